Source: an optimization exercise on an open RTL-to-GDS flow (aim: small area and a short achievable clock period). Production flows keep margins and buffers that such runs may drop.
Only simulation tests tie the RTL to the original design; equivalence was not proved.
Runs are listed by start time; runs that overlapped did not see each other's results, and the first one shown may already differ from the original design.
The series may have gaps, and a smaller design here may also do less where the tests do not look.

## constraint.sdc

```tcl
create_clock -name core_clock -period 10.0 [get_ports {clock}]
set_input_delay 2.0000 -clock core_clock [delete_from_list [all_inputs] [get_ports {clock}]]
set_output_delay 2.0000 -clock core_clock [all_outputs]
set_load 0.01 [all_outputs]
```

## config.mk

```make
export PLATFORM = sky130hd
export DESIGN_NAME = LegLiteSystem
export DESIGN_NICKNAME = LegLiteSystem
export VERILOG_FILES = /design/flow/design.v
export SDC_FILE = /design/flow/constraint.sdc
export NUM_CORES = 4
export LEC_CHECK = 0
export CAP_MARGIN = 20
export CORE_MARGIN = 5
export CORE_UTILIZATION = 45
export PLACE_DENSITY = 0.6
export SLEW_MARGIN = 20
```

## design.v

```verilog
`timescale 1ns / 1ps
module DMemory_IO(
     output logic [15:0] rdata,   
     output logic [6:0] io_display,  
     input logic clock,   
     input logic [15:0] addr,    
     input logic [15:0] wdata,   
     input logic write,   
     input logic read,    
     input logic io_sw0,  
     input logic io_sw1   
     );
reg [15:0] memcell[0:127];  
always_comb
	begin
	if (read == 0) rdata = 0;
	else  
		begin
		if (addr >= 0 && addr < 256) 
               rdata = memcell[addr[7:1]]; 
		else if (addr == 16'hfff0) 		
               rdata = {14'd0,io_sw1,io_sw0};
		else rdata = 0;  
		end
	end
always_ff @(posedge clock)
	if (write == 1 && addr == 16'hfffa) 
         io_display <= wdata[6:0];
always_ff @(posedge clock)
     if (write == 1 && addr>= 0 && addr < 256) 
          memcell[addr[7:1]] <= wdata;
endmodule
module RegFile(
     output logic [15:0] rdata1,   
     output logic [15:0] rdata2,   
     input logic clock,		
     input logic [15:0] wdata,    
     input logic [2:0] waddr,    
     input logic [2:0] raddr1,   
     input logic [2:0] raddr2,   
     input logic write     
     );			
reg [15:0] regcell[0:7];		 
always_ff @(posedge clock) 
     if (write==1) regcell[waddr]<=wdata;
always_comb
     begin
     if (raddr1 == 7) 	rdata1 = 0;
     else rdata1 = regcell[raddr1];
     end
always_comb
     begin
     if (raddr2 == 7) 	rdata2 = 0;
     else rdata2 = regcell[raddr2];
     end
endmodule
module ALU(
     output logic [15:0] result,  
     output logic zero_result,  
     input logic [15:0] indata0,      
     input logic [15:0] indata1,      
     input logic [2:0] select        
     );		
always_comb
	case(select)
	0: result = indata0 + indata1;
	1: result = indata0 - indata1;
	2: result = indata1;
	3: result = indata0 | indata1;
	4: result = indata0 & indata1;
	default: result = 0;
	endcase
always_comb  
	if (result == 0) 	zero_result = 1;
	else 			  	zero_result = 0;
endmodule
module MUX2(
     output logic [15:0] result,    
     input logic [15:0] indata0,   
     input logic [15:0] indata1,   
     input logic select     
     );	
always_comb
	case(select)
	0: result = indata0;
	1: result = indata1;
	endcase
endmodule
module MUX3(
     output logic [2:0] result,    
     input logic [2:0] indata0,   
     input logic [2:0] indata1,   
     input logic select     
     );	
always_comb
	case(select)
	0: result = indata0;
	1: result = indata1;
	endcase
endmodule
module MUX4(
     output logic [15:0] result,  
     input logic [15:0] indata0,  
     input logic [15:0] indata1,  
     input logic [15:0] indata2,  
     input logic [15:0] indata3,  
     input logic [1:0] select     
     );	
always_comb
	case(select)
	0: result = indata0;
	1: result = indata1;
	2: result = indata2;
	3: result = indata3;
	endcase
endmodule
`timescale 1ns / 1ps
module PCLogic(
     output logic [15:0] pc,   
     input logic clock,  
     input logic [15:0] signext,	 
     input logic uncondbranch,
     input logic branch,	
     input logic alu_zero,	
     input logic reset	
     );
always_ff @(posedge clock)
	begin
	if (reset==1) pc <= 0;
	else if ((uncondbranch == 1) || (branch == 1 && alu_zero == 1)) 
	pc <= pc + (signext << 1);
	else pc <= pc+2;  
	end
endmodule
`timescale 1ns / 1ps
module Control(
     output logic reg2loc,
     output logic uncondbranch,
     output logic branch,
     output logic memread,
     output logic memtoreg,
     output logic [2:0] alu_select,
     output logic memwrite,
     output logic alusrc,
     output logic regwrite,
     input logic [3:0] opcode
     );
always_comb
	case(opcode)
	0:	 
		begin
		reg2loc = 0;
		uncondbranch = 0;
		branch = 0;   
		memread = 0;  
		memtoreg = 0;
		alu_select = 0;  
		memwrite = 0; 
		alusrc = 0; 
		regwrite = 1;
		end
	5:     
	    begin
	    reg2loc = 0;
        uncondbranch = 0;
        branch = 0;   
        memread = 1;  
        memtoreg = 1;
        alu_select = 0; 
        memwrite = 0; 
        alusrc = 1; 
        regwrite = 1;
        end
     6:     
        begin
        reg2loc = 1;
        uncondbranch = 0;
        branch = 0;   
        memread = 0;  
        memtoreg = 1;
        alu_select = 0; 
        memwrite = 1; 
        alusrc = 1; 
        regwrite = 0;
        end
    7:     
        begin
        reg2loc = 1;
        uncondbranch = 0;
        branch = 1;   
        memread = 0;  
        memtoreg = 0;
        alu_select = 2; 
        memwrite = 0; 
        alusrc = 0; 
        regwrite = 0;
        end
    8:     
        begin
        reg2loc = 0;
        uncondbranch = 0;
        branch = 0;   
        memread = 0;  
        memtoreg = 0;
        alu_select = 0; 
        memwrite = 0; 
        alusrc = 1; 
        regwrite = 1;
        end
    9:     
        begin
        reg2loc = 0;
        uncondbranch = 0;
        branch = 0;   
        memread = 0;  
        memtoreg = 0;
        alu_select = 4; 
        memwrite = 0; 
        alusrc = 1; 
        regwrite = 1;
        end          
	default:
		begin
		reg2loc = 0;
		uncondbranch = 0;
		branch = 0;   
		memread = 0;   
		memtoreg = 0;  
		alu_select = 0; 
		memwrite = 0; 
		alusrc = 0;    
		regwrite = 0;
		end
	endcase
endmodule
`timescale 1ns / 1ps
module LEGLiteSingle(
	iaddr,		 
	daddr,		 
	dwrite,		 
	dread,		 
	dwdata,		 
	alu_out,	 
	clock,
	idata,		 
	ddata,		 
	reset
	);
output [15:0] iaddr;
output [15:0] daddr;	
output dwrite;
output dread;
output [15:0] dwdata;
output [15:0] alu_out;
input clock;
input [15:0] idata;  
input [15:0] ddata;	
input reset;
wire reg2loc, uncondbranch, branch, memread, memtoreg, memwrite, alusrc, regwrite;
wire [2:0] aluSelect;
wire alu_zero;
wire [15:0] signExtend; 
assign signExtend = {{10{idata[11]}}, idata[11:6]};	
wire [15:0] aluresult;
wire [15:0] rdata1, rdata2, wdata;
wire [15:0] dmemMuxresult, aluMuxresult;
wire [2:0] regMuxresult;
PCLogic pc(iaddr, clock, signExtend, uncondbranch, branch, alu_zero, reset);
MUX3 regMux(regMuxresult,idata[11:9], idata[2:0], reg2loc);
Control cUnit(reg2loc, uncondbranch, branch,memread, memtoreg, aluSelect[2:0], memwrite, alusrc, regwrite, idata[15:12]);
RegFile reg1(rdata1[15:0], rdata2[15:0], clock, dmemMuxresult, idata[2:0], idata[5:3], regMuxresult, regwrite);
MUX2 aluMux(aluMuxresult, rdata2, signExtend, alusrc);
ALU alu1(aluresult, alu_zero, aluMuxresult, rdata1, aluSelect);
MUX2 dmem(dmemMuxresult, aluresult, ddata, memtoreg);
assign daddr = aluresult;     
assign alu_out = aluresult;  
assign dwrite = memwrite; 
assign dread = memread;
assign dwdata = rdata2;
assign wdata = dmemMuxresult;
endmodule
module LegLiteSystem(
     output logic [15:0] iaddr,       
     output logic [15:0] alu_out,     
     output logic [6:0]  io_display,  
     input  logic        clock,
     input  logic        reset,       
     input  logic [15:0] idata,       
     input  logic        io_sw0,
     input  logic        io_sw1
     );
wire [15:0] daddr, dwdata, ddata;
wire dwrite, dread;
LEGLiteSingle cpu(
     .iaddr(iaddr), .daddr(daddr), .dwrite(dwrite), .dread(dread),
     .dwdata(dwdata), .alu_out(alu_out), .clock(clock), .idata(idata),
     .ddata(ddata), .reset(reset));
DMemory_IO dmem(
     .rdata(ddata), .io_display(io_display), .clock(clock), .addr(daddr),
     .wdata(dwdata), .write(dwrite), .read(dread), .io_sw0(io_sw0),
     .io_sw1(io_sw1));
endmodule
```

## run.sh

```bash
#!/bin/bash
# synth_recipe.tcl (not shown) runs the flow's synth.tcl, then flattens the netlist and writes it again
# the make line also repeats each setting of config.mk as NAME=value (left out here)
make -C /OpenROAD-flow-scripts/flow DESIGN_CONFIG=/design/flow/config.mk WORK_HOME=/design/flow/orfs CLKGATE_MAP_FILE= SYNTH_SCRIPT=/design/flow/synth_recipe.tcl finish
```

==> flow_summary.ini, run 1 <==
[critical_path]
crit_buf_inv = 5
slowest_delay_ns = 0.50
path_cells = clkdlybuf4s50_1 > and3b_1 > mux2i_4 > buf_4 > mux2i_1 > nor2_1 > a21oi_1 > a21oi_4 > mux2_2 > ha_1 > o21a_1 > o21ai_0 > a211oi_2 > o41ai_2 > buf_4 > a21oi_1 > a211o_1 > and2_1 > mux2i_1 > and2_1 > inv_1 > clkdlybuf4s50_1
critical_path.slowest_cell = clkdlybuf4s50_1
path_delay_family = buffers and inverters
end_kind = output port
r2r_cells = 34
arrival_ns = 7.55
path_class = input pin to output port
r2r_start = cpu.reg1.regcell[5][1]$_DFFE_PP_
required_ns = 8.00
cp-start-kind = input pin
worst-path-stages = 22
worst_r2r_endpoint = cpu.pc.pc[15]$_SDFF_PP0_
path_max_fanout = 23
worst-r2r-setup-slack_ns = 2.51

[logic_synthesis]
ys_async_sr_fraction = 0
synth_area_sq_um = 85100
seq_area_frac_synth = 0.7714
yosysTopAreaCellShare = 0.7679
synth_edf_count = 2176
synth_commonest_cells = 2176 x edfxtp_1, 602 x o22ai_1, 496 x nand2_1
synth_seq_cells = 2191
synthCells = 5519
syn_avg_cell_area_sq_um = 15.42
synth.most_common_cell = edfxtp_1
synth.area.top_cells = edfxtp_1 77%, o22ai_1 4.4%, nand2_1 2.2%, nor2_1 2.0%, mux4_2 0.98%
synth_top_flop_cell = edfxtp_1
synth.largest_area_cell = edfxtp_1
synth_cell_types = 87
ys_warn_count = 7

[grt]
grt_pass1_wl_microns = 416100
grt_start_max_net_pins = 91
antenna_found_initial = 14
grt_use_total = 0.2946
grt_pass1_vias = 53010
grt-ovfl-total = 0

[floorplanning]
dieHeight_microns = 444.9
core_sq_um = 188000
placementRows = 159
initial_utilization = 0.4526
ios = 59
dieWidth_microns = 444.9
die_area_sq_um = 197900

[timing]
final_max_slew_viol_count = 0
fin_crit_sh = 0.9547
slew_headroom = 0.1116
fmax_mhz = 104.7
clock_skew_ns = 0.03882
hold_viol_final = 0
period_minus_slack_ns = 9.547
worst-slew-pin-transition_ns = 1.319
finalSetupViolations = 0
rsz0062_at_grt = no

[routing]
num_vias = 56170
routed_wl_microns = 297500
dr.pass1.iters = 8
ant_nets = 0
route.detailed.wl_per_inst_microns = 34.38
drtIter0Drc = 8034
drc_errors = 0
vias_per_cell = 6.491

[layout]
drive_above_1_share = 0.1596
flow.area_growth_from_synthesis_pct = 16.41
nets = 6018
finalInstanceArea_sq_um = 99060
nFillCells = 15190

[clocking]
clk_latency_ns = 0.90
numCtsBuffers = 215
cts_root_buffer = clkbuf_16
clk_pin_slew_ns = 0.06
cts_resized = 0
cts_tree = built
clockBufferDepth = 3
cts_hold_buf = 0
clock_sinks = 2191
cts_setup_buffers = 0
htreeDepth = 4

[placement]
port_buffers = 57
place.gp.congestion = 0.9362
dp_hpwl_microns = 181200
dpl-instance-area_sq_um = 92020

[min_path]
hold_path.startpoint = cpu.pc.pc[1]$_SDFF_PP0_
min_to = cpu.pc.pc[1]$_SDFF_PP0_
holdPathStages = 2
hold_path_class = flop to flop

[status]
outcome = complete, no violations

[job]
maxCapViolCount = 0
-- registers in the layout, summed over array words and instances, names as in the netlist --
name              cells
dmem.io_display       7
dmem.memcell       2048
cpu.pc.pc            15
cpu.reg1.regcell    121
-- layer usage --
metal,part of all wire,GRT usage,vias up
met2,0.45,0.4438,3825
met1,0.38,0.4022,28660
met3,0.12,0.08346,692
li1,-,-,22990
met4,0.050,0.1307,6
met5,0.00011,0,-
-- worst max-delay path by stage --
stage | start | to | slack, ns
2_1_floorplan | idata[14] | cpu.pc.pc[14]$_SDFF_PP0_ | -0.31
3_3_place_gp | idata[15] | cpu.pc.pc[15]$_SDFF_PP0_ | 0.20
3_5_place_dp | idata[15] | cpu.pc.pc[15]$_SDFF_PP0_ | 0.23
4_1_cts | idata[14] | alu_out[15] | 0.50
5_1_grt | idata[14] | alu_out[15] | 0.18
6_report | idata[14] | alu_out[15] | 0.45
-- worst reg2reg max path: cells and delay by family, from the launching register on --
kind,cells,cell delay (ns)
simple gates,12,2.68
mux,1,0.48
buf+inv,2,0.22
fa+ha+maj,4,0.87
xor+xnor,2,0.28
flops,1,0.41
compound gates,13,2.40
-- cells by family after synthesis --
group                      count (synthesis)  share of synthesized area
AOI/OAI and AO/OA                       1307                     0.1033
xor gates and xnor gates                  30                   0.003088
adders and majority gates                 34                   0.005176
buffers and inverters                    397                    0.02208
DFF                                     2191                     0.7714
muxes                                    119                    0.01981
other                                      1                 0.00004407
and+or+nand+nor                         1440                    0.07506
-- cell type report --
type | instances | area, sq um | share of cell area
Tap cell | 2495 | 3122 | 0.03151
Inverter | 42 | 197.7 | 0.001996
Timing Repair Buffer | 583 | 5077 | 0.05125
Sequential cell | 2191 | 65640 | 0.6626
Multi-Input combinational cell | 2931 | 18020 | 0.1820
Clock buffer | 271 | 5633 | 0.05686
Antenna cell | 12 | 30.03 | 0.0003031
Clock inverter | 129 | 1335 | 0.01348
-- stage by stage --
step	TNS [ns]	setup WS [ns]	util	hold WS (ns)	std cells
2_1_floorplan	-0.9200	-0.3103	-	0.6576	5519
3_3_place_gp	0	0.2028	0.4894	0.6653	8239
3_5_place_dp	0	0.2285	0.4895	0.6826	8240
4_1_cts	0	0.4959	0.5265	0.6899	8640
5_1_grt	0	0.1843	0.5268	0.7078	8642
6_report	0	0.4526	0.5269	0.6781	8654
-- placed cells by master, fill, tap and decap left out, types with 45 or more instances in the layout --
cell / netlist / routed
edfxtp_1: 2176 / 2176
clkdlybuf4s50_1: 0 / 55
buf_12: 2 / 45
clkbuf_16: 0 / 217
a21oi_1: 112 / 105
nand2_1: 496 / 488
o211ai_1: 55 / 55
nor4_1: 66 / 66
mux2i_1: 59 / 58
nor2_1: 446 / 436
nand3_1: 142 / 140
o22ai_1: 602 / 602
o21ai_0: 121 / 115
nor3_1: 128 / 122
clkbuf_1: 120 / 54
buf_4: 28 / 480
o221ai_1: 83 / 83
Power of run 1 is not shown: the default activity estimate is doubtful for this run.
==> inputs of run 2 (changes only) <==
==> design.v (replaced) <==
module LegLiteSystem(
     output logic [15:0] iaddr,       
     output logic [15:0] alu_out,     
     output logic [6:0]  io_display,  
     input  logic        clock,
     input  logic        reset,       
     input  logic [15:0] idata,       
     input  logic        io_sw0,
     input  logic        io_sw1
     );
wire [3:0]  op   = idata[15:12];
wire [2:0]  rm   = idata[11:9];
wire [2:0]  rn   = idata[5:3];
wire [2:0]  rd   = idata[2:0];
wire [15:0] simm = {{10{idata[11]}}, idata[11:6]};
wire is_add  = (op == 4'd0);
wire is_ld   = (op == 4'd5);
wire is_st   = (op == 4'd6);
wire is_cbz  = (op == 4'd7);
wire is_addi = (op == 4'd8);
wire is_andi = (op == 4'd9);
logic [15:0] rf [0:6];
logic [6:0] sa, sb, ss;
Dec3 u_deca(.a(rn), .en(1'b1), .y(sa));
DecB u_decb(.a(rm), .op(op), .y(sb));
Dec3 u_decs(.a(rd), .en(1'b1), .y(ss));
logic [15:0] xa, xb, xs;
wire use_imm = op[3] | (op[1] ^ op[0]);
wire [15:0] opc = simm & {16{use_imm}};
for (genvar j = 0; j < 16; j++) begin : g_rdp
     logic [6:0] col;
     for (genvar k = 0; k < 7; k++) begin : g_c
          assign col[k] = rf[k][j];
     end
     Rd7 u_ra(.sel(sa), .d(col), .y(xa[j]));
     Rd7B u_rb(.sel(sb), .d(col), .c(opc[j]), .y(xb[j]));
     Rd7 u_rs(.sel(ss), .d(col), .y(xs[j]));
end
wire [15:0] sum;
Alu16 u_alu(.a(xa), .b(xb), .andi(op[3] & op[0]), .s(sum));
assign alu_out = sum;
logic [15:0] mem [0:127];
wire [8:0] alo;
Add8 u_aadd(.a(xa[7:0]), .b(simm[7:0]), .s(alo));
wire [7:0] ahi = xa[15:8];
wire hi0  = (ahi == 8'h00);
wire hi1  = (ahi == 8'h01);
wire hiff = (ahi == 8'hff);
wire in_mem = simm[15] ? (alo[8] ? hi0 : hi1) : (alo[8] ? hiff : hi0);
wire [6:0] widx = alo[7:1];
wire is_sw  = (sum == 16'hfff0);    
wire is_dsp = (sum == 16'hfffa);
logic [127:0] wsel;
always_comb
     for (int k = 0; k < 128; k++) wsel[k] = (widx == k[6:0]);
logic [15:0] mrd;
for (genvar j = 0; j < 16; j++) begin : g_rd
     logic [127:0] col;
     for (genvar k = 0; k < 128; k++) begin : g_col
          assign col[k] = mem[k][j];
     end
     MemReadBit u_rd(.d(col), .sel(wsel), .y(mrd[j]));
end
wire mem_we = is_st && in_mem;
always_ff @(posedge clock)
     for (int k = 0; k < 128; k++)
          if (mem_we && wsel[k]) mem[k] <= xs;
always_ff @(posedge clock)
     if (is_st && is_dsp) io_display <= xs[6:0];
wire rf_we = (is_add || is_ld || is_addi || is_andi) && (rd != 3'd7);
wire ld_mem = op[2] && in_mem;
wire [15:0] wrest = op[2] ? ((is_sw && !in_mem) ? {14'd0, io_sw1, io_sw0} : 16'd0) : alu_out;
logic [15:0] wdata;
for (genvar j = 0; j < 16; j++) begin : g_wb
     Ao21 u_wb(.a(mrd[j]), .b(ld_mem), .c(wrest[j]), .y(wdata[j]));
end
always_ff @(posedge clock)
     if (rf_we) rf[rd] <= wdata;
logic [15:1] pc;
wire take = is_cbz && (xa == 16'd0);
always_ff @(posedge clock)
     if (reset) pc <= 15'd0;
     else pc <= pc + (take ? simm[14:0] : 15'd1);
assign iaddr = {pc, 1'b0};
endmodule
module MemReadBit(
     input  logic [127:0] d,
     input  logic [127:0] sel,
     output logic         y
     );
logic [42:0] t;    
for (genvar g = 0; g < 42; g++) begin : g_aoi
     Aoi222 u_aoi(.a0(d[3*g]), .b0(sel[3*g]), .a1(d[3*g+1]), .b1(sel[3*g+1]),
              .a2(d[3*g+2]), .b2(sel[3*g+2]), .y(t[g]));
end
Aoi22 u_last(.a0(d[126]), .b0(sel[126]), .a1(d[127]), .b1(sel[127]), .y(t[42]));
logic [10:0] u;    
for (genvar g = 0; g < 10; g++) begin : g_nand
     Nand4 u_nand(.a(t[4*g]), .b(t[4*g+1]), .c(t[4*g+2]), .d(t[4*g+3]), .y(u[g]));
end
assign u[10] = ~(t[40] & t[41] & t[42]);
logic [2:0] v;     
Nor4 u_v0(.a(u[0]), .b(u[1]), .c(u[2]), .d(u[3]), .y(v[0]));
Nor4 u_v1(.a(u[4]), .b(u[5]), .c(u[6]), .d(u[7]), .y(v[1]));
assign v[2] = ~(u[8] | u[9] | u[10]);
assign y = ~(v[0] & v[1] & v[2]);
endmodule
module Aoi222(input logic a0, b0, a1, b1, a2, b2, output logic y);
assign y = ~((a0 & b0) | (a1 & b1) | (a2 & b2));
endmodule
module Aoi22(input logic a0, b0, a1, b1, output logic y);
assign y = ~((a0 & b0) | (a1 & b1));
endmodule
module Nand4(input logic a, b, c, d, output logic y);
assign y = ~(a & b & c & d);
endmodule
module Nor4(input logic a, b, c, d, output logic y);
assign y = ~(a | b | c | d);
endmodule
module Alu16(
     input  logic [15:0] a,
     input  logic [15:0] b,
     input  logic        andi,
     output logic [15:0] s
     );
wire andin = ~andi;
logic [15:0] gn0, tn0, x0;
for (genvar i = 0; i < 16; i++) begin : g_in
     Nand3 u_g(.a(a[i]), .b(b[i]), .c(andin), .y(gn0[i]));
     Nor2 u_t(.a(a[i]), .b(b[i]), .y(tn0[i]));
     AluX u_x(.a(a[i]), .b(b[i]), .andi(andi), .x(x0[i]));
end
logic [15:0] g1, t1, g2n, t2n, g3, t3, g4n;
for (genvar i = 0; i < 16; i++) begin : g_l1
     if (i >= 1) begin : g_op
          Oai21 u_g(.a(tn0[i]), .b(gn0[i-1]), .c(gn0[i]), .y(g1[i]));
          Nor2 u_t(.a(tn0[i]), .b(tn0[i-1]), .y(t1[i]));
     end else begin : g_pass
          Inv u_g(.a(gn0[i]), .y(g1[i]));
          Inv u_t(.a(tn0[i]), .y(t1[i]));
     end
end
for (genvar i = 0; i < 16; i++) begin : g_l2
     if (i >= 2) begin : g_op
          Aoi21 u_g(.a(t1[i]), .b(g1[i-2]), .c(g1[i]), .y(g2n[i]));
          Nand2 u_t(.a(t1[i]), .b(t1[i-2]), .y(t2n[i]));
     end else begin : g_pass
          Inv u_g(.a(g1[i]), .y(g2n[i]));
          Inv u_t(.a(t1[i]), .y(t2n[i]));
     end
end
for (genvar i = 0; i < 16; i++) begin : g_l3
     if (i >= 4) begin : g_op
          Oai21 u_g(.a(t2n[i]), .b(g2n[i-4]), .c(g2n[i]), .y(g3[i]));
          Nor2 u_t(.a(t2n[i]), .b(t2n[i-4]), .y(t3[i]));
     end else begin : g_pass
          Inv u_g(.a(g2n[i]), .y(g3[i]));
          Inv u_t(.a(t2n[i]), .y(t3[i]));
     end
end
for (genvar i = 8; i < 16; i++) begin : g_l4
     Aoi21 u_g(.a(t3[i]), .b(g3[i-8]), .c(g3[i]), .y(g4n[i]));
end
assign g4n[7:0] = 8'd0;    
assign s[0] = x0[0];
assign s[1] = ~(x0[1] ^ gn0[0]);
assign s[2] = x0[2] ^ g1[1];
assign s[3] = ~(x0[3] ^ g2n[2]);
assign s[4] = ~(x0[4] ^ g2n[3]);
for (genvar i = 5; i <= 8; i++) begin : g_s3
     assign s[i] = x0[i] ^ g3[i-1];
end
for (genvar i = 9; i <= 15; i++) begin : g_s4
     assign s[i] = ~(x0[i] ^ g4n[i-1]);
end
endmodule
module AluX(
     input  logic a, b, andi,
     output logic x
     );
assign x = andi ? (a & b) : (a ^ b);
endmodule
module Aoi21(input logic a, b, c, output logic y);
assign y = ~((a & b) | c);
endmodule
module Oai21(input logic a, b, c, output logic y);
assign y = ~((a | b) & c);
endmodule
module Nand2(input logic a, b, output logic y);
assign y = ~(a & b);
endmodule
module Nor2(input logic a, b, output logic y);
assign y = ~(a | b);
endmodule
module Inv(input logic a, output logic y);
assign y = ~a;
endmodule
module Dec3(
     input  logic [2:0] a,
     input  logic       en,
     output logic [6:0] y
     );
for (genvar k = 0; k < 7; k++) begin : g_y
     assign y[k] = en && (a == k);
end
endmodule
module DecB(
     input  logic [2:0] a,
     input  logic [3:0] op,
     output logic [6:0] y
     );
logic nadd, o32n, o1n;
Nor2 u_o32(.a(op[3]), .b(op[2]), .y(o32n));
Inv u_o1(.a(op[1]), .y(o1n));
Nand2 u_add(.a(o32n), .b(o1n), .y(nadd));
logic [2:0] an;
for (genvar i = 0; i < 3; i++) begin : g_inv
     Inv u_i(.a(a[i]), .y(an[i]));
end
for (genvar k = 0; k < 7; k++) begin : g_y
     logic dn;
     Nand3 u_d(.a(k[0] ? a[0] : an[0]), .b(k[1] ? a[1] : an[1]), .c(k[2] ? a[2] : an[2]), .y(dn));
     Nor2 u_y(.a(dn), .b(nadd), .y(y[k]));
end
endmodule
module Nand3(input logic a, b, c, output logic y);
assign y = ~(a & b & c);
endmodule
module Rd7B(
     input  logic [6:0] sel,
     input  logic [6:0] d,
     input  logic       c,
     output logic       y
     );
assign y = |(sel & d) | c;
endmodule
module Rd7(
     input  logic [6:0] sel,
     input  logic [6:0] d,
     output logic       y
     );
assign y = |(sel & d);
endmodule
module Add8(
     input  logic [7:0] a,
     input  logic [7:0] b,
     output logic [8:0] s
     );
wire [7:0] g0 = a & b;
wire [7:0] t0 = a | b;
wire [7:0] x0 = a ^ b;
logic [7:0] g1n, t1n, g2, t2, g3n;
for (genvar i = 1; i < 8; i++) begin : g_l1
     Aoi21 u_g(.a(t0[i]), .b(g0[i-1]), .c(g0[i]), .y(g1n[i]));
     Nand2 u_t(.a(t0[i]), .b(t0[i-1]), .y(t1n[i]));
end
for (genvar i = 2; i < 8; i++) begin : g_l2
     if (i >= 3) begin : g_op
          Oai21 u_g(.a(t1n[i]), .b(g1n[i-2]), .c(g1n[i]), .y(g2[i]));
          Nor2 u_t(.a(t1n[i]), .b(t1n[i-2]), .y(t2[i]));
     end else begin : g_op0
          Oai21 u_g(.a(t1n[i]), .b(~g0[0]), .c(g1n[i]), .y(g2[i]));
          Nor2 u_t(.a(t1n[i]), .b(~t0[0]), .y(t2[i]));
     end
end
for (genvar i = 4; i < 8; i++) begin : g_l3
     Aoi21 u_g(.a(t2[i]), .b(g2[i-4]), .c(g2[i]), .y(g3n[i]));
end
assign g2[0] = g0[0];
assign g2[1] = ~g1n[1];
assign t2[1:0] = 2'b00;    
assign s[0] = x0[0];
assign s[1] = x0[1] ^ g0[0];
assign s[2] = ~(x0[2] ^ g1n[1]);
assign s[3] = x0[3] ^ g2[2];
assign s[4] = x0[4] ^ g2[3];
for (genvar i = 5; i <= 7; i++) begin : g_s3
     assign s[i] = ~(x0[i] ^ g3n[i-1]);
end
assign s[8] = ~g3n[7];
endmodule
module Ao21(input logic a, b, c, output logic y);
assign y = (a & b) | c;
endmodule
--- a/config.mk
+++ b/config.mk
@@ -7,6 +7,11 @@
 export LEC_CHECK = 0
 export CAP_MARGIN = 20
-export CORE_MARGIN = 5
+export CORE_MARGIN = 2
 export CORE_UTILIZATION = 45
+export CTS_BUF_LIST = sky130_fd_sc_hd__clkbuf_16
+export CTS_CLUSTER_SIZE = 20
 export PLACE_DENSITY = 0.6
+export SETUP_SLACK_MARGIN = 3.7
 export SLEW_MARGIN = 20
+export SYNTH_HIERARCHICAL = 1
+export TNS_END_PERCENT = 5
==> flow_summary.ini, run 2 <==
[critical_path]
r2r_start = rf[3][1]$_DFFE_PP_
end_kind = flop
cp-start-kind = input pin
required_ns = 10.55
path_max_fanout = 16
crit_start = idata[3]
path_class = input pin to flop
arrival_ns = 7.45

[layout]
flow.area_growth_from_synthesis_pct = 20.73
final_cell_mix = 2167 x edfxtp_1, 704 x a222oi_1, 417 x buf_4
layout_commonest_cell = edfxtp_1
seq_area_sq_um = 65370
largest_reg_flops = 2048
nFillCells = 13410
nets = 4930
final_util = 0.5479
stdcell_count = 7391
drive_above_1_share = 0.2310
multiInputGateArea_sq_um = 16190

[clocking]
numCtsBuffers = 211
cts_hold_buf = 0
clk_pin_slew_ns = 0.06
clock_sinks = 2182
cts_tree = built
cts_root_buffer = clkbuf_16
clk_latency_ns = 0.86
htreeDepth = 4
clockBufferDepth = 3

[routing]
drc_errors = 0
route.detailed.wl_per_inst_microns = 32.64
ant_nets = 0
drtIter0Drc = 10460
routed_wl_microns = 241300
num_vias = 49120
dr.pass1.iters = 14
vias_per_cell = 6.645

[logic_synthesis]
yosysTopAreaCellShare = 0.8115
syn_avg_cell_area_sq_um = 19.46
synth.most_common_cell = edfxtp_1
seq_area_frac_synth = 0.8153
ys_warn_count = 8
synth_seq_cells = 2182
synth.largest_area_cell = edfxtp_1
synth_area_sq_um = 80190
synth_edf_count = 2167
synth_cell_types = 58
synth_commonest_cells = 2167 x edfxtp_1, 704 x a222oi_1, 323 x nor2_1
ys_async_sr_fraction = 0
synthCells = 4121
synth_top_flop_cell = edfxtp_1
synth.area.top_cells = edfxtp_1 81%, a222oi_1 8.8%, nor2_1 1.5%, nand4_1 1.3%, a22oi_1 0.75%

[grt]
grt_use_met1 = 0.3753
grt_pass1_vias = 46140
grt_use_total = 0.2616
grt-ovfl-total = 0
grt_start_max_net_pins = 89
grt-busiest-layer = met2
use_met3 = 0.05189
grt_pass1_wl_microns = 340900
grtUsageMet2 = 0.4012
antenna_found_initial = 4

[placement]
dp.cells = 6815
dp_hpwl_microns = 143300
place.gp.congestion = 0.9066
port_buffers = 57

[timing]
fmax_mhz = 144.9
final_max_slew_viol_count = 0
worst-slew-pin-transition_ns = 1.196
finalSetupViolations = 0
clock_skew_ns = 0.04123
fin_crit_sh = 0.6901
rsz0062_at_grt = yes
period_minus_slack_ns = 6.901
finalSetupTns_ns = 0
hold_viol_final = 0
slew_headroom = 0.1993

[min_path]
hold_path.startpoint = pc[15]$_SDFF_PP0_
hold_path_class = flop to flop

[floorplanning]
dieWidth_microns = 426.1
dieHeight_microns = 426.1
initial_utilization = 0.4538
placementRows = 154
die_area_sq_um = 181600
core_sq_um = 176700
ios = 59

[job]
maxCapViolCount = 0

[status]
outcome = complete, no violations
==> run 2: changes by cell type in the layout (fill, tap and decap cells not counted), sizes merged, moves of 55 or more <==
cell    before  now
nor2       447  323
o221ai      83    0
nand4       28  165
nand2      501   57
nor3       128    8
o21ai      128   36
mux2i       60    2
o22ai      602    2
a222oi       0  704
clkbuf     271  212
a21oi      114   52
a22oi        9   96
o211ai      55    0
==> run 2: path summary, 6_finish.rpt <==
check / depth (start not counted) / slack (ns) / to
max: 22 / 3.10 / rf[2][9]$_DFFE_PP_
min: 2 / 0.52 / pc[15]$_SDFF_PP0_
max reg2reg: 18 / 4.19 / rf[2][9]$_DFFE_PP_
min reg2reg: 2 / 0.52 / pc[15]$_SDFF_PP0_
==> run 2: cell type report <==
class,instances,area share
clock inverter,177,0.01672
antenna,7,0.0001809
sequential,2182,0.6753
inverter,44,0.001809
timing repair buffer,572,0.05375
multi-input combinational,1857,0.1672
tap,2340,0.03024
clock buffer,212,0.05480
==> run 2: logic make-up (layout without fill, tap and decap cells) <==
kind of cell	after synthesis	after routing	share of synthesized area
AOI/OAI and AO/OA	950	950	0.1124
xor gates and xnor gates	31	31	0.003386
adders and majority gates	42	42	0.006647
buffers and inverters	97	1005	0.004790
DFF	2182	2182	0.8153
muxes	23	23	0.003948
other	2	22	0.00009366
and+or+nand+nor	794	796	0.05352
==> run 2: per-layer routing <==
| layer | wire length (microns) | share of wire |
|---|---|---|
| met1 | 92490 | 0.38 |
| met2 | 110700 | 0.46 |
| met3 | 28950 | 0.12 |
| met4 | 9121 | 0.038 |
| met5 | 0 | 0 |
==> run 2: through the flow <==
step                hold slack, ns  instance area, sq um  setup slack [ns]
floorplan                   0.5444                 80300             3.698
global placement            0.4972                 86320            0.5851
detailed placement          0.5190                 86350            0.6488
CTS                         0.5328                 96690             3.390
global route                0.5599                 96790             3.152
finish                      0.5181                 96810             3.099
==> run 2: worst max-delay path: stages <==
cell and delay (ns):
bufbuf_16 0.24, and4b_4 0.45, a22oi_1 0.11, nand3_2 0.18, inv_2 0.06, ha_4 0.16, inv_4 0.07, nand2_4 0.06
o21ai_4 0.23, buf_12 0.14, xor2_4 0.31, nor2_4 0.15, buf_12 0.16, nand2_8 0.20, nor2_1 0.08, buf_4 0.21
a222oi_1 0.51, nand4_1 0.50, nor4_4 0.62, nand3_1 0.15, or4_4 0.55, a21o_1 0.27
==> run 2: Yosys stat by module (local to each module, per instance), excerpt <==
module	cells inside	copies in the design	flops+latches
LegLiteSystem	2700	1	2182
Alu16	17	1	0
Dec3	7	2	0
Rd7B	5	16	0
Rd7	4	32	0
AluX	2	16	0
MemReadBit	3	16	0
Aoi22	1	16	0
Aoi222	1	672	0
Aoi21	1	31	0
Ao21	1	16	0
Nand3	1	22	0
==> run 2: what timing repair did <==
| action | 4_1_cts | 5_1_grt |
|---|---|---|
| setup buffers | 165 | 3 |
| gates resized for setup | 437 | 9 |
| setup endpoints to repair | 1816 | 164 |
| pin swaps | 144 | 12 |
| gates cloned | 11 | 0 |
Power of run 2 is not shown: the default activity estimate is doubtful for this run.
==> inputs of run 3 (changes only) <==
--- a/config.mk
+++ b/config.mk
@@ -8,8 +8,9 @@
 export CAP_MARGIN = 20
 export CORE_MARGIN = 2
-export CORE_UTILIZATION = 45
-export CTS_BUF_LIST = sky130_fd_sc_hd__clkbuf_16
-export CTS_CLUSTER_SIZE = 20
-export PLACE_DENSITY = 0.6
+export CORE_UTILIZATION = 55
+export CTS_BUF_LIST = sky130_fd_sc_hd__clkbuf_8
+export CTS_CLUSTER_DIAMETER = 50
+export CTS_CLUSTER_SIZE = 14
+export PLACE_DENSITY = 0.68
 export SETUP_SLACK_MARGIN = 3.7
 export SLEW_MARGIN = 20
==> flow_summary.ini, run 3 <==
[status]
outcome = complete, no violations

[logic_synthesis]
synth_edf_count = 2167
synth_top_flop_cell = edfxtp_1
ys_warn_count = 8
synth_commonest_cells = 2167 x edfxtp_1, 704 x a222oi_1, 323 x nor2_1
synth.most_common_cell = edfxtp_1
ys_async_sr_fraction = 0
syn_avg_cell_area_sq_um = 19.46
synth_seq_cells = 2182
synthCells = 4121
synth.area.top_cells = edfxtp_1 81%, a222oi_1 8.8%, nor2_1 1.5%, nand4_1 1.3%, a22oi_1 0.75%
synth_area_sq_um = 80190
synth_cell_types = 58
yosysTopAreaCellShare = 0.8115
synth.largest_area_cell = edfxtp_1
seq_area_frac_synth = 0.8153

[layout]
largest_reg_flops = 2048
stdcell_count = 6774
drive_above_1_share = 0.2168
layout_commonest_cell = edfxtp_1
final_cell_mix = 2167 x edfxtp_1, 704 x a222oi_1, 386 x buf_4
flow.area_growth_from_synthesis_pct = 14.42
nets = 4844
nFillCells = 9803

[placement]
place.gp.congestion = 0.9123
port_buffers = 57
dp.cells = 6369
dp_hpwl_microns = 138600

[grt]
grt_pass1_vias = 45350
grt_start_max_net_pins = 100
antenna_found_initial = 6
grt_pass1_wl_microns = 322300
grt_use_total = 0.3025
grt-ovfl-total = 0

[clocking]
htreeDepth = 4
numCtsBuffers = 185
cts_hold_buf = 0
cts_tree = built
clockBufferDepth = 3
clock_sinks = 2182
clk_latency_ns = 0.99
cts_root_buffer = clkbuf_8
clk_pin_slew_ns = 0.09

[timing]
rsz0062_at_grt = yes
fmax_mhz = 146.0
finalSetupViolations = 0
fin_crit_sh = 0.6849
hold_viol_final = 0
finalSetupTns_ns = 0
slew_headroom = 0.2034
period_minus_slack_ns = 6.849
final_max_slew_viol_count = 0
worst-slew-pin-transition_ns = 1.195
clock_skew_ns = 0.08844

[routing]
drtIter0Drc = 9816
num_vias = 48370
drc_errors = 0
ant_nets = 0
routed_wl_microns = 228700
route.detailed.wl_per_inst_microns = 33.77
vias_per_cell = 7.140
dr.pass1.iters = 22

[critical_path]
end_kind = flop
cp-start-kind = input pin
path_cells = buf_12 > and4b_2 > a222oi_1 > nand3_2 > buf_4 > ha_2 > a21oi_4 > o21ai_4 > a21oi_4 > xnor2_4 > nand3b_1 > buf_12 > buf_6 > nor2_1 > buf_6 > a222oi_1 > nand4_1 > nor4_4 > buf_4 > nand3_4 > or4_4 > a21o_4
crit_start = idata[5]
required_ns = 10.70
critical_path.slowest_cell = a222oi_1
slowest_delay_ns = 0.75
r2r_cells = 22
path_max_fanout = 10
arrival_ns = 7.55
setup.worst_path.end = rf[5][9]$_DFFE_PP_
worst-r2r-setup-slack_ns = 4.07
path_class = input pin to flop
r2r_start = rf[0][1]$_DFFE_PP_
worst_r2r_endpoint = rf[5][9]$_DFFE_PP_

[floorplanning]
die_area_sq_um = 148900
core_sq_um = 145200
ios = 59
dieHeight_microns = 385.8
initial_utilization = 0.5522
dieWidth_microns = 385.8
placementRows = 140

[min_path]
hold_path.startpoint = pc[15]$_SDFF_PP0_
holdPathStages = 2
hold_path_class = flop to flop

[job]
maxCapViolCount = 0
[run 3: cell counts after synthesis]
Identical to the previous run, type by type.
[run 3: worst min-delay path by stage]
stage                        endpoint  slack [ns]
floorplan           pc[15]$_SDFF_PP0_        0.54
global placement    pc[15]$_SDFF_PP0_        0.50
detailed placement  pc[15]$_SDFF_PP0_        0.51
CTS                 pc[15]$_SDFF_PP0_        0.53
global route        pc[15]$_SDFF_PP0_        0.57
finish              pc[15]$_SDFF_PP0_        0.52
[run 3: layout make-up]
| type | instances | area [sq um] | share of cell area |
|---|---|---|---|
| Sequential cell | 2182 | 65370 | 0.7125 |
| Multi-Input combinational cell | 1860 | 16080 | 0.1752 |
| Timing Repair Buffer | 509 | 4506 | 0.04911 |
| Clock buffer | 189 | 2601 | 0.02835 |
| Tap cell | 1917 | 2399 | 0.02614 |
| Clock inverter | 72 | 625.6 | 0.006818 |
| Inverter | 44 | 170.2 | 0.001855 |
| Antenna cell | 1 | 2.502 | 0.00002727 |
[run 3: kinds of logic (layout without fill, tap and decap cells)]
| group | count (synthesis) | after routing | synth area share |
|---|---|---|---|
| buffers and inverters | 97 | 814 | 0.004790 |
| other | 2 | 16 | 0.00009366 |
| xor gates and xnor gates | 31 | 31 | 0.003386 |
| muxes | 23 | 23 | 0.003948 |
| DFF | 2182 | 2182 | 0.8153 |
| AOI/OAI and AO/OA | 950 | 950 | 0.1124 |
| and+or+nand+nor | 794 | 799 | 0.05352 |
| adders and majority gates | 42 | 42 | 0.006647 |
[run 3: worst max-delay path, delay by kind of cell]
family,cells,cell delay (ns)
AO/OA/AOI/OAI,6,1.80
XOR/XNOR,1,0.18
adder cells (fa/ha/maj),1,0.20
buffers and inverters,6,0.90
AND/OR/NAND/NOR,8,2.43
[run 3: per-stage QoR]
stage	hold slack (ns)	cell area (sq um)	setup slack, ns	util
global placement	0.4971	85580	0.5951	0.5893
CTS	0.5316	91100	3.473	0.6274
finish	0.5238	91750	3.151	0.6318
floorplan	0.5444	80300	3.698	-
global route	0.5707	91750	3.280	0.6318
detailed placement	0.5108	85680	0.5423	0.5900
[run 3: per-module statistics from Yosys (local to each module, per instance), a selection]
| module | cells inside | times used |
|---|---|---|
| Nand2 | 1 | 18 |
| Aoi22 | 1 | 16 |
| Add8 | 47 | 1 |
| Dec3 | 7 | 2 |
| Nand4 | 1 | 160 |
| MemReadBit | 3 | 16 |
| Rd7B | 5 | 16 |
| Nand3 | 1 | 22 |
| Aoi222 | 1 | 672 |
| Nor4 | 1 | 32 |
| Ao21 | 1 | 16 |
| Aoi21 | 1 | 31 |
| Inv | 1 | 11 |
| LegLiteSystem | 2700 | 1 |
[run 3: timing repair]
item,in CTS,in global routing
pin swaps,141,46
setup endpoints to repair,1224,128
setup buffers,98,35
hold endpoints to repair,0,0
gates resized for setup,380,58
gates cloned,7,2
[run 3: metal layers]
metal | vias up | wire length (microns) | GRT usage | part of all wire
li1 | 19800 | - | - | -
met2 | 3717 | 105400 | 0.4631 | 0.46
met5 | - | 48 | 0 | 0.00021
met3 | 496 | 31180 | 0.07748 | 0.14
met1 | 24350 | 81930 | 0.4200 | 0.36
met4 | 8 | 10180 | 0.1182 | 0.045
Power of run 3 is not shown: the default activity estimate is doubtful for this run.
==> inputs of run 4 (changes only) <==
--- a/design.v
+++ b/design.v
@@ -48,10 +48,12 @@
 wire hiff = (ahi == 8'hff);
 wire in_mem = simm[15] ? (alo[8] ? hi0 : hi1) : (alo[8] ? hiff : hi0);
-wire [6:0] widx = alo[7:1];
 wire is_sw  = (sum == 16'hfff0);    
 wire is_dsp = (sum == 16'hfffa);
+logic [7:0]  wlo;
+logic [31:0] whi;
+SumDec u_sdec(.a(xa[7:0]), .b(simm[7:0]), .lo(wlo), .hi(whi));
 logic [127:0] wsel;
 always_comb
-     for (int k = 0; k < 128; k++) wsel[k] = (widx == k[6:0]);
+     for (int k = 0; k < 128; k++) wsel[k] = wlo[k % 8] && whi[k / 4];
 logic [15:0] mrd;
 for (genvar j = 0; j < 16; j++) begin : g_rd
@@ -84,4 +86,31 @@
 assign iaddr = {pc, 1'b0};
 endmodule
+module SumDec(
+     input  logic [7:0]  a,
+     input  logic [7:0]  b,
+     output logic [7:0]  lo,
+     output logic [31:0] hi
+     );
+logic [1:0][1:0] z [2:7];
+logic [1:0] z1;
+for (genvar k = 0; k < 2; k++) begin : g_z1
+     assign z1[k] = ((a[1] ^ b[1] ^ k[0]) == (a[0] & b[0]));
+end
+for (genvar i = 2; i < 8; i++) begin : g_z
+     for (genvar kp = 0; kp < 2; kp++) begin : g_kp
+          for (genvar k = 0; k < 2; k++) begin : g_k
+               assign z[i][kp][k] = ((a[i] ^ b[i] ^ k[0]) ==
+                                     ((a[i-1] == b[i-1]) ? a[i-1] : !kp[0]));
+          end
+     end
+end
+for (genvar w = 0; w < 8; w++) begin : g_lo
+     assign lo[w] = z1[w % 2] && z[2][w % 2][(w / 2) % 2] && z[3][(w / 2) % 2][(w / 4) % 2];
+end
+for (genvar w = 0; w < 32; w++) begin : g_hi
+     assign hi[w] = z[4][w % 2][(w / 2) % 2] && z[5][(w / 2) % 2][(w / 4) % 2] &&
+                    z[6][(w / 4) % 2][(w / 8) % 2] && z[7][(w / 8) % 2][(w / 16) % 2];
+end
+endmodule
 module MemReadBit(
      input  logic [127:0] d,
@@ -99,10 +128,10 @@
      Nand4 u_nand(.a(t[4*g]), .b(t[4*g+1]), .c(t[4*g+2]), .d(t[4*g+3]), .y(u[g]));
 end
-assign u[10] = ~(t[40] & t[41] & t[42]);
+Nand3 u_n10(.a(t[40]), .b(t[41]), .c(t[42]), .y(u[10]));
 logic [2:0] v;     
 Nor4 u_v0(.a(u[0]), .b(u[1]), .c(u[2]), .d(u[3]), .y(v[0]));
 Nor4 u_v1(.a(u[4]), .b(u[5]), .c(u[6]), .d(u[7]), .y(v[1]));
-assign v[2] = ~(u[8] | u[9] | u[10]);
-assign y = ~(v[0] & v[1] & v[2]);
+Nor3 u_v2(.a(u[8]), .b(u[9]), .c(u[10]), .y(v[2]));
+Nand3 u_y(.a(v[0]), .b(v[1]), .c(v[2]), .y(y));
 endmodule
 module Aoi222(input logic a0, b0, a1, b1, a2, b2, output logic y);
@@ -224,4 +253,7 @@
 end
 endmodule
+module Nor3(input logic a, b, c, output logic y);
+assign y = ~(a | b | c);
+endmodule
 module Nand3(input logic a, b, c, output logic y);
 assign y = ~(a & b & c);
--- a/config.mk
+++ b/config.mk
@@ -13,5 +13,5 @@
 export CTS_CLUSTER_SIZE = 14
 export PLACE_DENSITY = 0.68
-export SETUP_SLACK_MARGIN = 3.7
+export SETUP_SLACK_MARGIN = 3.9
 export SLEW_MARGIN = 20
 export SYNTH_HIERARCHICAL = 1
==> flow_summary.ini, run 4 <==
[clocking]
cts_hold_buf = 0
numCtsBuffers = 189
clock_sinks = 2182
clk_pin_slew_ns = 0.08
clockBufferDepth = 3
htreeDepth = 4
cts_tree = built
clk_latency_ns = 0.97
cts_root_buffer = clkbuf_8

[critical_path]
path_max_fanout = 5
r2r_cells = 14
cp-start-kind = input pin
r2r_start = rf[0][3]$_DFFE_PP_
worst_r2r_endpoint = rf[6][6]$_DFFE_PP_
end_kind = output port
required_ns = 8.00
worst-r2r-setup-slack_ns = 4.70
path_class = input pin to output port
arrival_ns = 4.48

[grt]
antenna_found_initial = 8
grt_use_total = 0.2921
grt_start_max_net_pins = 101
grt_pass1_wl_microns = 319300
grt-ovfl-total = 0
grtUsageMet2 = 0.4469
grt_use_met1 = 0.4250
grt-busiest-layer = met2
grt_pass1_vias = 45090
use_met3 = 0.06195

[min_path]
hold_path_class = flop to flop
hold_path.startpoint = pc[12]$_SDFF_PP0_
holdPathStages = 2
min_to = pc[12]$_SDFF_PP0_

[layout]
flow.area_growth_from_synthesis_pct = 12.40
nets = 4610
stdcell_count = 6531
largest_reg_flops = 2048
drive_above_1_share = 0.1892
final_cell_mix = 2167 x edfxtp_1, 704 x a222oi_1, 193 x clkbuf_8
layout_commonest_cell = edfxtp_1

[routing]
num_vias = 47970
dr.pass1.iters = 15
vias_per_cell = 7.345
route.detailed.wl_per_inst_microns = 34.41
drc_errors = 0
routed_wl_microns = 224700
drtIter0Drc = 10130
ant_nets = 0

[timing]
fin_crit_sh = 0.6480
period_minus_slack_ns = 6.480
finalSetupTns_ns = 0
slew_headroom = 0.1715
finalSetupViolations = 0
worst-slew-pin-transition_ns = 1.232
rsz0062_at_grt = yes
final_max_slew_viol_count = 0
fmax_mhz = 154.3
clock_skew_ns = 0.05823
hold_viol_final = 0

[placement]
dp.cells = 6164
place.gp.congestion = 0.9329
dp_hpwl_microns = 132600
port_buffers = 57

[logic_synthesis]
synth_area_sq_um = 81210
ys_warn_count = 10
synthCells = 4138
syn_avg_cell_area_sq_um = 19.62

[job]
maxCapViolCount = 0

[floorplanning]
dieWidth_microns = 388.2
ios = 59
core_sq_um = 147100
initial_utilization = 0.5519
placementRows = 141
dieHeight_microns = 388.2
die_area_sq_um = 150700

[status]
outcome = complete, no violations
[run 4: changes by cell type in the layout (fill, tap and decap cells not counted), moves of 10 or more]
cell | previous run | this run
ha_1 | 32 | 44
nor4_1 | 6 | 23
nor2_1 | 251 | 25
nor2_2 | 49 | 9
and3_1 | 2 | 126
nand2_1 | 46 | 26
xnor2_4 | 3 | 13
and2_1 | 6 | 68
buf_4 | 386 | 135
and2_2 | 0 | 45
or4_1 | 11 | 1
nor4_2 | 14 | 27
and2_4 | 0 | 20
[run 4: final cells by class]
type                       count  area (sq um)
timing repair buffer         234          2300
fill                       10170         55860
inverter                      52         203.9
antenna                        2         5.005
multi-input combinational   1878         17790
clock buffer                 193          2656
clock inverter                60         529.3
sequential                  2182         65370
tap                         1930          2415
[run 4: how the worst max path moves through the flow]
stage	endpoint	startpoint	cells after the start
after floorplan	alu_out[14]	idata[4]	9
after global placement	alu_out[10]	idata[11]	12
after detailed placement	rf[0][1]$_DFFE_PP_	idata[5]	15
after CTS	alu_out[10]	idata[14]	14
after global routing	alu_out[14]	idata[14]	17
final	alu_out[7]	idata[14]	17
[run 4: what timing repair did]
action                                   CTS  global route
gates cloned                               8             0
pin swaps                                123            93
buffers inserted                          94            10
hold endpoints to repair                   0             0
endpoints found under the setup margin  1833          1727
resized for setup                        388           153
[run 4: layer usage]
metal | vias up | share of wire
met2 | 3473 | 0.47
met5 | - | 0
met3 | 435 | 0.13
li1 | 19500 | -
met1 | 24560 | 0.37
met4 | 0 | 0.032
[run 4: worst max-delay path, stage by stage]
cell,delay [ns]
buf_8,0.10
buf_12,0.11
nor2_4,0.20
nand2_8,0.13
nor2_4,0.27
buf_12,0.15
a22o_1,0.14
a221oi_2,0.04
nand3_2,0.15
nand3_4,0.12
o21ai_4,0.18
a21oi_2,0.06
buf_4,0.15
o21ai_4,0.17
buf_4,0.15
xor2_2,0.18
buf_2,0.16
[run 4: through the flow]
stage	hold slack [ns]	utilization	setup WS, ns	area (sq um)
6_report	0.5414	0.6204	3.520	91280
5_1_grt	0.5865	0.6204	3.442	91280
4_1_cts	0.5443	0.6156	3.633	90570
3_5_place_dp	0.5322	0.5783	1.527	85090
3_3_place_gp	0.5186	0.5777	1.539	85000
2_1_floorplan	0.5297	-	3.914	81310
Power of run 4 is not shown: the default activity estimate is doubtful for this run.
==> inputs of run 5 (changes only) <==
--- a/design.v
+++ b/design.v
@@ -22,7 +22,7 @@
 logic [15:0] rf [0:6];
 logic [6:0] sa, sb, ss;
-Dec3 u_deca(.a(rn), .en(1'b1), .y(sa));
+Dec3 u_deca(.a(rn), .y(sa));
 DecB u_decb(.a(rm), .op(op), .y(sb));
-Dec3 u_decs(.a(rd), .en(1'b1), .y(ss));
+Dec3 u_decs(.a(rd), .y(ss));
 logic [15:0] xa, xb, xs;
 wire use_imm = op[3] | (op[1] ^ op[0]);
@@ -208,5 +208,7 @@
      output logic x
      );
-assign x = andi ? (a & b) : (a ^ b);
+wire n = ~(a & b);
+wire o = a | b;
+assign x = o & (n ^ andi);
 endmodule
 module Aoi21(input logic a, b, c, output logic y);
@@ -227,9 +229,8 @@
 module Dec3(
      input  logic [2:0] a,
-     input  logic       en,
      output logic [6:0] y
      );
 for (genvar k = 0; k < 7; k++) begin : g_y
-     assign y[k] = en && (a == k);
+     assign y[k] = (a == k);
 end
 endmodule
@@ -239,8 +240,6 @@
      output logic [6:0] y
      );
-logic nadd, o32n, o1n;
-Nor2 u_o32(.a(op[3]), .b(op[2]), .y(o32n));
-Inv u_o1(.a(op[1]), .y(o1n));
-Nand2 u_add(.a(o32n), .b(o1n), .y(nadd));
+logic isadd;
+Nor3 u_add(.a(op[3]), .b(op[2]), .c(op[1]), .y(isadd));
 logic [2:0] an;
 for (genvar i = 0; i < 3; i++) begin : g_inv
@@ -250,7 +249,10 @@
      logic dn;
      Nand3 u_d(.a(k[0] ? a[0] : an[0]), .b(k[1] ? a[1] : an[1]), .c(k[2] ? a[2] : an[2]), .y(dn));
-     Nor2 u_y(.a(dn), .b(nadd), .y(y[k]));
+     Nor2b u_y(.a(dn), .bn(isadd), .y(y[k]));
 end
 endmodule
+module Nor2b(input logic a, bn, output logic y);
+assign y = ~(a | ~bn);
+endmodule
 module Nor3(input logic a, b, c, output logic y);
 assign y = ~(a | b | c);
--- a/config.mk
+++ b/config.mk
@@ -6,5 +6,5 @@
 export NUM_CORES = 4
 export LEC_CHECK = 0
-export CAP_MARGIN = 20
+export CAP_MARGIN = 10
 export CORE_MARGIN = 2
 export CORE_UTILIZATION = 55
@@ -12,7 +12,7 @@
 export CTS_CLUSTER_DIAMETER = 50
 export CTS_CLUSTER_SIZE = 14
-export PLACE_DENSITY = 0.68
-export SETUP_SLACK_MARGIN = 3.9
-export SLEW_MARGIN = 20
+export PLACE_DENSITY = 0.72
+export SETUP_SLACK_MARGIN = 4.0
+export SLEW_MARGIN = 10
 export SYNTH_HIERARCHICAL = 1
 export TNS_END_PERCENT = 5
==> flow_summary.ini, run 5 <==
[placement]
port_buffers = 57
place.gp.congestion = 0.9249
dp_hpwl_microns = 131200
dp.cells = 6148

[layout]
drive_above_1_share = 0.1753
stdcell_count = 6534
flow.area_growth_from_synthesis_pct = 11.69
final_cell_mix = 2167 x edfxtp_1, 704 x a222oi_1, 191 x clkbuf_8
largest_reg_flops = 2048
layout_commonest_cell = edfxtp_1
final_util = 0.6204
nets = 4595

[grt]
grtUsageMet2 = 0.4320
grt-ovfl-total = 0
grt-busiest-layer = met2
grt_pass1_vias = 45320
use_met3 = 0.06783
grt_use_total = 0.2836
antenna_found_initial = 5
grt_start_max_net_pins = 129
grt_use_met1 = 0.4040
grt_pass1_wl_microns = 312200

[clocking]
clk_pin_slew_ns = 0.07
cts_tree = built
clockBufferDepth = 3
clock_sinks = 2182
cts_hold_buf = 0
numCtsBuffers = 190
cts_root_buffer = clkbuf_8
clk_latency_ns = 1.00
htreeDepth = 4

[min_path]
hold_path_class = flop to flop

[floorplanning]
placementRows = 140
die_area_sq_um = 150600
dieHeight_microns = 388.1
core_sq_um = 146100
initial_utilization = 0.5555
dieWidth_microns = 388.1
ios = 59

[critical_path]
required_ns = 8.00
cp-start-kind = input pin
path_max_fanout = 8
arrival_ns = 4.51
end_kind = output port
path_class = input pin to output port

[timing]
worst_hold_slack_ns = 0.5521
rsz0062_at_grt = yes
fin_crit_sh = 0.6506
finalSetupTns_ns = 0
slew_headroom = 0.1468
hold_viol_final = 0
finalSetupViolations = 0
fmax_mhz = 153.7
period_minus_slack_ns = 6.506
clock_skew_ns = 0.08087
final_max_slew_viol_count = 0
worst-slew-pin-transition_ns = 1.280

[routing]
ant_nets = 0
dr.pass1.iters = 14
route.detailed.wl_per_inst_microns = 33.60
drtIter0Drc = 9638
num_vias = 47910
routed_wl_microns = 219600
drc_errors = 0
vias_per_cell = 7.332

[status]
outcome = complete, no violations

[logic_synthesis]
synth_area_sq_um = 81150
synthCells = 4151
syn_avg_cell_area_sq_um = 19.55
ys_warn_count = 10

[job]
maxCapViolCount = 0
==> run 5: worst paths after layout <==
kind / slack [ns] / depth (start not counted) / startpoint / to
max: 3.49 / 15 / idata[3] / alu_out[11]
max reg2reg: 4.60 / 13 / rf[0][1]$_DFFE_PP_ / rf[6][3]$_DFFE_PP_
min: 0.55 / 2 / pc[12]$_SDFF_PP0_ / pc[12]$_SDFF_PP0_
min reg2reg: 0.55 / 2 / pc[12]$_SDFF_PP0_ / pc[12]$_SDFF_PP0_
==> run 5: stage by stage <==
step / setup WS [ns] / instance area (sq um)
6_report: 3.494 / 90640
5_1_grt: 3.421 / 90640
4_1_cts: 3.501 / 90180
3_5_place_dp: 1.341 / 84960
3_3_place_gp: 1.456 / 84960
2_1_floorplan: 3.996 / 81210
==> run 5: timing repair <==
action / in CTS / in global routing
resized for setup: 310 / 82
pin swaps: 79 / 55
buffers inserted: 83 / 27
cloned: 4 / 1
setup endpoints to repair: 2193 / 165
==> run 5: critical path, stage by stage <==
cell and delay, ns:
buf_4 0.16, and3b_4 0.25, buf_12 0.14, a222oi_1 0.32, nand3_1 0.17, buf_4 0.21, nor2_4 0.17, o21ai_4 0.10
a21oi_4 0.21, buf_6 0.13, inv_1 0.04, a21oi_2 0.17, xnor2_2 0.13, buf_4 0.17, buf_6 0.13
==> run 5: cell type report <==
type | instances | area, sq um
sequential | 2182 | 65370
clock buffer | 191 | 2629
tap | 1917 | 2399
multi-input combinational | 1875 | 17110
timing repair buffer | 238 | 2257
clock inverter | 77 | 671.9
fill | 9988 | 55450
inverter | 51 | 191.4
antenna | 3 | 7.507
==> run 5: routing by layer <==
| layer | wire length (microns) | part of all wire |
|---|---|---|
| met1 | 80240 | 0.37 |
| met5 | 35 | 0.00016 |
| met4 | 8894 | 0.041 |
| met2 | 101100 | 0.46 |
| met3 | 29310 | 0.13 |
Power of run 5 is not shown: the default activity estimate is doubtful for this run.
==> inputs of run 6 (changes only) <==
--- a/design.v
+++ b/design.v
@@ -37,7 +37,6 @@
      Rd7 u_rs(.sel(ss), .d(col), .y(xs[j]));
 end
-wire [15:0] sum;
-Alu16 u_alu(.a(xa), .b(xb), .andi(op[3] & op[0]), .s(sum));
-assign alu_out = sum;
+wire [15:0] sum;     
+Alu16 u_alu(.a(xa), .b(xb), .andi(op[3] & op[0]), .s(alu_out), .si(sum));
 logic [15:0] mem [0:127];
 wire [8:0] alo;
@@ -72,5 +71,5 @@
 wire rf_we = (is_add || is_ld || is_addi || is_andi) && (rd != 3'd7);
 wire ld_mem = op[2] && in_mem;
-wire [15:0] wrest = op[2] ? ((is_sw && !in_mem) ? {14'd0, io_sw1, io_sw0} : 16'd0) : alu_out;
+wire [15:0] wrest = op[2] ? ((is_sw && !in_mem) ? {14'd0, io_sw1, io_sw0} : 16'd0) : sum;
 logic [15:0] wdata;
 for (genvar j = 0; j < 16; j++) begin : g_wb
@@ -151,5 +150,6 @@
      input  logic [15:0] b,
      input  logic        andi,
-     output logic [15:0] s
+     output logic [15:0] s,
+     output logic [15:0] si    
      );
 wire andin = ~andi;
@@ -192,14 +192,23 @@
 end
 assign g4n[7:0] = 8'd0;    
-assign s[0] = x0[0];
-assign s[1] = ~(x0[1] ^ gn0[0]);
-assign s[2] = x0[2] ^ g1[1];
-assign s[3] = ~(x0[3] ^ g2n[2]);
-assign s[4] = ~(x0[4] ^ g2n[3]);
-for (genvar i = 5; i <= 8; i++) begin : g_s3
-     assign s[i] = x0[i] ^ g3[i-1];
-end
-for (genvar i = 9; i <= 15; i++) begin : g_s4
-     assign s[i] = ~(x0[i] ^ g4n[i-1]);
+logic [15:0] cc;    
+assign cc[0] = 1'b0;
+assign cc[1] = gn0[0];
+assign cc[2] = g1[1];
+assign cc[3] = g2n[2];
+assign cc[4] = g2n[3];
+assign cc[8:5] = g3[7:4];
+assign cc[15:9] = g4n[14:8];
+for (genvar i = 0; i < 16; i++) begin : g_sum
+     if (i == 0) begin : g_b0
+          assign s[i] = x0[i];
+          assign si[i] = x0[i];
+     end else if (i == 1 || i == 3 || i == 4 || i >= 9) begin : g_inv
+          Xnor2 u_s(.a(x0[i]), .b(cc[i]), .y(s[i]));
+          Xnor2 u_si(.a(x0[i]), .b(cc[i]), .y(si[i]));
+     end else begin : g_true
+          Xor2 u_s(.a(x0[i]), .b(cc[i]), .y(s[i]));
+          Xor2 u_si(.a(x0[i]), .b(cc[i]), .y(si[i]));
+     end
 end
 endmodule
@@ -252,4 +261,10 @@
 end
 endmodule
+module Xor2(input logic a, b, output logic y);
+assign y = a ^ b;
+endmodule
+module Xnor2(input logic a, b, output logic y);
+assign y = ~(a ^ b);
+endmodule
 module Nor2b(input logic a, bn, output logic y);
 assign y = ~(a | ~bn);
@@ -267,5 +282,9 @@
      output logic       y
      );
-assign y = |(sel & d) | c;
+logic t0, t1, t2;    
+Aoi222 u_t0(.a0(d[0]), .b0(sel[0]), .a1(d[1]), .b1(sel[1]), .a2(d[2]), .b2(sel[2]), .y(t0));
+Aoi222 u_t1(.a0(d[3]), .b0(sel[3]), .a1(d[4]), .b1(sel[4]), .a2(d[5]), .b2(sel[5]), .y(t1));
+Aoi21 u_t2(.a(d[6]), .b(sel[6]), .c(c), .y(t2));
+Nand3 u_y(.a(t0), .b(t1), .c(t2), .y(y));
 endmodule
 module Rd7(
@@ -274,5 +293,9 @@
      output logic       y
      );
-assign y = |(sel & d);
+logic t0, t1, t2;    
+Aoi222 u_t0(.a0(d[0]), .b0(sel[0]), .a1(d[1]), .b1(sel[1]), .a2(d[2]), .b2(sel[2]), .y(t0));
+Aoi222 u_t1(.a0(d[3]), .b0(sel[3]), .a1(d[4]), .b1(sel[4]), .a2(d[5]), .b2(sel[5]), .y(t1));
+Nand2 u_t2(.a(d[6]), .b(sel[6]), .y(t2));
+Nand3 u_y(.a(t0), .b(t1), .c(t2), .y(y));
 endmodule
 module Add8(
==> flow_summary.ini, run 6 <==
[routing]
dr.pass1.iters = 17
drc_errors = 0
drtIter0Drc = 10300
routed_wl_microns = 218800
vias_per_cell = 7.342
ant_nets = 0
route.met3.wl_microns = 29200
num_vias = 47790
met1_length_microns = 79290
highest_layer = met4
route.detailed.wl_per_inst_microns = 33.61
wl_met2_microns = 100800

[placement]
place.gp.congestion = 0.9150
dp_hpwl_microns = 129700
port_buffers = 57

[grt]
grt_pass1_wl_microns = 311000
grt_use_total = 0.2834
antenna_found_initial = 6
grt-ovfl-total = 0
grt_start_max_net_pins = 129
grt_pass1_vias = 45150

[layout]
multiInputGateArea_sq_um = 16940
flow.area_growth_from_synthesis_pct = 11.09
drive_above_1_share = 0.1645
final_cell_mix = 2167 x edfxtp_1, 768 x a222oi_1, 188 x clkbuf_8
layout_commonest_cell = edfxtp_1
seq_area_sq_um = 65370
largest_reg_flops = 2048
nets = 4584
final_util = 0.6169
nFillCells = 10090

[critical_path]
critical_path.slowest_cell = nor3_4
end_kind = output port
crit_buf_inv = 4
path_class = input pin to output port
r2r_start = rf[3][4]$_DFFE_PP_
arrival_ns = 4.52
slowest_delay_ns = 0.32
required_ns = 8.00
path_delay_family = simple AND/OR/NAND/NOR gates
worst_r2r_endpoint = rf[4][5]$_DFFE_PP_
cp-start-kind = input pin
r2r_cells = 14
worst-path-stages = 14
path_max_fanout = 8
worst-r2r-setup-slack_ns = 4.54
path_cells = buf_8 > buf_8 > nor3_4 > nor2b_4 > buf_4 > a222oi_1 > nand3_4 > nand3_2 > o21ai_2 > a21oi_2 > o21ai_1 > a21oi_2 > xnor2_1 > buf_2
crit_start = idata[14]
setup.worst_path.end = alu_out[15]

[timing]
hold_viol_final = 0
clock_skew_ns = 0.04615
worst-slew-pin-transition_ns = 1.211
final_max_slew_viol_count = 0
finalSetupTns_ns = 0
finalSetupViolations = 0
period_minus_slack_ns = 6.524
slew_headroom = 0.1929
fin_crit_sh = 0.6524
worst_hold_slack_ns = 0.5403
rsz0062_at_grt = yes
fmax_mhz = 153.3

[floorplanning]
core_sq_um = 146100
dieWidth_microns = 388.1
dieHeight_microns = 388.1
placementRows = 140
ios = 59
die_area_sq_um = 150600
initial_utilization = 0.5554

[min_path]
hold_path_class = flop to flop
holdPathStages = 2

[clocking]
clk_pin_slew_ns = 0.08
cts_tree = built
cts_root_buffer = clkbuf_8
clk_latency_ns = 0.94
numCtsBuffers = 185
clockBufferDepth = 3
clock_sinks = 2182
htreeDepth = 4

[logic_synthesis]
synthCells = 4151
syn_avg_cell_area_sq_um = 19.55
ys_warn_count = 10
synth_area_sq_um = 81130

[job]
maxCapViolCount = 0

[status]
outcome = complete, no violations
-- run 6: tightest hold or removal path: stages (launching register included) --
cell and delay, ns:
dfxtp_1 0.36, nand3_1 0.08, a21oi_1 0.06
-- run 6: how the worst min path moves through the flow --
stage / startpoint / endpoint / slack [ns]
final: pc[12]$_SDFF_PP0_ / pc[12]$_SDFF_PP0_ / 0.54
after global routing: pc[12]$_SDFF_PP0_ / pc[12]$_SDFF_PP0_ / 0.57
after CTS: pc[12]$_SDFF_PP0_ / pc[12]$_SDFF_PP0_ / 0.54
after detailed placement: pc[12]$_SDFF_PP0_ / pc[12]$_SDFF_PP0_ / 0.53
after global placement: pc[12]$_SDFF_PP0_ / pc[12]$_SDFF_PP0_ / 0.53
after floorplan: pc[12]$_SDFF_PP0_ / pc[12]$_SDFF_PP0_ / 0.53
-- run 6: metal layers --
layer	global-route usage	up-vias
met5	0	-
met4	0.1084	0
met3	0.06710	502
met2	0.4361	3600
met1	0.3968	24210
li1	-	19480
-- run 6: final cells by class --
type | instances | share of cell area
Antenna cell | 2 | 0.00005553
Clock buffer | 188 | 0.02871
Clock inverter | 62 | 0.005289
Inverter | 51 | 0.002193
Multi-Input combinational cell | 1871 | 0.1880
Sequential cell | 2182 | 0.7253
Tap cell | 1917 | 0.02661
Timing Repair Buffer | 236 | 0.02386
-- run 6: what timing repair did --
item | CTS | global route
resized for setup | 348 | 27
hold buffers | 0 | 0
setup buffers | 90 | 10
gates cloned | 2 | 0
pin swaps | 110 | 24
endpoints found under the setup margin | 2192 | 129
-- run 6: metrics by stage --
stage	cells	cell area [sq um]	worst slack, ns
5_1_grt	6509	90130	3.462
3_3_place_gp	6154	84960	1.389
3_5_place_dp	6154	84960	1.335
4_1_cts	6496	89920	3.709
6_report	6509	90130	3.476
2_1_floorplan	4151	81210	4.024
Power of run 6 is not shown: the default activity estimate is doubtful for this run.
==> inputs of run 7 (changes only) <==
==> design.v: back to that of run 5 <==
--- a/config.mk
+++ b/config.mk
@@ -8,9 +8,9 @@
 export CAP_MARGIN = 10
 export CORE_MARGIN = 2
-export CORE_UTILIZATION = 55
+export CORE_UTILIZATION = 60
 export CTS_BUF_LIST = sky130_fd_sc_hd__clkbuf_8
 export CTS_CLUSTER_DIAMETER = 50
 export CTS_CLUSTER_SIZE = 14
-export PLACE_DENSITY = 0.72
+export PLACE_DENSITY = 0.76
 export SETUP_SLACK_MARGIN = 4.0
 export SLEW_MARGIN = 10
==> flow_summary.ini, run 7 <==
[floorplanning]
die_area_sq_um = 138200
dieHeight_microns = 371.8
ios = 59
initial_utilization = 0.6066
dieWidth_microns = 371.8
placementRows = 134
core_sq_um = 133800

[min_path]
hold_path_class = flop to flop

[grt]
grt-ovfl-total = 0
grt_use_total = 0.3161
grt_pass1_wl_microns = 315200
antenna_found_initial = 4
grt_pass1_vias = 45710
grt_start_max_net_pins = 93

[placement]
dpl-instance-area_sq_um = 84690
dp_hpwl_microns = 130400
port_buffers = 57
place.gp.congestion = 0.9457

[timing]
worst-slew-pin-transition_ns = 1.238
slew_headroom = 0.1744
finalSetupViolations = 0
finalSetupTns_ns = 0
fmax_mhz = 155.2
rsz0062_at_grt = yes
fin_crit_sh = 0.6442
final_max_slew_viol_count = 0
clock_skew_ns = 0.05006
period_minus_slack_ns = 6.442
hold_viol_final = 0

[layout]
nFillCells = 8237
largest_reg_flops = 2048
nets = 4619
layout_commonest_cell = edfxtp_1
finalInstanceArea_sq_um = 91060
flow.area_growth_from_synthesis_pct = 12.21
drive_above_1_share = 0.1919
final_cell_mix = 2167 x edfxtp_1, 704 x a222oi_1, 188 x clkbuf_8

[clocking]
cts_hold_buf = 0
cts_tree = built
clockBufferDepth = 3
numCtsBuffers = 186
cts_root_buffer = clkbuf_8
clock_sinks = 2182
clk_pin_slew_ns = 0.08
htreeDepth = 4
clk_latency_ns = 0.98

[routing]
drtIter0Drc = 10900
num_vias = 48800
drc_errors = 0
ant_nets = 0
vias_per_cell = 7.622
route.detailed.wl_per_inst_microns = 34.93
dr.pass1.iters = 15
routed_wl_microns = 223600

[critical_path]
required_ns = 8.00
end_kind = output port
cp-start-kind = input pin
path_max_fanout = 12
path_class = input pin to output port
arrival_ns = 4.44

[logic_synthesis]
synth_area_sq_um = 81150
syn_avg_cell_area_sq_um = 19.55
ys_warn_count = 10
synthCells = 4151

[status]
outcome = complete, no violations

[job]
maxCapViolCount = 0
[run 7: what timing repair did]
action / 4_1_cts / 5_1_grt
pin swaps: 107 / 135
gates cloned: 5 / 2
setup buffers: 91 / 51
resized for setup: 362 / 162
setup endpoints to repair: 2193 / 1667
[run 7: per-stage QoR]
stage | setup WS (ns) | instances | hold slack (ns) | utilization
2_1_floorplan | 3.996 | 4151 | 0.5297 | -
3_3_place_gp | 1.288 | 5993 | 0.5129 | 0.6330
3_5_place_dp | 1.249 | 5993 | 0.5343 | 0.6330
4_1_cts | 3.600 | 6338 | 0.5469 | 0.6725
5_1_grt | 3.473 | 6394 | 0.5728 | 0.6805
6_report | 3.558 | 6402 | 0.5459 | 0.6806
[run 7: final cells by class]
type | count | area (sq um) | share of cell area
Inverter | 51 | 200.2 | 0.002198
Sequential cell | 2182 | 65370 | 0.7179
Timing Repair Buffer | 266 | 2576 | 0.02829
Multi-Input combinational cell | 1875 | 17440 | 0.1915
Antenna cell | 11 | 27.53 | 0.0003023
Tap cell | 1768 | 2212 | 0.02429
Clock buffer | 188 | 2587 | 0.02841
Clock inverter | 61 | 648.1 | 0.007117
[run 7: worst max-delay path: stages]
cell	delay, ns
buf_8	0.14
inv_2	0.08
nand3_2	0.09
nor2b_4	0.05
buf_12	0.14
a22o_1	0.23
a221oi_4	0.24
nand3_4	0.17
nor2_4	0.23
o21ai_4	0.10
a21oi_4	0.19
buf_6	0.14
inv_1	0.05
a21oi_2	0.17
xnor2_2	0.14
buf_6	0.14
buf_6	0.12
[run 7: path summary, 6_finish.rpt]
check,from,endpoint,depth (start not counted),slack [ns]
min,pc[12]$_SDFF_PP0_,pc[12]$_SDFF_PP0_,2,0.55
min reg2reg,pc[12]$_SDFF_PP0_,pc[12]$_SDFF_PP0_,2,0.55
max,idata[10],alu_out[11],17,3.56
max reg2reg,rf[0][3]$_DFFE_PP_,rf[5][9]$_DFFE_PP_,14,4.67
[run 7: layer usage]
metal | wire length, microns | part of all wire | track usage | vias up
met4 | 8506 | 0.038 | 0.1133 | 2
met3 | 33130 | 0.15 | 0.08624 | 508
li1 | - | - | - | 19560
met1 | 78690 | 0.35 | 0.4443 | 24620
met2 | 103100 | 0.46 | 0.4808 | 4110
met5 | 165 | 0.00074 | 0.008741 | -
Power of run 7 is not shown: the default activity estimate is doubtful for this run.

port drivers added, routing unchanged:
Ports are ideal in the flow. The routed layouts listed here were re-timed in OpenROAD. Step 1: set_driving_cell puts a clkbuf_16 on clock and a buf_2 on each other input, an assumption about the parent block. Step 2 times the ports against the registers' clock, not the clock port: input delays grow and output delays shrink by t, the midpoint of the rising clock arrivals with the driver on. a / b / c = ideal ports / drivers / drivers and shift; a / b = the first two.
run | t, ns | setup WS [ns] | cell pins on the clock port's net
run 1 | 0.955 | 0.453 / 0.425 / -0.032 | 1
run 2 | 0.920 | 3.099 / 3.075 / 2.155 | 1
run 3 | 1.018 | 3.151 / 3.072 / 2.054 | 1
run 4 | 1.014 | 3.520 / 3.469 / 2.777 | 1
run 5 | 1.037 | 3.494 / 3.462 / 2.609 | 1
run 6 | 1.003 | 3.476 / 3.402 / 2.496 | 1
run 7 | 1.038 | 3.558 / 3.494 / 2.753 | 1
Met with ideal ports but missed after step 2: setup timing in run 1. The setup slack of run 3, which loses most, moves by -0.079 ns with the drivers and by -1.097 ns with both steps.
